Source: an optimization exercise on an open RTL-to-GDS flow (aim: small area). Production flows keep margins and buffers that such runs may drop. RTL that was checked went through simulation tests only; none was proved equivalent to the original. Order is by start time. A run may have started before the one above it ended, and the first run may already hold edits. The series may have gaps, and a smaller design here may also do less where the tests do not look. No functional check of the RTL was part of run 4. The clock port is modelled as an ideal driver; clocking choices that lean on that would not hold on a real chip. Power and IR drop assume default switching activity.

<file path="flow/design.v">
module at21_ctrl
(
   clkin,
   reset,
   write,
   shift_bytes,
   datain,
   addr,
   read,
   read_sn,
   busy,
   data_valid,
   dataout,
   sdo,
   sdo_en,
   sdi
);
   parameter CLOCK_FREQ = 20_000000;
   parameter DEVADDR    = 3'b000;
   parameter CLOCK_DIV  = CLOCK_FREQ/1000000;
   input          clkin;        
   input          reset;        
   input          write;        
   input          shift_bytes;  
   input  [7:0]   datain;       
   input  [6:0]   addr;         
   input          read;         
   input          read_sn;      
   output         busy;         
   output         data_valid;   
   output [7:0]   dataout;      
   output         sdo;          
   output         sdo_en;       
   input          sdi;          
   reg  [9:0]  clkdiv_cnt;
   always@(posedge clkin) begin
      if(reset) begin
         clkdiv_cnt <= 0;
      end
      else begin
         clkdiv_cnt <= clkdiv_cnt + 1'b1;
         if(clkdiv_cnt==CLOCK_DIV-1)
            clkdiv_cnt <= 0;
      end
   end
   wire                    fsm_en=(clkdiv_cnt==CLOCK_DIV-1);
   reg  [2:0]              fsm_st;
   reg  [14*3-1:0]  fsm_cmd;
   reg  [3:0]              fsm_cnt;
   reg  [7:0]              fsm_time;
   wire [2:0]              fsm_st_next = fsm_cmd[14*3-1:14*3-3];
   reg                     busy;
   always@(posedge clkin) begin
      if(reset) begin
         fsm_st <= 3'b000;
         fsm_cmd <= {3'b001,3'b001,   3'b001,  3'b001,  3'b001,   3'b001,  3'b001,  3'b001,  3'b001,  3'b001,  3'b001,  3'b001, 3'b001, 3'b001};
         fsm_cnt <= 0;
         fsm_time <= 0;
         busy <= 1'b0;
      end
      else begin
         if(fsm_en) begin
            case(fsm_st)
               3'b000: begin
                  fsm_time <= fsm_time + 1'b1;
                  if(fsm_time==96+8+24-1) begin
                     fsm_time <= 0;
                     fsm_cmd <= {fsm_cmd[14*3-4:0],3'b001};
                     fsm_st <= fsm_st_next;
                  end
                  if(fsm_time==96+8+4)
                     busy <= sdi;
               end
               3'b001: begin
                  if(fsm_st_next!=3'b001) begin
                     fsm_time <= fsm_time + 1'b1;
                     if(fsm_time==150-1) begin
                        fsm_time <= 0;
                        fsm_cmd <= {fsm_cmd[14*3-4:0],3'b001};
                        fsm_st <= fsm_st_next;
                     end
                     busy <= 1'b1;
                  end
                  else begin
                     fsm_time <= 0;
                     fsm_cmd <= {fsm_cmd[14*3-4:0],3'b001};
                     fsm_st <= fsm_st_next;
                     busy <= 1'b0;
                  end
               end
               3'b011: begin  
                  fsm_time <= fsm_time + 1'b1;
                  if(fsm_time==16-1) begin
                     fsm_time <= 0;
                     fsm_cnt <= fsm_cnt + 1'b1;
                     if(fsm_cnt==8+1-1) begin
                        fsm_cnt <= 0;
                        fsm_cmd <= {fsm_cmd[14*3-4:0],3'b001};
                        fsm_st <= fsm_st_next;
                     end
                  end
               end
               3'b010: begin  
                  fsm_time <= fsm_time + 1'b1;
                  if(fsm_time==16-1) begin
                     fsm_time <= 0;
                     fsm_cnt <= fsm_cnt + 1'b1;
                     if(fsm_cnt==8+1-1) begin
                        fsm_cnt <= 0;
                        fsm_cmd <= {fsm_cmd[14*3-4:0],3'b001};
                        fsm_st <= fsm_st_next;
                     end
                  end
               end
               3'b100: begin  
                  fsm_time <= fsm_time + 1'b1;
                  if(fsm_time==16-1) begin
                     fsm_time <= 0;
                     fsm_cnt <= fsm_cnt + 1'b1;
                     if(fsm_cnt==8+1-1) begin
                        fsm_cnt <= 0;
                        fsm_cmd <= {fsm_cmd[14*3-4:0],3'b001};
                        fsm_st <= fsm_st_next;
                     end
                  end
               end
               3'b101: begin  
                  fsm_time <= fsm_time + 1'b1;
                  if(fsm_time==16-1) begin
                     fsm_time <= 0;
                     fsm_cnt <= fsm_cnt + 1'b1;
                     if(fsm_cnt==8+1-1) begin
                        fsm_cnt <= 0;
                        fsm_cmd <= {fsm_cmd[14*3-4:0],3'b001};
                        fsm_st <= fsm_st_next;
                     end
                  end
               end 
               3'b110: begin  
                  fsm_time <= fsm_time + 1'b1;
                  if(fsm_time==16-1) begin
                     fsm_time <= 0;
                     fsm_cnt <= fsm_cnt + 1'b1;
                     if(fsm_cnt==8+1-1) begin
                        fsm_cnt <= 0;
                        fsm_cmd <= {fsm_cmd[14*3-4:0],3'b001};
                        fsm_st <= fsm_st_next;
                     end
                  end
               end
               3'b111: begin
                  fsm_time <= fsm_time + 1'b1;
                  if(fsm_time==2-1) begin
                     fsm_time <= 0;
                     fsm_cmd <= {fsm_cmd[14*3-4:0],3'b001};
                     fsm_st <= fsm_st_next;
                  end
               end
            endcase
         end
         if(fsm_st==3'b001) begin
            if(write)
               fsm_cmd <= {3'b001,3'b011,3'b100,3'b110,3'b110, 3'b110,3'b110,3'b110,3'b110,3'b110,3'b110,3'b111,  3'b001, 3'b001};
            else if(read)
               fsm_cmd <= {3'b001,3'b011,3'b100,3'b001,  3'b010,3'b101, 3'b101, 3'b101, 3'b101, 3'b101, 3'b101, 3'b101,3'b101,3'b111 };
            else if(read_sn)
               fsm_cmd <= {3'b001,3'b011,3'b100,3'b001,  3'b010,3'b101, 3'b101, 3'b101, 3'b101, 3'b101, 3'b101, 3'b101,3'b101,3'b111 };
         end
      end
   end
   reg  [7:0]               tx_devaddr;
   reg  [7:0]               tx_memaddr;
   reg  [8*8-1:0]  tx_dataout;
   reg  [7:0]               shift_byte;
   reg                      data_valid;
   reg  [7:0]               dataout;
   always@(posedge clkin) begin
      if(reset) begin
         tx_devaddr <= 0;
         tx_memaddr <= 0;
         tx_dataout <= 0;
         shift_byte <= 0;
         data_valid <= 1'b0;
         dataout <= 0;
      end
      else begin
         if(shift_bytes)
            tx_dataout <= {tx_dataout[8*8-9:0],datain};
         case(fsm_st)
            3'b000: begin
               tx_dataout <= 0;
               shift_byte <= 0;
            end
            3'b001: begin
               if(write | read) begin
                  tx_devaddr <= {4'b1010,DEVADDR,1'b0};
                  tx_memaddr <= {1'b0,addr};
               end
               else if(read_sn) begin
                  tx_devaddr <= {4'b1011,DEVADDR,1'b0};
                  tx_memaddr <= 0;
               end
            end
            3'b011: begin
               if(fsm_cnt==0&fsm_time==0)
                  shift_byte <= tx_devaddr|1'b0;
               if(fsm_en&fsm_time==16-1)
                  shift_byte <= {shift_byte[6:0],1'b0};
            end
            3'b010: begin
               if(fsm_cnt==0&fsm_time==0)
                  shift_byte <= tx_devaddr|1'b1;
               if(fsm_en&fsm_time==16-1)
                  shift_byte <= {shift_byte[6:0],1'b0};
            end
            3'b100: begin
               if(fsm_cnt==0&fsm_time==0)
                  shift_byte <= tx_memaddr;
               if(fsm_en&fsm_time==16-1)
                  shift_byte <= {shift_byte[6:0],1'b0};
            end
            3'b101: begin
               if(fsm_en&fsm_time==3-1)
                  shift_byte <= {shift_byte[6:0],sdi};
               data_valid <= 1'b0;
               if(fsm_en&fsm_time==16-1&fsm_cnt==8-1) begin
                  data_valid <= 1'b1;
                  dataout <= shift_byte;
               end
            end 
            3'b110: begin
               if(fsm_en&fsm_cnt==0&fsm_time==0) begin
                  shift_byte <= tx_dataout[8*8-1:8*8-8];
                  tx_dataout <= {tx_dataout[8*8-9:0],8'h00};
               end
               if(fsm_en&fsm_time==16-1)
                  shift_byte <= {shift_byte[6:0],1'b0};
            end
            3'b111: begin
               shift_byte <= 0;
            end
         endcase
      end
   end
   reg   sdo;
   reg   sdo_en;
   wire  sdo_next = shift_byte[7];
   always@* begin
      if(reset) begin
         sdo <= 1'b0;
         sdo_en <= 1'b0;
      end
      else begin
         case(fsm_st)
            3'b000: begin
               sdo <= 1'b0;    
               if(fsm_time<96)   
                  sdo_en <= 1'b1;
               else if(fsm_time<96+8)  
                  sdo_en <= 1'b0;
               else if(fsm_time<96+8+2)  
                  sdo_en <= 1'b1;
               else
                  sdo_en <= 1'b0;
            end
            3'b001: begin
               sdo <= 1'b0;
               sdo_en <= 1'b0;
            end
            3'b010: begin
               sdo <= 1'b0;
               sdo_en <= fsm_cnt<8 ? (sdo_next ? fsm_time<2 : fsm_time<8) : (fsm_time<2);
            end
            3'b011: begin
               sdo <= 1'b0;
               sdo_en <= fsm_cnt<8 ? (sdo_next ? fsm_time<2 : fsm_time<8) : (fsm_time<2);
            end
            3'b100: begin
               sdo <= 1'b0;
               sdo_en <= fsm_cnt<8 ? (sdo_next ? fsm_time<2 : fsm_time<8) : (fsm_time<2);
            end
            3'b101: begin
               sdo <= 1'b0;
               sdo_en <= fsm_cnt<8 ? (fsm_time<2) : (fsm_st_next==3'b111 ? fsm_time<2 : fsm_time<8);
            end 
            3'b110: begin
               sdo <= 1'b0;
               sdo_en <= fsm_cnt<8 ? (sdo_next ? fsm_time<2 : fsm_time<8) : (fsm_time<2);
            end
            3'b111: begin
               sdo <= 1'b0;
               sdo_en <= 1'b0;
            end
         endcase
      end
   end
endmodule
</file>
<file path="flow/config.mk">
export PLATFORM = sky130hd
export DESIGN_NAME = at21_ctrl
export DESIGN_NICKNAME = at21_ctrl
export VERILOG_FILES = /design/flow/design.v
export SDC_FILE = /design/flow/constraint.sdc
export NUM_CORES = 4
export LEC_CHECK = 0
export CAP_MARGIN = 20
export CORE_MARGIN = 2
export CORE_UTILIZATION = 40
export SLEW_MARGIN = 20
</file>
<file path="flow/constraint.sdc">
create_clock -name core_clock -period 10.0 [get_ports {clkin}]
set_input_delay 2.0000 -clock core_clock [delete_from_list [all_inputs] [get_ports {clkin}]]
set_output_delay 2.0000 -clock core_clock [all_outputs]
set_load 0.01 [all_outputs]
</file>
<file path="flow/run.sh">
#!/bin/bash
# synth_recipe.tcl (not shown) runs the flow's synth.tcl, then flattens the netlist and writes it again
# the make line also repeats each setting of config.mk as NAME=value (left out here)
make -C /OpenROAD-flow-scripts/flow DESIGN_CONFIG=/design/flow/config.mk WORK_HOME=/design/flow/orfs CLKGATE_MAP_FILE= SYNTH_SCRIPT=/design/flow/synth_recipe.tcl finish
</file>
==> summary.md, run 1 <==
| Metric | Value |
|---|---|
| Area Growth Syn to Fin | 13.8% |
| Post-Synthesis Cells | 820 |
| Max cap viols | 0 |
| DIE HEIGHT | 136 um |
| Initial antenna violation count | 1 |
| Vias in the first global route | 5393 |
| Htree depth | 4 |
| # resized after CTS | 0 |
| Clock slew at reported path FFs | 0.06 ns |
| CTS tree | built |
| Fillers | between 1500 and 2000 |
| Synth Net Count | 848 |
| Final setup vio count | 0 |
| Achievable frequency | 200 MHz |
| Detailed router's first-iteration violation count | 537 |
| Initial core utilization | 0.406 |
| Worst-Skew Late Latency | 0.43 ns |
| Grt total ovfl | 0 |
| Final Hold Vio Count | 0 |
| Synth Cell Area | 7000 um^2 |
| Buffers on Ports | 32 |
| Crit path capture type | primary output |
| Slew Viols, Final | 0 |
| TritonCTS Sinks | about 160 |
| CP startpoint kind | primary input |
| Wire length per cell | 15.9 um |
| Post-CTS Setup Bufs | 0 |
| Library cells used by synthesis | 69 |
| RSZ-0062 raised after global routing | no |
| Setup CP Type | in2out |
| Outcome | no timing/DRC/antenna violations |
| First-pass GRT wire length | 27800 um |
| Measured slew at the worst slew-check pin | roughly 1.1 ns |
| DRT Pass-1 Iters | 5 |
| Slew headroom | 0.262 |
| Chip Width | 136 um |
| Cell leakage power | 2.82 nW |
| Gpl congestion | 0.833 |
| Vias per cell | between 5 and 6 |
| CP max FO | 11 |
| Class of the most critical hold timing path | reg2reg |
| Worst reg-to-reg setup slack | around 6.9 ns |
| Max VDD drop | 117 uV |
| Most frequent cells in the layout | dfxtp_1, nand2_1, nor2_1, nand3_1, a21oi_1 |
| Via count | 5922 |
| Post-layout minimum cycle time | 5.01 ns |
| Global Route Usage Sum | 0.188 |
| #FFs+latches synth | 158 |
| Tcrit/Tclk final | 0.501 |
| Top_reg_cell synth | dfxtp_1 |
| Cell row count | 48 |
| CP required | roughly 8.0 ns |
| CTS Buffer Depth | 2 |
| Die area | 18600 um^2 |
| Final net count | 848 |
| Power per standard cell area | 161 nW/um^2 |
| Cts bufs inserted | 17 |
| Largest net degree at the start of global routing | 68 |
| Setup TNS | 0 ns |
| Fraction of layout cells with a size suffix above 1 | 0.0744 |
| Root Driver | clkbuf_16 |
| Synth Warn # | 1 |
| Average size of a mapped cell | 8.54 um^2 |
| Core Area | 17200 um^2 |
| Worst hold stages | 1 |
| Post-route ant nets | 0 |
| Worst clock skew | 0.00966 ns |
| Io pins | 34 |
| Hold_buf cts | 0 |
| Most common cell after layout, fill and taps aside | dfxtp_1 |
| Util after Layout | 0.463 |
| HPWL after DPL | 10800 um |
| Worst reg-to-reg path cell count | 5 |
| Synth async-reset ratio | 0 |
| Sequential area share after synthesis | 0.452 |
| Post-synth EDFFs | 0 |
| Crit path arrival time | 3.01 ns |
| Number of remaining DRC errors | 0 |
| Final wirelength | 16900 um |
-- where the power goes --
group	internal, W	switching, W
Combinational	0.0000125	0.0000197
Sequential	0.000631	0.00000191
Clock	0.000334	0.000284
Total	0.000978	0.000306
-- routing by layer --
metal / vias to the layer above / wire length [um] / GRT usage
met5: - / 0 / 0
met4: 0 / 252 / 0.0654
met3: 17 / 861 / 0.0440
met2: 154 / 7270 / 0.274
met1: 2763 / 8490 / 0.270
li1: 2988 / - / -
-- worst max-delay path, stage by stage --
cell,delay [ns]
buf_2,0.19
a21oi_1,0.23
clkdlybuf4s50_1,0.58
-- cell usage after synthesis (4+ instances only) --
cell type / n / area, um^2
mux2_2: 4 / 45.0
a32oi_1: 5 / 43.8
nor2_1: 65 / 244
nor4_1: 4 / 25.0
nand2b_1: 7 / 43.8
o32ai_1: 13 / 114
xor2_1: 5 / 43.8
ha_1: 6 / 75.1
inv_1: 21 / 78.8
clkbuf_1: 36 / 135
a31o_2: 4 / 35.0
a21oi_1: 49 / 245
a31oi_1: 10 / 62.6
nand2_1: 107 / 402
nand3b_1: 4 / 30.0
a22oi_1: 19 / 143
and3_1: 19 / 119
nor3_1: 29 / 145
mux2i_1: 27 / 270
a21boi_0: 10 / 75.1
nand4_1: 8 / 50.1
o21ai_0: 30 / 150
a22o_1: 7 / 61.3
buf_2: 12 / 60.1
a211oi_1: 6 / 45.0
o22ai_1: 35 / 219
dfxtp_1: 158 / 3160
nand3_1: 53 / 265
buf_1: 5 / 18.8
-- sequential cells by signal, summed over array words and instances (netlist names) --
name,count
busy,1
clkdiv_cnt,10
data_valid,1
dataout,8
fsm_cmd,42
fsm_cnt,4
fsm_st,3
fsm_time,8
shift_byte,8
tx_dataout,64
tx_devaddr,2
tx_memaddr,7
-- cells by family (layout without fill, tap and decap cells) --
| group | count (synthesis) | after routing | share of synthesized area |
|---|---|---|---|
| xor+xnor | 8 | 8 | 0.0100 |
| simple gates | 326 | 326 | 0.227 |
| fa+ha+maj | 6 | 6 | 0.0107 |
| compound gates | 211 | 211 | 0.206 |
| other cells | 1 | 2 | 0.000535 |
| flops | 158 | 158 | 0.452 |
| mux | 31 | 31 | 0.0450 |
| buf+inv | 79 | 92 | 0.0488 |
-- worst paths after layout --
path / startpoint / to
setup / recovery: reset / sdo_en
hold / removal: fsm_cmd[0] / fsm_cmd[0]
setup reg to reg: fsm_st[0] / fsm_cmd[8]
hold reg to reg: fsm_cmd[0] / fsm_cmd[0]
-- final cells by class --
type	instances	area, um^2	share of cell area
flip-flops and latches	158	3160	0.397
diodes	1	2.50	0.000314
repair buffers	39	368	0.0461
clock inverters	13	124	0.0155
multi-input cells	583	3510	0.441
clock buffers	19	443	0.0555
well taps	225	282	0.0353
inverters	21	78.8	0.00989
-- stage by stage --
step	worst slack, ns	hold slack [ns]	instances	cell area (um^2)	power (W)
floorplan	5.35	0.415	820	7000	0.000664
detailed placement	4.99	0.430	1026	7400	0.000680
CTS	4.99	0.451	1058	7970	0.00130
global placement	5.00	0.427	1026	7400	0.000679
finish	4.99	0.447	1059	7970	0.00128
global route	4.72	0.467	1058	7970	0.00133
==> run 2: changes to the inputs <==
==> flow/design.v (replaced) <==
module at21_ctrl
(
   clkin,
   reset,
   write,
   shift_bytes,
   datain,
   addr,
   read,
   read_sn,
   busy,
   data_valid,
   dataout,
   sdo,
   sdo_en,
   sdi
);
   input          clkin;
   input          reset;
   input          write;
   input          shift_bytes;
   input  [7:0]   datain;
   input  [6:0]   addr;
   input          read;
   input          read_sn;
   output         busy;
   output         data_valid;
   output [7:0]   dataout;
   output         sdo;
   output         sdo_en;
   input          sdi;
   localparam C_RESET = 3'd0;
   localparam C_START = 3'd1;
   localparam C_STOP  = 3'd2;
   localparam C_DEV   = 3'd4;    
   localparam C_MEM   = 3'd5;    
   localparam C_DIN   = 3'd6;    
   localparam C_DOUT  = 3'd7;    
   localparam A_IDLE  = 2'd0;    
   localparam A_LOAD  = 2'd1;    
   localparam A_S0    = 2'd2;    
   localparam A_S1    = 2'd3;    
   reg  [4:0] div;
   wire       en = div[4] & div[1] & div[0];    
   always @(posedge clkin) begin
      if (reset | en)
         div <= 5'd0;
      else
         div <= div + 5'd1;
   end
   reg  [2:0] cls;
   reg  [2:0] aux;
   reg  [7:0] t;       
   reg        sn;      
   reg  [7:0] sb;      
   reg  [63:0] pbuf;   
   reg        busy;
   reg        data_valid;
   wire [3:0] tu = t[3:0];
   wire       c_reset = (cls == C_RESET);
   wire       c_start = (cls == C_START);
   wire       c_stop  = (cls == C_STOP);
   wire       c_bit   = cls[2];
   wire       c_dev   = (cls == C_DEV);
   wire       c_mem   = (cls == C_MEM);
   wire       c_din   = (cls == C_DIN);
   wire       c_dout  = (cls == C_DOUT);
   wire       s_wait  = ~aux[1];             
   wire       req     = c_start & (write | read | read_sn);
   reg term;
   always @* begin
      case (cls)
         C_RESET: term = &t[6:0];                         
         C_START: term = s_wait | (t[7] & t[4] & t[2] & t[0]);  
         C_STOP:  term = t[0];                            
         default: term = t[7] & (&tu);                    
      endcase
   end
   reg [2:0] cls_n;
   reg [2:0] aux_n;
   always @* begin
      cls_n = cls;
      aux_n = aux;
      case (cls)
         C_RESET: begin cls_n = C_START; aux_n = {1'b0, A_IDLE}; end
         C_START: begin
            case (aux[1:0])
               A_IDLE: ;
               A_LOAD: aux_n[1:0] = A_S0;
               A_S0:   begin cls_n = C_DEV; aux_n[1:0] = 2'b00; end
               A_S1:   begin cls_n = C_DEV; aux_n[1:0] = 2'b01; end
            endcase
         end
         C_STOP: begin cls_n = C_START; aux_n = {1'b0, A_IDLE}; end
         C_DEV: begin
            if (aux[1])
               begin cls_n = C_START; aux_n[1:0] = A_S0; end
            else if (aux[0])
               begin cls_n = C_DIN; aux_n = 3'd0; end
            else
               cls_n = C_MEM;
         end
         C_MEM: begin
            if (aux[2])
               begin cls_n = C_DOUT; aux_n = 3'd0; end
            else
               begin cls_n = C_START; aux_n[1:0] = A_S1; end
         end
         default: begin  
            if (&aux)
               cls_n = C_STOP;
            aux_n = aux + 3'd1;
         end
      endcase
   end
   always @(posedge clkin) begin
      if (reset) begin
         cls <= C_RESET;
         t <= 8'd0;
         busy <= 1'b0;
      end
      else begin
         if (en) begin
            if (term) begin
               t <= 8'd0;
               cls <= cls_n;
               aux <= aux_n;
            end
            else
               t <= t + 8'd1;
            if (c_reset && t[6:0] == 7'd108)
               busy <= sdi;
            if (c_start)
               busy <= aux[1];
         end
         if (req) begin
            aux[2] <= write;
            if (!(en && term && aux[1]))
               aux[1:0] <= A_LOAD;
            else
               aux[1:0] <= {1'b1, aux[0]};
         end
      end
   end
   always @(posedge clkin) begin
      if (req)
         sn <= ~(write | read);
   end
   wire dload = c_dout & en & (t == 8'd0);
   always @(posedge clkin) begin
      if (req)
         sb <= {1'b0, addr & {7{write | read}}};
      else if (dload)
         sb <= pbuf[63:56];
      else if (en && ((c_din && tu == 4'd2) || ((c_mem || c_dout) && tu == 4'd15)))
         sb <= {sb[6:0], sdi};
   end
   always @(posedge clkin) begin
      data_valid <= ~reset & en & c_din & (&t[6:0]);
   end
   always @(posedge clkin) begin
      if (shift_bytes | dload | c_reset)
         pbuf <= {pbuf[55:0], (dload | c_reset) ? 8'h00 : datain};
   end
   assign dataout = sb;
   assign sdo = 1'b0;
   reg pat;
   always @* begin
      case (t[6:4])
         3'd0: pat = 1'b1;
         3'd2: pat = 1'b1;
         3'd3: pat = sn;
         3'd7: pat = aux[0];
         default: pat = 1'b0;
      endcase
   end
   wire b = t[7] ? (~c_din | (&aux)) : (c_din | (c_dev ? pat : sb[7]));
   wire drv_bit = ~tu[3] & ((~tu[2] & ~tu[1]) | ~b);
   wire drv_rst = ~(t[6] & t[5]) | (t[6:1] == 6'b110100);
   assign sdo_en = ~reset & (c_bit ? drv_bit : (c_reset & drv_rst));
endmodule
==> run 2 against run 1 <==
Compared with the run above:
- sequential share of layout area is 18 points higher
- sequential cell count is 64 lower
- count of clock-buffer cells in the layout is 10 lower
- critical path depth stayed put
- global-route usage is 5.2 points lower
- setup slack worse by 0.58 ns
- cell count is 55% lower
- die area is 42% lower
- maximum frequency is 10% lower
- non-clock buffer count is 6 lower
- core utilization is 0.77 points higher
- register-to-register slack worse by 0.59 ns
==> summary.md, run 2 <==
| Metric | Value |
|---|---|
| Worst clock skew | 0.00626 ns |
| Worst hold stages | 0 |
| Sequential area share after synthesis | 0.661 |
| Slew headroom | 0.433 |
| Clock slew at reported path FFs | around 0.10 ns |
| Slew Viols, Final | 0 |
| RSZ-0062 raised after global routing | no |
| Max incr delay on CP | roughly 0.76 ns |
| Setup CP Type | in2out |
| Final Cell Area | 4580 um^2 |
| Reg-to-reg endpoint | pbuf[40] |
| Initial antenna violation count | 0 |
| HPWL after DPL | roughly 4600 um |
| WP buf/inv | 2 |
| Top post-synthesis cells by count | edfxtp_1, nand2_1, dfxtp_1 |
| Measured slew at the worst slew-check pin | about 0.84 ns |
| # resized after CTS | 0 |
| Post-Synthesis Cells | 308 |
| Setup TNS | 0 ns |
| CP startpoint kind | primary input |
| Via count | approximately 2400 |
| #FFs+latches synth | 94 |
| Worst Min Path Start | pbuf[33] |
| Synth Warn # | 1 |
| Top flop regs | pbuf (64), sb (8), t (8) |
| Area Growth Syn to Fin | 14.8% |
| Worst reg-to-reg setup slack | 6.28 ns |
| Post-layout minimum cycle time | 5.60 ns |
| Synth Cell Area | approximately 4000 um^2 |
| Root Driver | clkbuf_8 |
| Max VDD drop | 88.0 uV |
| Average size of a mapped cell | 12.9 um^2 |
| Fraction of layout cells with a size suffix above 1 | 0.0794 |
| Most frequent cells in the layout | edfxtp_1, clkdlybuf4s50_1, nand2_1, dfxtp_1, a21oi_1 |
| Leading cell type by number of instances after synthesis | edfxtp_1 |
| Tcrit/Tclk final | 0.560 |
| Crit path capture type | primary output |
| Library cells used by synthesis | 52 |
| Max reg flops | 64 |
| Placed insts | 457 |
| Reg2reg start | cls[0] |
| Achievable frequency | 179 MHz |
| Outcome | no timing/DRC/antenna violations |
| Number of remaining DRC errors | 0 |
| Ant. Diodes | 0 |
| Fillers | 905 |
| CTS Buffer Depth | 2 |
| Final net count | 367 |
| Hold Path End | pbuf[41] |
| CTS tree | built |
| Io pins | 34 |
| Vias in the first global route | 2170 |
| Global Route Usage Sum | 0.136 |
| CP Cell Sequence | clkdlybuf4s50_1 > a21oi_1 > clkdlybuf4s50_1 |
| Area leader, netlist | edfxtp_1 |
| CP delay by family, top | buffers and inverters |
| Post-CTS Setup Bufs | 0 |
| Most used cell along the critical path | clkdlybuf4s50_1 |
| Synth async-reset ratio | 0 |
| Cell row count | 36 |
| Htree depth | 3 |
| Worst-Skew Late Latency | between 0.3 and 0.4 ns |
| Grt peak-use layer | met1 |
| Area contributors post-synth | edfxtp_1, dfxtp_1, ha_1 |
| Cell leakage power | roughly 1.8 nW |
| Chip Width | around 100 um |
| Grt total ovfl | 0 |
| Most common cell after layout, fill and taps aside | edfxtp_1 |
| Vias per cell | 5.11 |
| Synth Net Count | 340 |
| Met3 Use GR | 0.0352 |
| Post-synth EDFFs | 75 |
| Power per standard cell area | about 150 nW/um^2 |
| Crit path arrival time | 3.60 ns |
| Wire length per cell | 14.9 um |
| Gpl congestion | ~0.86 |
| Final Hold Vio Count | 0 |
| Post-DP Area | 4380 um^2 |
| Routing usage on met2 | 0.181 |
| Detailed router's first-iteration violation count | approximately 170 |
| Met1 GRT Util | 0.204 |
| Fin cells | 473 |
| CP required | about 8.0 ns |
| CP max-delay cell | clkdlybuf4s50_1 |
| Die area | 10800 um^2 |
| Class of the most critical hold timing path | reg2reg |
| Pre-CTS setup slack | approximately 4.4 ns |
| CP max FO | 18 |
| DRT Pass-1 Iters | 4 |
| Hold_buf cts | 0 |
| Initial core utilization | 0.410 |
| Largest Register | pbuf |
| Top_reg_cell synth | edfxtp_1 |
| Final setup vio count | 0 |
| Largest net degree at the start of global routing | 54 |
| First-pass GRT wire length | 11500 um |
| Final wirelength | 7050 um |
| Worst reg-to-reg path cell count | 6 |
| Max cap viols | 0 |
| Crit path setup slack, layout | 4.40 ns |
| Post-route ant nets | 0 |
| TritonCTS Sinks | 94 |
| Post-synth top area share | 0.565 |
| Core Area | 9730 um^2 |
| Cts bufs inserted | 9 |
| DIE HEIGHT | 104 um |
| Buffers on Ports | 32 |
==> run 2: changes by cell type in the layout (fill, tap and decap cells not counted), sizes merged, moves of 18 or more <==
cell    previous run  this run
edfxtp             0        75
nand3             53        11
nor3              29        11
dfxtp            158        19
o22ai             35         0
mux2i             27         9
nor2              65        12
a21oi             50        18
nand2            108        24
==> run 2: cell families (layout without fill, tap and decap cells) <==
logic type      Yosys count  in the layout  synth area share
buf+inv                  26             58            0.0348
xor+xnor                  7              7            0.0154
compound gates           59             59            0.0983
simple gates            100            100             0.130
other cells               1              1          0.000941
fa+ha+maj                10             10            0.0314
flops                    94             94             0.661
mux                      11             11            0.0283
==> run 2: final cells by class <==
cell class / count / area [um^2] / area share
Clock buffer: 9 / 124 / 0.0271
Clock inverter: 7 / 75.1 / 0.0164
Inverter: 9 / 33.8 / 0.00738
Multi-Input combinational cell: 188 / 1220 / 0.266
Sequential cell: 94 / 2630 / 0.575
Tap cell: 133 / 166 / 0.0364
Timing Repair Buffer: 33 / 328 / 0.0716
==> run 2: per-layer routing <==
metal / wire length (um) / vias to the layer above
li1: - / 1200
met1: 3440 / 1131
met2: 3070 / 74
met3: 402 / 11
met4: 135 / 0
met5: 0 / -
==> run 2: power breakdown <==
group	leakage (nW)	internal [W]	switching [W]	total [W]
logic	0.639	0.0000103	0.00000558	0.0000159
clock network	0.0985	0.0000989	0.000148	0.000247
registers	1.04	0.000417	0.00000276	0.000420
==> run 2: worst max-delay path by stage <==
| stage | slack, ns | endpoint | from | cells after the start |
|---|---|---|---|---|
| CTS | 4.37 | sdo_en | reset | 3 |
| global placement | 4.43 | sdo_en | reset | 3 |
| detailed placement | 4.38 | sdo_en | reset | 3 |
| floorplan | 5.34 | sdo_en | reset | 3 |
| global route | 4.32 | sdo_en | reset | 3 |
| finish | 4.40 | sdo_en | reset | 3 |
==> run 2: per-stage QoR <==
step	hold WS, ns	utilization	total power [W]
after detailed placement	0.405	0.450	0.000445
final	0.420	0.470	0.000683
after CTS	0.423	0.470	0.000692
after floorplan	0.400	-	0.000435
after global placement	0.401	0.450	0.000445
after global routing	0.428	0.470	0.000710
==> run 2: worst reg2reg max path, cell delays in order, from the launching register on <==
cell and delay [ns]:
dfxtp_1 0.70, inv_1 0.30, nor4_1 0.31, nand4_1 0.62, a21boi_1 0.48, nand2b_2 0.35
buf_4 0.59
==> run 3: changes to the inputs <==
==> flow/flow/run.sh (new file) <==
#!/bin/bash
# Layout flow: the standard flow, with the smallest buffer for the port
# buffers and a clock tree without dummy loads.
set -euo pipefail
export BUFFER_PORTS_ARGS="-buffer_cell sky130_fd_sc_hd__buf_1"
export CTS_ARGS="-sink_clustering_enable -repair_clock_nets -dont_use_dummy_load"
bash standard.sh synth > synth.log 2>&1
bash standard.sh > layout.log 2>&1
==> flow/standard.sh (new file) <==
#!/bin/bash
# synth_recipe.tcl (not shown) runs the flow's synth.tcl, then flattens the netlist and writes it again
# the make line also repeats each setting of config.mk as NAME=value (left out here)
make -C /OpenROAD-flow-scripts/flow DESIGN_CONFIG=/design/flow/config.mk WORK_HOME=/design/flow/orfs CLKGATE_MAP_FILE= SYNTH_SCRIPT=/design/flow/synth_recipe.tcl "${@:-finish}"
removed: flow/run.sh
==> run 3 against run 2 <==
Compared with the run above:
- still clean on timing, DRC and antenna
- combinational power down about 30%
- cell count fell by 1.3%
- sequential cell count unchanged
- critical path depth up 1
- sequential share of layout area grew 3.6 points
- routed wire length is 1.9% higher
- critical endpoint unchanged
- highest routed layer unchanged
==> summary.md, run 3 <==
| Metric | Value |
|---|---|
| Outcome | no timing/DRC/antenna violations |
| CTS Buffer Depth | 2 |
| Power per standard cell area | between 100 and 150 nW/um^2 |
| CP required | 8.00 ns |
| Final net count | 368 |
| First-pass GRT wire length | between 10000 and 15000 um |
| Worst setup endpoint | sdo_en |
| Hold_buf cts | 0 |
| Post-CTS Setup Bufs | 0 |
| CP max FO | 18 |
| Die area | 10800 um^2 |
| Clock slew at reported path FFs | 0.09 ns |
| Switch share | 0.194 |
| Top_reg_cell synth | edfxtp_1 |
| Reg2reg start | cls[0] |
| Htree depth | 3 |
| Fraction of layout cells with a size suffix above 1 | 0.0629 |
| Final setup vio count | 0 |
| Met3 Use GR | 0.0352 |
| Adder-Cell Fraction of Synth Area | 0.0314 |
| Routing usage on met2 | 0.210 |
| Post-route ant nets | 0 |
| Max reg flops | 64 |
| Chip Width | 104 um |
| Synth async-reset ratio | 0 |
| Sequential power share | 0.673 |
| Worst reg-to-reg setup slack | approximately 6.2 ns |
| Met1 GRT Util | 0.191 |
| Post-Synthesis Cells | 308 |
| Largest family of logic cells by synthesized area | simple AND/OR/NAND/NOR gates |
| Initial antenna violation count | 0 |
| Power Internal | 0.000504 W |
| Synth Warn # | 1 |
| Worst-Skew Late Latency | 0.34 ns |
| Slew headroom | 0.486 |
| HPWL after DPL | ~4700 um |
| Achievable frequency | 219 MHz |
| Via count | 2393 |
| Top flop regs | pbuf (64), sb (8), t (8) |
| Crit path capture type | primary output |
| Post-synthesis mux area share | 0.0283 |
| Cts bufs inserted | 9 |
| Sw Pwr | between 0.0001 and 0.00015 W |
| Detailed router's first-iteration violation count | 124 |
| Tcrit/Tclk final | 0.456 |
| Area Growth Syn to Fin | 8.10% |
| Max VDD drop | 65.2 uV |
| Average size of a mapped cell | between 10 and 15 um^2 |
| Critical path origin | reset |
| Vias in the first global route | 2349 |
| Grt peak-use layer | met2 |
| CTS tree | built |
| Max cap viols | 0 |
| DRT Pass-1 Iters | 4 |
| Core Area | between 9000 and 10000 um^2 |
| Cell leakage power | between 1.5 and 2 nW |
| RSZ-0062 raised after global routing | no |
| Post-synth top area share | 0.565 |
| Gpl congestion | 0.858 |
| Combinational Power Share | 0.018 |
| Area leader, netlist | edfxtp_1 |
| Reg-to-reg endpoint | pbuf[23] |
| Synth Cell Area | 3990 um^2 |
| Wire length per cell | about 15 um |
| Most frequent cells in the layout | edfxtp_1, buf_1, nand2_1, dfxtp_1, a21oi_1 |
| Setup TNS | 0 ns |
| Setup CP Type | in2out |
| Class of the most critical hold timing path | reg2reg |
| Slew Viols, Final | 0 |
| Vias per cell | 5.12 |
| Leading cell type by number of instances after synthesis | edfxtp_1 |
| Initial core utilization | 0.410 |
| Cell row count | 36 |
| Most common cell after layout, fill and taps aside | edfxtp_1 |
| Largest net degree at the start of global routing | 53 |
| Measured slew at the worst slew-check pin | 0.770 ns |
| CP startpoint kind | primary input |
| Io pins | 34 |
| Root Driver | clkbuf_8 |
| Post-Synth Simple-Gate Area | 0.130 |
| Post-layout minimum cycle time | around 4.6 ns |
| Top post-synthesis cells by count | edfxtp_1, nand2_1, dfxtp_1 |
| Library cells used by synthesis | 52 |
| DIE HEIGHT | a little over 100 um |
| Post-synth EDFFs | 75 |
| Global Route Usage Sum | 0.139 |
| Final Hold Vio Count | 0 |
| Buffers on Ports | 32 |
| XOR/XNOR Fraction of Synth Area | 0.0154 |
| Ant. Diodes | 0 |
| Grt total ovfl | 0 |
| Final wirelength | 7180 um |
| Post-synthesis compound-gate area fraction | 0.0983 |
| # resized after CTS | 0 |
| Worst clock skew | 0.0309 ns |
| TritonCTS Sinks | 94 |
| Clock share of power | 0.310 |
| #FFs+latches synth | 94 |
| Sequential area share after synthesis | 0.661 |
| Synth Net Count | 340 |
| Number of remaining DRC errors | 0 |
| Worst reg-to-reg path cell count | 6 |
| Crit path arrival time | 2.56 ns |
| Worst hold slack | 0.402 ns |
| Largest Register | pbuf |
| Area contributors post-synth | edfxtp_1, dfxtp_1, ha_1 |
[run 3: cell counts after synthesis]
No cell type changed its count.
[run 3: layer usage]
layer  up-vias  part of all wire
li1       1185                 -
met1      1147              0.48
met2        53              0.46
met3         8             0.042
met4         0             0.017
met5         -                 0
[run 3: critical path, stage by stage]
cell     delay (ns)
buf_1          0.07
buf_4          0.20
a21oi_1        0.13
buf_1          0.16
[run 3: cell type report]
cell class,count,area (um^2)
Timing Repair Buffer,34,135
Multi-Input combinational cell,188,1220
Inverter,9,33.8
Clock buffer,9,124
Fill cell,936,5420
Tap cell,133,166
Sequential cell,94,2630
[run 3: power groups by stage]
| stage | sequential [W] | clock, W | combinational, W |
|---|---|---|---|
| floorplan | 0.000428 | 0 | 0.00000734 |
| global placement | 0.000429 | 0 | 0.0000107 |
| detailed placement | 0.000429 | 0 | 0.0000114 |
| CTS | 0.000420 | 0.000204 | 0.0000114 |
| global route | 0.000421 | 0.000219 | 0.0000128 |
| finish | 0.000420 | 0.000193 | 0.0000112 |
[run 3: worst min path at each step]
stage / from / to / slack [ns] / cells past startpoint
floorplan: pbuf[2] / pbuf[10] / 0.40 / 0
global placement: pbuf[4] / pbuf[12] / 0.40 / 0
detailed placement: pbuf[26] / pbuf[34] / 0.40 / 0
CTS: pbuf[30] / pbuf[38] / 0.41 / 0
global route: pbuf[30] / pbuf[38] / 0.41 / 0
finish: pbuf[30] / pbuf[38] / 0.40 / 0
[run 3: logic make-up (layout without fill, tap and decap cells)]
kind of cell | count (synthesis) | after routing
muxes | 11 | 11
adders and majority gates | 10 | 10
and+or+nand+nor | 100 | 100
AOI/OAI and AO/OA | 59 | 59
other | 1 | 1
buffers and inverters | 26 | 52
DFF | 94 | 94
xor gates and xnor gates | 7 | 7
[run 3: stage by stage]
stage	utilization	setup slack, ns	total power, W	std cells	area [um^2]
after floorplan	-	5.34	0.000435	308	3990
after global placement	0.430	5.43	0.000440	458	4180
after detailed placement	0.430	5.43	0.000440	458	4180
after CTS	0.443	5.42	0.000636	467	4310
after global routing	0.443	5.39	0.000652	467	4310
final	0.443	5.44	0.000625	467	4310
==> run 4: changes to the inputs <==
--- a/flow/design.v
+++ b/flow/design.v
@@ -41,12 +41,12 @@
    localparam A_S0    = 2'd2;    
    localparam A_S1    = 2'd3;    
    reg  [4:0] div;
-   wire       en = div[4] & div[1] & div[0];    
+   wire       en = div[4] & ~div[1] & ~div[0];
    always @(posedge clkin) begin
       if (reset | en)
          div <= 5'd0;
       else
-         div <= div + 5'd1;
+         div <= {div[3:0], ~(div[4] ^ div[1])};
    end
    reg  [2:0] cls;
    reg  [2:0] aux;
@@ -149,7 +149,7 @@
    wire dload = c_dout & en & (t == 8'd0);
    always @(posedge clkin) begin
       if (req)
-         sb <= {1'b0, addr & {7{write | read}}};
+         sb <= {1'b0, addr};
       else if (dload)
          sb <= pbuf[63:56];
       else if (en && ((c_din && tu == 4'd2) || ((c_mem || c_dout) && tu == 4'd15)))
@@ -174,7 +174,7 @@
          default: pat = 1'b0;
       endcase
    end
-   wire b = t[7] ? (~c_din | (&aux)) : (c_din | (c_dev ? pat : sb[7]));
+   wire b = t[7] ? (~c_din | (&aux)) : (c_din | (c_dev ? pat : (sb[7] & ~sn)));
    wire drv_bit = ~tu[3] & ((~tu[2] & ~tu[1]) | ~b);
    wire drv_rst = ~(t[6] & t[5]) | (t[6:1] == 6'b110100);
    assign sdo_en = ~reset & (c_bit ? drv_bit : (c_reset & drv_rst));
==> flow/flow/run.sh (replaced) <==
#!/bin/bash
# Layout flow: the standard flow with three changes.
# - synthesis: the standard script, but ABC maps the logic for area
#   (flow/area.abc) and Yosys's adder cells are not used;
# - the port buffers are the smallest buffer, buf_1;
# - the clock tree is built without dummy loads.
set -euo pipefail
W=$(pwd)
export MY_ABC_SCRIPT=$W/flow/area.abc
export BUFFER_PORTS_ARGS="-buffer_cell sky130_fd_sc_hd__buf_1"
export CTS_ARGS="-sink_clustering_enable -repair_clock_nets -dont_use_dummy_load"
sed "s#$W/synth_recipe.tcl#$W/flow/synth.tcl#" standard.sh > my_standard.sh
grep -q "$W/flow/synth.tcl" my_standard.sh
bash my_standard.sh synth > synth.log 2>&1
bash my_standard.sh > layout.log 2>&1
==> flow/flow/area.abc (new file) <==
strash
dch -f
amap
topo
==> flow/flow/synth.tcl (new file) <==
proc synth {args} { yosys synth -nofsm -noshare {*}$args }
# map the combinational logic with the flow's own ABC script (MY_ABC_SCRIPT)
proc my_abc_script {name1 name2 op} {
  upvar #0 abc_args a
  set i [lsearch -exact $a -script]
  if { $i >= 0 && [info exists ::env(MY_ABC_SCRIPT)] } {
    lset a [expr {$i + 1}] $::env(MY_ABC_SCRIPT)
  }
}
trace add variable ::abc_args write my_abc_script
# no adder cells: Yosys maps arithmetic to plain gates for ABC
set ::env(ADDER_MAP_FILE) ""
source $::env(SCRIPTS_DIR)/synth.tcl
# left out here: clear keep_hierarchy, flatten, clean up, hide names made inside functions, write 1_2_yosys.v
==> run 4 against run 3 <==
Compared with the run above:
- still clean on timing, DRC and antenna
- cell count down 11%
- via count down 7.5%
- register-to-register slack better by 0.66 ns
- clock skew down 0.0022 ns
- synthesized cell count down 13%
- critical path depth down 1
- die area down 10%
- count of clock-buffer cells in the layout unchanged
- area after synthesis down 11%
- global-route usage up 0.29 points
- critical endpoint unchanged
- largest cell class unchanged
- highest routed layer unchanged
==> summary.md, run 4 <==
| Metric | Value |
|---|---|
| Placed insts | 408 |
| Synth async-reset ratio | 0 |
| Root Driver | clkbuf_8 |
| Area leader, netlist | edfxtp_1 |
| Grt total ovfl | 0 |
| DRT Pass-1 Iters | 4 |
| Die area | 9670 um^2 |
| Tcrit/Tclk final | 0.461 |
| Buffers on Ports | 32 |
| Class of the most critical hold timing path | reg2reg |
| Initial antenna violation count | 0 |
| Final net count | 333 |
| Measured slew at the worst slew-check pin | around 1.0 ns |
| Clock slew at reported path FFs | 0.09 ns |
| Largest Register | pbuf |
| Post-layout minimum cycle time | approximately 4.6 ns |
| CP delay by family, top | buffers and inverters |
| Most frequent cells in the layout | edfxtp_1, nor2_1, buf_1, clkinv_1, dfxtp_1 |
| Slew Viols, Final | 0 |
| DIE HEIGHT | 98.3 um |
| Max reg flops | 64 |
| Vias in the first global route | around 2100 |
| Global Route Usage Sum | 0.142 |
| Slew headroom | 0.329 |
| Most used cell along the critical path | buf_1 |
| Final setup vio count | 0 |
| Synth Net Count | 289 |
| Post-route ant nets | 0 |
| Via count | 2214 |
| Crit path capture type | primary output |
| Fin cells | 417 |
| Number of remaining DRC errors | 0 |
| # resized after CTS | 0 |
| Max cap viols | 0 |
| CTS Buffer Depth | 2 |
| Reg2reg start | div[1] |
| Sequential area share after synthesis | 0.740 |
| Library cells used by synthesis | 32 |
| Worst-Skew Late Latency | 0.35 ns |
| Setup TNS | 0 ns |
| Final wirelength | 6510 um |
| Post-synth EDFFs | 75 |
| Average size of a mapped cell | 13.3 um^2 |
| Leading cell type by number of instances after synthesis | edfxtp_1 |
| Top_reg_cell synth | edfxtp_1 |
| CP Cell Sequence | buf_1 > nor2_1 > buf_1 |
| Most common cell after layout, fill and taps aside | edfxtp_1 |
| Vias per cell | 5.31 |
| Initial core utilization | 0.410 |
| Top flop regs | pbuf (64), sb (8), t (8) |
| Top post-synthesis cells by count | edfxtp_1, nor2_1, clkinv_1 |
| Gpl congestion | 0.823 |
| Cts bufs inserted | 9 |
| Area Growth Syn to Fin | 10.9% |
| Final Cell Area | 3950 um^2 |
| Io pins | 34 |
| Post-DP Area | 3820 um^2 |
| Area contributors post-synth | edfxtp_1, dfxtp_1, nor2_1 |
| RSZ-0062 raised after global routing | no |
| Outcome | no timing/DRC/antenna violations |
| Core Area | 8680 um^2 |
| Worst clock skew | 0.0287 ns |
| CP max-delay cell | buf_1 |
| Synth Warn # | 1 |
| CTS tree | built |
| First-pass GRT wire length | roughly 11000 um |
| Post-synth top area share | 0.633 |
| Final Hold Vio Count | 0 |
| Synth Cell Area | around 3600 um^2 |
| Post-Synthesis Cells | 267 |
| HPWL after DPL | around 4500 um |
| Cell row count | 34 |
| Achievable frequency | 217 MHz |
| Post-CTS Setup Bufs | 0 |
| Critical path origin | reset |
| CP required | roughly 8 ns |
| WP buf/inv | 2 |
| TritonCTS Sinks | 94 |
| Wire length per cell | 15.6 um |
| CP max FO | 10 |
| Setup CP Type | in2out |
| Max incr delay on CP | 0.36 ns |
| Worst Min Path Start | pbuf[46] |
| #FFs+latches synth | 94 |
| Ant. Diodes | 0 |
| Detailed router's first-iteration violation count | around 110 |
| Chip Width | 98.3 um |
| CP startpoint kind | primary input |
| Htree depth | 3 |
| Hold_buf cts | 0 |
| Crit path arrival time | 2.61 ns |
| Fraction of layout cells with a size suffix above 1 | 0.0388 |
| Largest net degree at the start of global routing | 65 |
run 4: path summary, 6_finish.rpt:
| kind | slack, ns | cells past startpoint | to |
|---|---|---|---|
| worst min-delay path | 0.40 | 0 | pbuf[54] |
| worst max register to register | 6.88 | 9 | sb[6] |
| worst min register to register | 0.40 | 0 | pbuf[54] |
| worst max-delay path | 5.39 | 3 | sdo_en |
run 4: stage by stage:
stage | hold WS, ns | utilization | setup slack [ns]
detailed placement | 0.405 | 0.440 | 5.42
global route | 0.398 | 0.455 | 5.33
CTS | 0.395 | 0.455 | 5.41
floorplan | 0.400 | - | 5.83
global placement | 0.401 | 0.440 | 5.45
finish | 0.398 | 0.455 | 5.39
run 4: routing by layer:
| metal | share of wire | global-route usage | vias up |
|---|---|---|---|
| met5 | 0 | 0 | - |
| met4 | 0.011 | 0.0580 | 0 |
| met3 | 0.047 | 0.0351 | 5 |
| met2 | 0.46 | 0.210 | 51 |
| met1 | 0.48 | 0.200 | 1060 |
| li1 | - | - | 1098 |
run 4: kinds of logic after synthesis:
logic type / Yosys count / share of synthesized area
AO/OA/AOI/OAI: 51 / 0.107
buffers and inverters: 29 / 0.0316
flip-flops: 94 / 0.740
other: 1 / 0.00105
AND/OR/NAND/NOR: 92 / 0.121
run 4: final cells by class:
class / count / area (um^2)
repair buffers: 34 / 135
fillers: 807 / 4730
clock buffers: 9 / 124
multi-input cells: 144 / 815
inverters: 28 / 105
well taps: 108 / 135
flip-flops and latches: 94 / 2630
Power of run 4 is not shown: the default activity estimate is doubtful for this run.
==> run 5: changes to the inputs <==
--- a/flow/design.v
+++ b/flow/design.v
@@ -55,7 +55,6 @@
    reg  [7:0] sb;      
    reg  [63:0] pbuf;   
    reg        busy;
-   reg        data_valid;
    wire [3:0] tu = t[3:0];
    wire       c_reset = (cls == C_RESET);
    wire       c_start = (cls == C_START);
@@ -82,7 +81,7 @@
       cls_n = cls;
       aux_n = aux;
       case (cls)
-         C_RESET: begin cls_n = C_START; aux_n = {1'b0, A_IDLE}; end
+         C_RESET: cls_n = C_START;   
          C_START: begin
             case (aux[1:0])
                A_IDLE: ;
@@ -91,7 +90,7 @@
                A_S1:   begin cls_n = C_DEV; aux_n[1:0] = 2'b01; end
             endcase
          end
-         C_STOP: begin cls_n = C_START; aux_n = {1'b0, A_IDLE}; end
+         C_STOP: cls_n = C_START;    
          C_DEV: begin
             if (aux[1])
                begin cls_n = C_START; aux_n[1:0] = A_S0; end
@@ -114,20 +113,23 @@
       endcase
    end
    always @(posedge clkin) begin
+      if (reset | (en & term))
+         t <= 8'd0;
+      else
+         t <= t + {7'd0, en};
+   end
+   always @(posedge clkin) begin
       if (reset) begin
          cls <= C_RESET;
-         t <= 8'd0;
+         aux <= 3'd0;
          busy <= 1'b0;
       end
       else begin
          if (en) begin
             if (term) begin
-               t <= 8'd0;
                cls <= cls_n;
                aux <= aux_n;
             end
-            else
-               t <= t + 8'd1;
             if (c_reset && t[6:0] == 7'd108)
                busy <= sdi;
             if (c_start)
@@ -155,9 +157,7 @@
       else if (en && ((c_din && tu == 4'd2) || ((c_mem || c_dout) && tu == 4'd15)))
          sb <= {sb[6:0], sdi};
    end
-   always @(posedge clkin) begin
-      data_valid <= ~reset & en & c_din & (&t[6:0]);
-   end
+   assign data_valid = c_din & t[7] & ~(|tu) & ~(|div[2:0]);
    always @(posedge clkin) begin
       if (shift_bytes | dload | c_reset)
          pbuf <= {pbuf[55:0], (dload | c_reset) ? 8'h00 : datain};
==> flow/flow/run.sh (replaced) <==
#!/bin/bash
# Layout flow: the standard flow with three changes.
# - synthesis: the standard script, but ABC maps the logic for area with
#   several scripts (flow/area*.abc) and the smallest result is kept, and
#   Yosys's adder cells are not used (flow/synth.tcl);
# - the port buffers are the smallest buffer, buf_1;
# - the clock tree is built without dummy loads.
# Each make step's full log is in orfs/logs/; make's output is in synth.log
# and layout.log.
set -euo pipefail
W=$(pwd)
export MY_ABC_SCRIPTS="$(ls $W/flow/area*.abc | tr '\n' ' ')"
export BUFFER_PORTS_ARGS="-buffer_cell sky130_fd_sc_hd__buf_1"
export CTS_ARGS="-sink_clustering_enable -repair_clock_nets -dont_use_dummy_load"
sed "s#$W/synth_recipe.tcl#$W/flow/synth.tcl#" standard.sh > my_standard.sh
grep -q "$W/flow/synth.tcl" my_standard.sh
bash my_standard.sh synth > synth.log 2>&1
bash my_standard.sh > layout.log 2>&1
==> flow/flow/area1.abc (new file) <==
strash
&get -n
&deepsyn -J 200 -S 1
&put
dch -f
amap
topo
==> flow/flow/area2.abc (new file) <==
strash
&get -n
&deepsyn -J 200 -S 2
&put
dch -f
amap
topo
==> flow/flow/area3.abc (new file) <==
strash
&get -n
&deepsyn -J 200 -S 3
&put
dch -f
amap
topo
==> flow/flow/area4.abc (new file) <==
strash
&get -n
&deepsyn -J 200 -S 4
&put
dch -f
amap
topo
==> flow/flow/area5.abc (new file) <==
strash
&get -n
&deepsyn -J 200 -S 5
&put
dch -f
amap
topo
==> flow/flow/area6.abc (new file) <==
strash
&get -n
&deepsyn -J 200 -S 6
&put
dch -f
amap
topo
==> flow/flow/synth.tcl (replaced) <==
# synth_recipe.tcl with one change: ABC maps the combinational logic with
# each of the flow's area scripts (MY_ABC_SCRIPTS) in turn and the smallest
# result is kept. Registers are mapped before ABC, so they are unchanged.
proc synth {args} { yosys synth -nofsm -noshare {*}$args }
proc my_area {} {
  set s [tee -q -s result.string stat {*}$::lib_args]
  if { [regexp {Chip area for module[^:]*:\s*([0-9.]+)} $s -> a] } { return $a }
  return 1e18
}
proc my_abc {args} {
  set i [lsearch -exact $args -script]
  design -save my_pre_abc
  set best 1e18
  foreach scr $::env(MY_ABC_SCRIPTS) {
    design -load my_pre_abc
    yosys abc {*}[lreplace $args [expr {$i + 1}] [expr {$i + 1}] $scr]
    set a [my_area]
    puts "MY_ABC $scr area $a"
    if { $a < $best } {
      set best $a
      design -save my_best_abc
    }
  }
  design -load my_best_abc
  puts "MY_ABC best area $best"
}
# the preamble sets abc_args after importing Yosys's commands: replace abc then
proc my_hook {name1 name2 op} {
  if { [info commands abc] ne "" && [info commands my_orig_abc] eq "" } {
    rename abc my_orig_abc
    proc abc {args} { my_abc {*}$args }
  }
}
trace add variable ::abc_args write my_hook
# no adder cells: Yosys maps arithmetic to plain gates for ABC
set ::env(ADDER_MAP_FILE) ""
source $::env(SCRIPTS_DIR)/synth.tcl
# left out here: clear keep_hierarchy, flatten, clean up, hide names made inside functions, write 1_2_yosys.v
removed: flow/flow/area.abc
==> run 5 against run 4 <==
Compared with the run above:
- synthesized cell count decreased by 4.9%
- setup slack improved by 0.044 ns
- hold slack better by 0.013 ns
- area after synthesis fell by 4.3%
- register-to-register slack improved by 0.05 ns
- cell area shrank 3.8%
- cell count shrank 3.6%
- via count decreased by 8.3%
- clock skew is 0.0096 ns lower
- critical path depth unchanged
- sequential share of layout area up 1.3 points
- critical path type unchanged
- non-clock buffer count increased by 1
==> summary.md, run 5 <==
| Metric | Value |
|---|---|
| #FFs+latches synth | 93 |
| Achievable frequency | 219 MHz |
| Synth async-reset ratio | 0 |
| Hold Path End | pbuf[24] |
| Worst clock skew | 0.0191 ns |
| Combinational Power Share | 0.015 |
| Largest Register | pbuf |
| Power Internal | 0.000496 W |
| Class of the most critical hold timing path | reg2reg |
| Most frequent cells in the layout | edfxtp_1, nor2_1, clkinv_1, buf_1, dfxtp_1 |
| Wire length per cell | 13.7 um |
| Average size of a mapped cell | 13.4 um^2 |
| Post-synth EDFFs | 72 |
| Hold_buf cts | 0 |
| Via count | slightly above 2000 |
| HPWL after DPL | 3680 um |
| Synth Net Count | approximately 280 |
| Post-route ant nets | 0 |
| Sequential area share after synthesis | 0.758 |
| Cell row count | 33 |
| Slew headroom | 0.501 |
| Vias in the first global route | 1804 |
| Sequential power share | 0.675 |
| Crit path capture type | primary output |
| Initial antenna violation count | 0 |
| Final setup vio count | 0 |
| Slew Viols, Final | 0 |
| Final Hold Vio Count | 0 |
| Largest net degree at the start of global routing | 65 |
| # resized after CTS | 0 |
| Power per standard cell area | between 150 and 200 nW/um^2 |
| Synth Warn # | 1 |
| CTS Buffer Depth | 2 |
| CTS tree | built |
| Post-synth top area share | 0.635 |
| Switch share | 0.187 |
| Core Area | 8220 um^2 |
| CP startpoint kind | primary input |
| Post-CTS Setup Bufs | 0 |
| Max reg flops | 64 |
| Root Driver | clkbuf_8 |
| Worst reg-to-reg setup slack | 6.93 ns |
| Die area | 9270 um^2 |
| TritonCTS Sinks | 93 |
| Worst hold stages | 0 |
| Area contributors post-synth | edfxtp_1, dfxtp_1, nor2_1 |
| Placed insts | 393 |
| Htree depth | 3 |
| Grt total ovfl | 0 |
| Final net count | between 300 and 400 |
| Initial core utilization | 0.415 |
| Area leader, netlist | edfxtp_1 |
| Buffers on Ports | 32 |
| Fin cells | 402 |
| Measured slew at the worst slew-check pin | 0.748 ns |
| Library cells used by synthesis | 30 |
| Final wirelength | approximately 5500 um |
| Post-layout minimum cycle time | 4.57 ns |
| Worst Min Path Start | pbuf[16] |
| Worst reg-to-reg path cell count | 7 |
| Clock slew at reported path FFs | approximately 0.090 ns |
| Design Power | 0.000610 W |
| Area Growth Syn to Fin | 11.5% |
| Post-Synthesis Cells | 254 |
| Tcrit/Tclk final | 0.457 |
| Ant. Diodes | 0 |
| Critical path origin | reset |
| Worst-Skew Late Latency | 0.34 ns |
| Setup CP Type | in2out |
| Global Route Usage Sum | 0.127 |
| CP required | 8.00 ns |
| Chip Width | 96.3 um |
| Max VDD drop | 78.0 uV |
| Vias per cell | about 5 |
| Leading cell type by number of instances after synthesis | edfxtp_1 |
| Io pins | 34 |
| Synth Cell Area | approximately 3400 um^2 |
| DIE HEIGHT | 96.3 um |
| Setup TNS | 0 ns |
| Top_reg_cell synth | edfxtp_1 |
| Max cap viols | 0 |
| Top post-synthesis cells by count | edfxtp_1, nor2_1, clkinv_1 |
| DRT Pass-1 Iters | 5 |
| Gpl congestion | 0.900 |
| Crit path arrival time | approximately 2.6 ns |
| Number of remaining DRC errors | 0 |
| Most common cell after layout, fill and taps aside | edfxtp_1 |
| Top flop regs | pbuf (64), sb (8), t (8) |
| Reg2reg start | cls[0] |
| Detailed router's first-iteration violation count | 176 |
| Fraction of layout cells with a size suffix above 1 | 0.0438 |
| Reg-to-reg endpoint | pbuf[0] |
| Cell leakage power | 1.38 nW |
| Clock share of power | 0.309 |
| Sw Pwr | 0.000114 W |
| First-pass GRT wire length | 8560 um |
| CP max FO | 10 |
| Crit path setup slack, layout | 5.43 ns |
| Outcome | no timing/DRC/antenna violations |
| RSZ-0062 raised after global routing | no |
| Cts bufs inserted | 9 |
| Pre-CTS setup slack | 5.42 ns |
run 5: metrics by stage:
step	hold slack, ns	utilization	area [um^2]
after floorplan	0.400	-	3410
after global placement	0.400	0.447	3670
after detailed placement	0.405	0.447	3670
after CTS	0.409	0.462	3800
after global routing	0.407	0.462	3800
final	0.412	0.462	3800
run 5: area by class of cell:
type,count,area [um^2]
clock buffer,9,124
fill,736,4420
inverter,32,120
multi-input combinational,128,697
sequential,93,2580
tap,105,131
timing repair buffer,35,143
run 5: power groups by stage:
stage	clock, W	sequential (W)	combinational (W)
global route	0.000210	0.000412	0.0000107
floorplan	0	0.000421	0.00000448
global placement	0	0.000421	0.00000930
detailed placement	0	0.000421	0.00000937
finish	0.000189	0.000412	0.00000936
CTS	0.000196	0.000412	0.00000946
run 5: kinds of logic (layout without fill, tap and decap cells):
logic type             Yosys count  in the layout  synth area share
AOI/OAI and AO/OA               43             43            0.0911
other                            1              1           0.00110
DFF                             93             93             0.758
and+or+nand+nor                 84             84             0.112
buffers and inverters           33             76            0.0375
run 5: how the worst max path moves through the flow:
stage / end / slack (ns)
after global placement: sdo_en / 5.44
after floorplan: pbuf[0] / 5.26
final: sdo_en / 5.43
after global routing: sdo_en / 5.33
after detailed placement: sdo_en / 5.42
after CTS: sdo_en / 5.43
run 5: routing by layer:
metal  routed length (um)  track usage  vias to the layer above
li1                     -            -                     1020
met1                 2760        0.177                      953
met3                  277       0.0329                        6
met4                   74       0.0669                        0
met2                 2400        0.181                       51
met5                    0            0                        -
run 5: worst max-delay path, stage by stage:
cell and delay, ns:
buf_1 0.33, nor2_1 0.09, buf_1 0.14
==> run 6: changes to the inputs <==
==> flow/flow/run.sh (replaced) <==
#!/bin/bash
# Layout flow: the standard flow with three changes.
# - synthesis: the standard script, but ABC maps the logic for area with
#   several scripts (flow/area*.abc) and the smallest result is kept, and
#   Yosys's adder cells are not used (flow/synth.tcl);
# - the port buffers are the smallest buffer, buf_1;
# - the clock tree is built from clkbuf_4 without dummy loads, and
#   flow/cts_post.tcl upsizes the clock buffers whose load slew is high.
# Each make step's full log is in orfs/logs/; make's output is in synth.log
# and layout.log.
set -euo pipefail
W=$(pwd)
export MY_ABC_SCRIPTS="$(ls $W/flow/area*.abc | tr '\n' ' ')"
export BUFFER_PORTS_ARGS="-buffer_cell sky130_fd_sc_hd__buf_1"
export CTS_ARGS="-sink_clustering_enable -repair_clock_nets -dont_use_dummy_load -buf_list sky130_fd_sc_hd__clkbuf_4"
export POST_CTS_TCL=$W/flow/cts_post.tcl
sed "s#$W/synth_recipe.tcl#$W/flow/synth.tcl#" standard.sh > my_standard.sh
grep -q "$W/flow/synth.tcl" my_standard.sh
bash my_standard.sh synth > synth.log 2>&1
bash my_standard.sh > layout.log 2>&1
==> flow/flow/area10.abc (new file) <==
strash
&get -n
&deepsyn -J 200 -S 10
&put
dch -f
amap
topo
==> flow/flow/area7.abc (new file) <==
strash
&get -n
&deepsyn -J 200 -S 7
&put
dch -f
amap
topo
==> flow/flow/area8.abc (new file) <==
strash
&get -n
&deepsyn -J 200 -S 8
&put
dch -f
amap
topo
==> flow/flow/area9.abc (new file) <==
strash
&get -n
&deepsyn -J 200 -S 9
&put
dch -f
amap
topo
==> flow/flow/cts_post.tcl (new file) <==
set my_target 0.110
for {set it 0} {$it < 4} {incr it} {
  estimate_parasitics -placement
  set changed 0
  foreach inst [get_cells *] {
    set m [get_property $inst ref_name]
    if { $m ne "sky130_fd_sc_hd__clkbuf_4" } { continue }
    set out [get_pins -of_objects $inst -filter "direction == output"]
    set mx 0
    foreach p [get_pins -of_objects [get_nets -of_objects $out] -filter "direction == input"] {
      set s [get_property $p slew_max]
      if { $s > $mx } { set mx $s }
    }
    if { $mx > $my_target } {
      puts "cts_post: [get_property $inst full_name] load slew $mx: clkbuf_8"
      replace_cell $inst sky130_fd_sc_hd__clkbuf_8
      incr changed
    }
  }
  if { $changed == 0 } { break }
}
detailed_placement
check_placement -verbose
estimate_parasitics -placement
--- a/flow/flow/synth.tcl
+++ b/flow/flow/synth.tcl
@@ -13,7 +13,10 @@
   set best 1e18
   foreach scr $::env(MY_ABC_SCRIPTS) {
     design -load my_pre_abc
-    yosys abc {*}[lreplace $args [expr {$i + 1}] [expr {$i + 1}] $scr]
+    if { [catch { yosys abc {*}[lreplace $args [expr {$i + 1}] [expr {$i + 1}] $scr] } err] } {
+      puts "MY_ABC $scr failed: $err"
+      continue
+    }
     set a [my_area]
     puts "MY_ABC $scr area $a"
     if { $a < $best } {
==> run 6 against run 5 <==
Compared with the run above:
- count of clock-buffer cells in the layout is the same
- core utilization shrank 0.23 points
- cell count is the same
==> summary.md, run 6 <==
| Metric | Value |
|---|---|
| Outcome | no timing/DRC/antenna violations |
| Worst clock skew | a little under 0.02 ns |
| #FFs+latches synth | 93 |
| Max cap viols | 0 |
| Cell row count | 33 |
| Ant. Diodes | 0 |
| Synth Net Count | 276 |
| HPWL after DPL | between 3000 and 4000 um |
| Top_reg_cell synth | edfxtp_1 |
| Post-DP Area | 3670 um^2 |
| Worst-Skew Late Latency | 0.35 ns |
| Largest Register | pbuf |
| Die area | just over 9000 um^2 |
| Post-Synthesis Cells | 254 |
| Area Growth Syn to Fin | 10.9% |
| Achievable frequency | 219 MHz |
| Largest net degree at the start of global routing | 65 |
| Area contributors post-synth | edfxtp_1, dfxtp_1, nor2_1 |
| Synth Warn # | 1 |
| Max incr delay on CP | about 0.33 ns |
| Synth async-reset ratio | 0 |
| Final setup vio count | 0 |
| DIE HEIGHT | 96.3 um |
| Fin cells | 402 |
| Cell leakage power | 1.37 nW |
| Final wirelength | 5530 um |
| Worst hold slack | 0.413 ns |
| Fraction of layout cells with a size suffix above 1 | 0.0438 |
| Initial core utilization | 0.415 |
| Leading cell type by number of instances after synthesis | edfxtp_1 |
| Class of the most critical hold timing path | reg2reg |
| WP buf/inv | 2 |
| First-pass GRT wire length | 8570 um |
| Final net count | 321 |
| Area leader, netlist | edfxtp_1 |
| Sequential area share after synthesis | 0.758 |
| Setup TNS | 0 ns |
| CP Cell Sequence | buf_1 > nor2_1 > buf_1 |
| Chip Width | 96.3 um |
| Post-synth top area share | 0.635 |
| Initial antenna violation count | 0 |
| Slew Viols, Final | 0 |
| Gpl congestion | 0.900 |
| RSZ-0062 raised after global routing | no |
| Vias per cell | 5.07 |
| Tcrit/Tclk final | 0.457 |
| DRT Pass-1 Iters | 4 |
| Buffers on Ports | 32 |
| TritonCTS Sinks | between 90 and 100 |
| Average size of a mapped cell | 13.4 um^2 |
| Wire length per cell | 13.8 um |
| Clock slew at reported path FFs | 0.09 ns |
| Sequential power share | 0.690 |
| Vias in the first global route | 1838 |
| Synth Cell Area | 3410 um^2 |
| Most used cell along the critical path | buf_1 |
| Most frequent cells in the layout | edfxtp_1, nor2_1, clkinv_1, buf_1, dfxtp_1 |
| Clock share of power | 0.294 |
| Library cells used by synthesis | 30 |
| Top flop regs | pbuf (64), sb (8), t (8) |
| Post-layout minimum cycle time | between 4 and 5 ns |
| Placed insts | 393 |
| CP required | 8.00 ns |
| Slew headroom | 0.501 |
| Post-synth EDFFs | 72 |
| Crit path arrival time | between 2 and 3 ns |
| Crit path capture type | primary output |
| Sw Pwr | about 0.00011 W |
| Setup CP Type | in2out |
| Combinational Power Share | 0.016 |
| Number of remaining DRC errors | 0 |
| Global Route Usage Sum | 0.128 |
| CP startpoint kind | primary input |
| Most common cell after layout, fill and taps aside | edfxtp_1 |
| Grt total ovfl | 0 |
| CP delay by family, top | buffers and inverters |
| Max reg flops | 64 |
| Io pins | 34 |
| Final Cell Area | about 3800 um^2 |
| Top post-synthesis cells by count | edfxtp_1, nor2_1, clkinv_1 |
| Via count | 2037 |
| Core Area | 8220 um^2 |
| CP max FO | 10 |
| Util after Layout | 0.460 |
| CP max-delay cell | buf_1 |
| Power Internal | 0.000484 W |
| Max VDD drop | approximately 78 uV |
| Measured slew at the worst slew-check pin | between 0.7 and 0.8 ns |
| Final Hold Vio Count | 0 |
| Post-route ant nets | 0 |
| Detailed router's first-iteration violation count | 137 |
| CTS tree | built |
| Power per standard cell area | between 150 and 200 nW/um^2 |
| Switch share | 0.190 |
run 6: cell counts after synthesis:
Identical to the previous run, type by type.
run 6: kinds of logic (layout without fill, tap and decap cells):
kind of cell / after synthesis / count (layout) / share of synthesized area
flops: 93 / 93 / 0.758
other cells: 1 / 1 / 0.00110
compound gates: 43 / 43 / 0.0911
simple gates: 84 / 84 / 0.112
buf+inv: 33 / 76 / 0.0375
run 6: through the flow:
| stage | setup WS (ns) | power, W |
|---|---|---|
| floorplan | 5.26 | 0.000426 |
| global placement | 5.44 | 0.000430 |
| detailed placement | 5.42 | 0.000430 |
| global route | 5.33 | 0.000620 |
| finish | 5.43 | 0.000597 |
run 6: power groups by stage:
stage,clock network [W],logic (W),registers (W)
after floorplan,0,0.00000448,0.000421
after global placement,0,0.00000930,0.000421
after detailed placement,0,0.00000937,0.000421
after global routing,0.000197,0.0000107,0.000412
final,0.000176,0.00000941,0.000412
run 6: final timing paths:
kind / start / endpoint / slack (ns) / cells after the start
max: reset / sdo_en / 5.43 / 3
min: pbuf[24] / pbuf[32] / 0.41 / 0
max reg2reg: cls[0] / pbuf[22] / 6.94 / 7
min reg2reg: pbuf[24] / pbuf[32] / 0.41 / 0
run 6: area by class of cell:
| type | count | area, um^2 |
|---|---|---|
| fill | 732 | 4440 |
| sequential | 93 | 2580 |
| multi-input combinational | 128 | 697 |
| timing repair buffer | 35 | 143 |
| tap | 105 | 131 |
| inverter | 32 | 120 |
| clock buffer | 9 | 105 |
run 6: per-layer routing:
| metal | GRT usage | share of wire |
|---|---|---|
| met1 | 0.177 | 0.50 |
| met2 | 0.179 | 0.42 |
| met3 | 0.0345 | 0.059 |
| met4 | 0.0775 | 0.017 |
| met5 | 0 | 0 |
==> run 7: changes to the inputs <==
==> flow/flow/cts_post.tcl (replaced) <==
set my_target 0.120
for {set it 0} {$it < 12} {incr it} {
  estimate_parasitics -placement
  set worst ""
  set wslew $my_target
  foreach inst [get_cells *] {
    set m [get_property $inst ref_name]
    if { $m ne "sky130_fd_sc_hd__clkbuf_4" } { continue }
    set out [get_pins -of_objects $inst -filter "direction == output"]
    foreach p [get_pins -of_objects [get_nets -of_objects $out] -filter "direction == input"] {
      set s [get_property $p slew_max]
      if { $s > $wslew } {
        set wslew $s
        set worst $inst
      }
    }
  }
  if { $worst eq "" } { break }
  puts "cts_post: [get_property $worst full_name] load slew $wslew: clkbuf_8"
  replace_cell $worst sky130_fd_sc_hd__clkbuf_8
}
detailed_placement
check_placement -verbose
estimate_parasitics -placement
==> run 7 against run 6 <==
Compared with the run above:
- still clean on timing, DRC and antenna
- critical path depth stayed put
- routed wire length is 0.58% lower
- area after synthesis stayed put
- critical path type unchanged
==> summary.md, run 7 <==
| Metric | Value |
|---|---|
| Outcome | no timing/DRC/antenna violations |
| #FFs+latches synth | between 90 and 100 |
| CP max-delay cell | buf_1 |
| Final setup vio count | 0 |
| Achievable frequency | approximately 220 MHz |
| Grt total ovfl | 0 |
| Fillers | roughly 730 |
| Vias in the first global route | roughly 1800 |
| Number of remaining DRC errors | 0 |
| Max cap viols | 0 |
| Cell leakage power | 1.37 nW |
| Reg-to-reg endpoint | pbuf[22] |
| Post-synth top area share | 0.635 |
| Clock slew at reported path FFs | 0.12 ns |
| Initial antenna violation count | 0 |
| XOR/XNOR Fraction of Synth Area | 0 |
| Fin cells | 402 |
| HPWL after DPL | roughly 3700 um |
| DRT Pass-1 Iters | 4 |
| Final Hold Vio Count | 0 |
| Synth Net Count | 276 |
| RSZ-0062 raised after global routing | no |
| DIE HEIGHT | 96.3 um |
| Top_reg_cell synth | edfxtp_1 |
| Area contributors post-synth | edfxtp_1, dfxtp_1, nor2_1 |
| Top flop regs | pbuf (64), sb (8), t (8) |
| Largest net degree at the start of global routing | 65 |
| Crit path arrival time | 2.57 ns |
| Synth async-reset ratio | 0 |
| Largest Register | pbuf |
| Initial core utilization | 0.415 |
| Global Route Usage Sum | 0.127 |
| Post-synth EDFFs | 72 |
| Setup CP Type | in2out |
| Critical path origin | reset |
| Top post-synthesis cells by count | edfxtp_1, nor2_1, clkinv_1 |
| Most frequent cells in the layout | edfxtp_1, nor2_1, clkinv_1, buf_1, dfxtp_1 |
| Worst reg-to-reg setup slack | 6.89 ns |
| TritonCTS Sinks | 93 |
| Detailed router's first-iteration violation count | 136 |
| Adder-Cell Fraction of Synth Area | 0 |
| Worst reg-to-reg path cell count | 7 |
| Max reg flops | 64 |
| Area Growth Syn to Fin | 10.7% |
| Buffers on Ports | 32 |
| Die area | 9270 um^2 |
| CP Cell Sequence | buf_1 > nor2_1 > buf_1 |
| Worst-Skew Late Latency | between 0.3 and 0.4 ns |
| Vias per cell | 5.04 |
| Max incr delay on CP | 0.33 ns |
| Core Area | 8220 um^2 |
| CTS tree | built |
| Post-Synthesis Cells | 254 |
| Via count | 2026 |
| First-pass GRT wire length | between 8000 and 9000 um |
| Average size of a mapped cell | 13.4 um^2 |
| Post-synthesis mux area share | 0 |
| Final net count | 321 |
| Measured slew at the worst slew-check pin | ~0.75 ns |
| Area leader, netlist | edfxtp_1 |
| Io pins | 34 |
| Chip Width | 96.3 um |
| Power per standard cell area | 157 nW/um^2 |
| Crit path capture type | primary output |
| Setup TNS | 0 ns |
| Slew headroom | 0.500 |
| Tcrit/Tclk final | 0.457 |
| Cell row count | 33 |
| Reg2reg start | cls[0] |
| Max VDD drop | 78.2 uV |
| Fraction of layout cells with a size suffix above 1 | 0.0438 |
| Synth Cell Area | approximately 3400 um^2 |
| CP max FO | 10 |
| CP startpoint kind | primary input |
| Slew Viols, Final | 0 |
| Post-synthesis compound-gate area fraction | 0.0911 |
| Leading cell type by number of instances after synthesis | edfxtp_1 |
| Wire length per cell | around 14 um |
| Post-route ant nets | 0 |
| Most used cell along the critical path | buf_1 |
| Post-layout minimum cycle time | 4.57 ns |
| Post-Synth Simple-Gate Area | 0.112 |
| CP required | 8.00 ns |
| Class of the most critical hold timing path | reg2reg |
| Library cells used by synthesis | 30 |
| Placed insts | ~390 |
| Largest family of logic cells by synthesized area | simple AND/OR/NAND/NOR gates |
| Gpl congestion | 0.900 |
| Most common cell after layout, fill and taps aside | edfxtp_1 |
| Worst clock skew | between 0.03 and 0.04 ns |
| Ant. Diodes | 0 |
| Synth Warn # | 1 |
| Final wirelength | 5500 um |
| Sequential area share after synthesis | 0.758 |
| Worst setup endpoint | sdo_en |
run 7: cell counts after synthesis:
Identical to the previous run, type by type.
run 7: worst min-delay path by stage:
stage	endpoint	slack, ns	startpoint	cells past startpoint
global route	div[1]	0.43	div[0]	2
finish	div[1]	0.41	div[0]	2
global placement	pbuf[53]	0.40	pbuf[45]	0
floorplan	pbuf[10]	0.40	pbuf[2]	0
detailed placement	pbuf[15]	0.40	pbuf[7]	0
run 7: per-layer routing:
| metal | vias to the layer above | GRT usage | part of all wire |
|---|---|---|---|
| met4 | 0 | 0.0739 | 0.017 |
| met3 | 7 | 0.0329 | 0.042 |
| met5 | - | 0 | 0 |
| met2 | 43 | 0.179 | 0.42 |
| met1 | 956 | 0.176 | 0.52 |
| li1 | 1020 | - | - |
run 7: cell families after synthesis:
| kind of cell | count (synthesis) |
|---|---|
| flops | 93 |
| simple gates | 84 |
| compound gates | 43 |
| buf+inv | 33 |
| other cells | 1 |
run 7: worst max-delay path, delay by kind of cell:
family,cells,cell delay (ns)
AND/OR/NAND/NOR,1,0.09
buffers and inverters,2,0.47
run 7: cell type report:
class                           count  area (um^2)  area share
Clock buffer                        9         98.8      0.0262
Inverter                           32          120      0.0318
Multi-Input combinational cell    128          697       0.185
Sequential cell                    93         2580       0.685
Tap cell                          105          131      0.0348
Timing Repair Buffer               35          143      0.0378
run 7: per-stage QoR:
step            util  total power, W  hold WS (ns)  area [um^2]  setup WS [ns]
3_3_place_gp   0.447        0.000430         0.400         3670           5.44
2_1_floorplan      -        0.000426         0.400         3410           5.26
3_5_place_dp   0.447        0.000430         0.405         3670           5.42
6_report       0.459        0.000592         0.406         3770           5.43
5_1_grt        0.459        0.000614         0.429         3770           5.33
run 7: report_power, final:
group	internal, W	leakage, nW	switching, W	total, W
clock network	0.0000640	0.0544	0.000106	0.000170
registers	0.000411	1.03	0.000000667	0.000412
logic	0.00000414	0.281	0.00000523	0.00000937
total	0.000480	1.37	0.000112	0.000592
==> run 8: changes to the inputs <==
--- a/flow/flow/cts_post.tcl
+++ b/flow/flow/cts_post.tcl
@@ -1,4 +1,4 @@
-set my_target 0.120
+set my_target 0.112
 for {set it 0} {$it < 12} {incr it} {
   estimate_parasitics -placement
   set worst ""
==> run 8 against run 7 <==
Compared with the run above:
- still clean
- synthesized cell count unchanged
- clock skew down 0.016 ns
- maximum frequency about the same
- clock power up 4%
- setup slack better by 0.0030 ns
- global-route usage up 0.10 points
- via count up 0.54%
- critical path type unchanged
- highest routed layer unchanged
==> summary.md, run 8 <==
| Metric | Value |
|---|---|
| Outcome | no timing/DRC/antenna violations |
| Crit path arrival time | 2.57 ns |
| CP max-delay cell | buf_1 |
| Worst hold slack | 0.413 ns |
| Synth Warn # | 1 |
| CP required | 8.00 ns |
| Io pins | 34 |
| Initial core utilization | 0.415 |
| Post-Synthesis Cells | roughly 250 |
| Final wirelength | 5530 um |
| Measured slew at the worst slew-check pin | 0.748 ns |
| Via count | roughly 2000 |
| Top_reg_cell synth | edfxtp_1 |
| Leading cell type by number of instances after synthesis | edfxtp_1 |
| CP startpoint kind | primary input |
| DIE HEIGHT | 96.3 um |
| Detailed router's first-iteration violation count | 137 |
| Average size of a mapped cell | 13.4 um^2 |
| Worst clock skew | 0.0195 ns |
| Most used cell along the critical path | buf_1 |
| Area contributors post-synth | edfxtp_1, dfxtp_1, nor2_1 |
| Chip Width | 96.3 um |
| RSZ-0062 raised after global routing | no |
| Pre-CTS setup slack | 5.42 ns |
| Tcrit/Tclk final | 0.457 |
| Area leader, netlist | edfxtp_1 |
| Post-route ant nets | 0 |
| Power per standard cell area | 158 nW/um^2 |
| TritonCTS Sinks | just over 90 |
| CP Cell Sequence | buf_1 > nor2_1 > buf_1 |
| Ant. Diodes | 0 |
| Area Growth Syn to Fin | 10.9% |
| Fraction of layout cells with a size suffix above 1 | 0.0438 |
| Post-layout minimum cycle time | 4.57 ns |
| HPWL after DPL | ~3700 um |
| Slew Viols, Final | 0 |
| Buffers on Ports | 32 |
| Achievable frequency | between 200 and 250 MHz |
| First-pass GRT wire length | 8570 um |
| Slew headroom | 0.501 |
| Vias per cell | about 5 |
| Library cells used by synthesis | 30 |
| Most common cell after layout, fill and taps aside | edfxtp_1 |
| Initial antenna violation count | 0 |
| Largest net degree at the start of global routing | 65 |
| Class of the most critical hold timing path | reg2reg |
| Max reg flops | 64 |
| Core Area | 8220 um^2 |
| Number of remaining DRC errors | 0 |
| Synth Net Count | 276 |
| CP max FO | 10 |
| DRT Pass-1 Iters | 4 |
| Clock slew at reported path FFs | 0.09 ns |
| Top post-synthesis cells by count | edfxtp_1, nor2_1, clkinv_1 |
| Post-synth EDFFs | roughly 70 |
| Gpl congestion | 0.900 |
| Final net count | 321 |
| Synth Cell Area | 3410 um^2 |
| Cell leakage power | 1.37 nW |
| Setup CP Type | in2out |
| Max cap viols | 0 |
| Post-synth top area share | 0.635 |
| Vias in the first global route | roughly 1800 |
| #FFs+latches synth | 93 |
| Crit path setup slack, layout | between 5 and 6 ns |
| Global Route Usage Sum | 0.128 |
| Final setup vio count | 0 |
| Max incr delay on CP | 0.33 ns |
| Setup TNS | 0 ns |
| Crit path capture type | primary output |
| Largest Register | pbuf |
| Die area | 9270 um^2 |
| Top flop regs | pbuf (64), sb (8), t (8) |
| Synth async-reset ratio | 0 |
| Max VDD drop | about 78 uV |
| Sequential area share after synthesis | 0.758 |
| Cell row count | 33 |
| Wire length per cell | 13.8 um |
| Grt total ovfl | 0 |
| CTS tree | built |
| Most frequent cells in the layout | edfxtp_1, nor2_1, clkinv_1, buf_1, dfxtp_1 |
| Final Hold Vio Count | 0 |
| Worst-Skew Late Latency | 0.35 ns |
[run 8: cell counts after synthesis]
Identical to the previous run, type by type.
[run 8: cell type report]
type                       count  area [um^2]
fill                         732         4440
sequential                    93         2580
multi-input combinational    128          697
timing repair buffer          35          143
tap                          105          131
inverter                      32          120
clock buffer                   9          105
[run 8: critical path, delay by kind of cell]
kind | cells | cell delay (ns)
buffers and inverters | 2 | 0.47
AND/OR/NAND/NOR | 1 | 0.09
[run 8: through the flow]
step | cells | util | power (W) | instance area [um^2]
floorplan | 254 | - | 0.000426 | 3410
global placement | 393 | 0.447 | 0.000430 | 3670
detailed placement | 393 | 0.447 | 0.000430 | 3670
global route | 402 | 0.460 | 0.000620 | 3780
finish | 402 | 0.460 | 0.000597 | 3780
[run 8: kinds of logic (layout without fill, tap and decap cells)]
family	Yosys count	in the layout	synth area share
buf+inv	33	76	0.0375
simple gates	84	84	0.112
compound gates	43	43	0.0911
other cells	1	1	0.00110
flops	93	93	0.758
[run 8: worst paths after layout]
kind / end / cells past startpoint / slack, ns / startpoint
worst min-delay path: pbuf[32] / 0 / 0.41 / pbuf[24]
worst max-delay path: sdo_en / 3 / 5.43 / reset
worst min register to register: pbuf[32] / 0 / 0.41 / pbuf[24]
worst max register to register: pbuf[22] / 7 / 6.94 / cls[0]
[run 8: per-layer routing]
layer | global-route usage | vias to the layer above | part of all wire
met1 | 0.177 | 950 | 0.50
met3 | 0.0345 | 7 | 0.059
met2 | 0.179 | 56 | 0.42
met4 | 0.0775 | 0 | 0.017
li1 | - | 1024 | -
met5 | 0 | - | 0
[run 8: where the power goes]
part | leakage [nW] | internal [W] | switching [W]
sequential | 1.03 | 0.000411 | 0.000000675
combinational | 0.281 | 0.00000413 | 0.00000528
clock | 0.0569 | 0.0000682 | 0.000107
==> run 9: changes to the inputs <==
--- a/flow/config.mk
+++ b/flow/config.mk
@@ -5,7 +5,7 @@
 export SDC_FILE = /design/flow/constraint.sdc
 export NUM_CORES = 4
 export LEC_CHECK = 0
-export CAP_MARGIN = 20
+export CAP_MARGIN = 0
 export CORE_MARGIN = 2
 export CORE_UTILIZATION = 40
-export SLEW_MARGIN = 20
+export SLEW_MARGIN = 0
==> run 9 against run 8 <==
Compared with the run above:
- sequential share of layout area unchanged
- area after synthesis unchanged
- critical path depth unchanged
- total power unchanged
- sequential power hardly changed
- combinational power barely moved
- hold slack unchanged
- maximum frequency did not move
- critical endpoint unchanged
==> summary.md, run 9 <==
| Metric | Value |
|---|---|
| Area contributors post-synth | edfxtp_1, dfxtp_1, nor2_1 |
| Crit path arrival time | 2.57 ns |
| Post-layout minimum cycle time | around 4.6 ns |
| Worst clock skew | 0.0195 ns |
| Fin cells | 402 |
| Power Internal | 0.000484 W |
| Initial antenna violation count | 0 |
| Crit path capture type | primary output |
| Buffers on Ports | 32 |
| Via count | 2037 |
| Fraction of layout cells with a size suffix above 1 | 0.0438 |
| Largest net degree at the start of global routing | 65 |
| RSZ-0062 raised after global routing | no |
| Combinational Power Share | 0.016 |
| Gpl congestion | between 0.9 and 1 |
| Top post-synthesis cells by count | edfxtp_1, nor2_1, clkinv_1 |
| HPWL after DPL | about 3700 um |
| TritonCTS Sinks | 93 |
| Sw Pwr | 0.000113 W |
| Final Hold Vio Count | 0 |
| Synth Cell Area | 3410 um^2 |
| Clock slew at reported path FFs | around 0.090 ns |
| Sequential area share after synthesis | 0.758 |
| Post-synth EDFFs | around 70 |
| Library cells used by synthesis | 30 |
| Worst Min Path Start | pbuf[24] |
| Final setup vio count | 0 |
| Detailed router's first-iteration violation count | around 140 |
| Average size of a mapped cell | 13.4 um^2 |
| CP max FO | 10 |
| Synth Warn # | 1 |
| Clock share of power | 0.294 |
| Initial core utilization | 0.415 |
| Largest Register | pbuf |
| Worst hold slack | 0.413 ns |
| Placed insts | 393 |
| DIE HEIGHT | 96.3 um |
| Final Cell Area | 3780 um^2 |
| Die area | 9270 um^2 |
| Cell row count | 33 |
| Top_reg_cell synth | edfxtp_1 |
| Tcrit/Tclk final | 0.457 |
| Vias in the first global route | 1838 |
| Most frequent cells in the layout | edfxtp_1, nor2_1, clkinv_1, buf_1, dfxtp_1 |
| Final wirelength | between 5000 and 6000 um |
| Post-DP Area | about 3700 um^2 |
| Worst-Skew Late Latency | around 0.35 ns |
| Max reg flops | 64 |
| Slew headroom | 0.501 |
| Post-route ant nets | 0 |
| Measured slew at the worst slew-check pin | 0.748 ns |
| Grt total ovfl | 0 |
| First-pass GRT wire length | around 8600 um |
| Post-synth top area share | 0.635 |
| CP startpoint kind | primary input |
| Util after Layout | 0.460 |
| Power per standard cell area | 158 nW/um^2 |
| Area Growth Syn to Fin | 10.9% |
| Class of the most critical hold timing path | reg2reg |
| Most common cell after layout, fill and taps aside | edfxtp_1 |
| Area leader, netlist | edfxtp_1 |
| Sequential power share | 0.690 |
| Vias per cell | ~5.1 |
| #FFs+latches synth | 93 |
| Outcome | no timing/DRC/antenna violations |
| Final net count | 321 |
| Post-Synthesis Cells | roughly 250 |
| Setup CP Type | in2out |
| Reg2reg start | cls[0] |
| Critical path origin | reset |
| Wire length per cell | 13.8 um |
| CP required | around 8 ns |
| Chip Width | roughly 96 um |
| Synth Net Count | 276 |
| Switch share | 0.190 |
| Number of remaining DRC errors | 0 |
| Ant. Diodes | 0 |
| Global Route Usage Sum | 0.128 |
| Top flop regs | pbuf (64), sb (8), t (8) |
| Cell leakage power | 1.37 nW |
| Synth async-reset ratio | 0 |
| Core Area | 8220 um^2 |
| Io pins | 34 |
| Setup TNS | 0 ns |
| Leading cell type by number of instances after synthesis | edfxtp_1 |
| Slew Viols, Final | 0 |
| DRT Pass-1 Iters | 4 |
| Max cap viols | 0 |
| Achievable frequency | 219 MHz |
| Max VDD drop | 78.2 uV |
| CTS tree | built |
-- run 9: layer usage --
layer	vias up	share of wire	wire length, um	GRT usage
li1	1024	-	-	-
met1	950	0.50	2770	0.177
met2	56	0.42	2340	0.179
met3	7	0.059	329	0.0345
met4	0	0.017	93	0.0775
met5	-	0	0	0
-- run 9: power by group through the flow --
stage / clock network (W) / registers (W) / logic, W
3_3_place_gp: 0 / 0.000421 / 0.00000930
3_5_place_dp: 0 / 0.000421 / 0.00000937
6_report: 0.000176 / 0.000412 / 0.00000941
2_1_floorplan: 0 / 0.000421 / 0.00000448
5_1_grt: 0.000197 / 0.000412 / 0.0000107
-- run 9: logic make-up after synthesis --
logic type	after synthesis	share of synthesized area
AO/OA/AOI/OAI	43	0.0911
buffers and inverters	33	0.0375
flip-flops	93	0.758
other	1	0.00110
AND/OR/NAND/NOR	84	0.112
-- run 9: area by class of cell --
type                            instances  area, um^2
Fill cell                             732        4440
Tap cell                              105         131
Sequential cell                        93        2580
Inverter                               32         120
Timing Repair Buffer                   35         143
Clock buffer                            9         105
Multi-Input combinational cell        128         697
-- run 9: final timing paths --
check / end / slack (ns) / cells past startpoint
worst min register to register: pbuf[32] / 0.41 / 0
worst min-delay path: pbuf[32] / 0.41 / 0
worst max-delay path: sdo_en / 5.43 / 3
worst max register to register: pbuf[22] / 6.94 / 7
-- run 9: critical path: stages --
cell and delay (ns):
buf_1 0.33, nor2_1 0.09, buf_1 0.14
-- run 9: stage by stage --
step                      setup WS [ns]  total power, W
after global routing               5.33        0.000620
after floorplan                    5.26        0.000426
after detailed placement           5.42        0.000430
after global placement             5.44        0.000430
final                              5.43        0.000597
==> run 10: changes to the inputs <==
==> flow/flow/area11.abc (new file) <==
strash
&get -n
&deepsyn -J 200 -S 11
&put
dch -f
amap
topo
==> flow/flow/area12.abc (new file) <==
strash
&get -n
&deepsyn -J 200 -S 12
&put
dch -f
amap
topo
==> flow/flow/area13.abc (new file) <==
strash
&get -n
&deepsyn -J 200 -S 13
&put
dch -f
amap
topo
==> flow/flow/area14.abc (new file) <==
strash
&get -n
&deepsyn -J 200 -S 14
&put
dch -f
amap
topo
==> flow/flow/area15.abc (new file) <==
strash
&get -n
&deepsyn -J 200 -S 15
&put
dch -f
amap
topo
==> flow/flow/area16.abc (new file) <==
strash
&get -n
&deepsyn -J 200 -S 16
&put
dch -f
amap
topo
==> flow/flow/area17.abc (new file) <==
strash
&get -n
&deepsyn -J 200 -S 17
&put
dch -f
amap
topo
==> flow/flow/area18.abc (new file) <==
strash
&get -n
&deepsyn -J 200 -S 18
&put
dch -f
amap
topo
==> flow/flow/area19.abc (new file) <==
strash
&get -n
&deepsyn -J 200 -S 19
&put
dch -f
amap
topo
==> flow/flow/area20.abc (new file) <==
strash
&get -n
&deepsyn -J 200 -S 20
&put
dch -f
amap
topo
--- a/flow/config.mk
+++ b/flow/config.mk
@@ -5,7 +5,7 @@
 export SDC_FILE = /design/flow/constraint.sdc
 export NUM_CORES = 4
 export LEC_CHECK = 0
-export CAP_MARGIN = 0
+export CAP_MARGIN = 20
 export CORE_MARGIN = 2
 export CORE_UTILIZATION = 40
-export SLEW_MARGIN = 0
+export SLEW_MARGIN = 20
==> run 10 against run 9 <==
Compared with the run above:
- global-route usage increased by 0.52 points
- register-to-register slack worse by 0.18 ns
- hold slack got worse by 0.0089 ns
- sequential share of layout area increased by 0.36 points
- sequential power is essentially flat
- first-iteration DRC count down 24%
- clock skew grew 0.0063 ns
- count of clock-buffer cells in the layout unchanged
- routed wire length rose by 2.3%
- maximum frequency fell by 1.9%
- core utilization is 0.24 points lower
- total power decreased by 1.6%
- largest power group unchanged
==> summary.md, run 10 <==
| Metric | Value |
|---|---|
| CP required | 8.00 ns |
| Top post-synthesis cells by count | edfxtp_1, nor2_1, clkinv_1 |
| Setup CP Type | in2out |
| Design Power | 0.000588 W |
| Detailed router's first-iteration violation count | approximately 100 |
| Synth Warn # | 1 |
| Sequential area share after synthesis | 0.761 |
| Global Route Usage Sum | 0.133 |
| First-pass GRT wire length | 9110 um |
| Top flop regs | pbuf (64), sb (8), t (8) |
| Cell leakage power | 1.37 nW |
| Slew Viols, Final | 0 |
| Most used cell along the critical path | buf_1 |
| Power per standard cell area | 156 nW/um^2 |
| Average size of a mapped cell | 13.4 um^2 |
| Synth async-reset ratio | 0 |
| CP startpoint kind | primary input |
| Initial core utilization | 0.413 |
| Worst-Skew Late Latency | 0.34 ns |
| Measured slew at the worst slew-check pin | 0.772 ns |
| TritonCTS Sinks | 93 |
| Max incr delay on CP | around 0.40 ns |
| Final net count | 321 |
| Tcrit/Tclk final | 0.466 |
| Most common cell after layout, fill and taps aside | edfxtp_1 |
| Ant. Diodes | 0 |
| Final setup vio count | 0 |
| CP max-delay cell | buf_1 |
| Setup TNS | 0 ns |
| Max cap viols | 0 |
| WP buf/inv | 2 |
| Post-synth EDFFs | 72 |
| Achievable frequency | roughly 210 MHz |
| HPWL after DPL | a little under 4000 um |
| Library cells used by synthesis | 31 |
| Grt total ovfl | 0 |
| RSZ-0062 raised after global routing | no |
| Buffers on Ports | 32 |
| Most frequent cells in the layout | edfxtp_1, nor2_1, buf_1, clkinv_1, dfxtp_1 |
| Storage element area | ~2600 um^2 |
| Post-layout minimum cycle time | 4.66 ns |
| Final wirelength | 5660 um |
| Max reg flops | 64 |
| DIE HEIGHT | between 90 and 100 um |
| Worst clock skew | 0.0259 ns |
| Vias per cell | between 5 and 6 |
| #FFs+latches synth | 93 |
| Slew headroom | 0.485 |
| Largest net degree at the start of global routing | 65 |
| Via count | 2061 |
| Leading cell type by number of instances after synthesis | edfxtp_1 |
| Cell row count | 33 |
| Crit path arrival time | 2.66 ns |
| Outcome | no timing/DRC/antenna violations |
| Core Area | 8220 um^2 |
| Post-synth top area share | 0.637 |
| Final Hold Vio Count | 0 |
| CTS tree | built |
| CP Cell Sequence | buf_1 > nor2_1 > buf_1 |
| Class of the most critical hold timing path | reg2reg |
| Synth Cell Area | roughly 3400 um^2 |
| CP delay by family, top | buffers and inverters |
| Post-route ant nets | 0 |
| Area leader, netlist | edfxtp_1 |
| Post-Synthesis Cells | 254 |
| Multi-input gate area | 713 um^2 |
| Wire length per cell | roughly 14 um |
| CP max FO | 13 |
| Clock slew at reported path FFs | 0.10 ns |
| Vias in the first global route | 1896 |
| Area Growth Syn to Fin | 10.8% |
| Area contributors post-synth | edfxtp_1, dfxtp_1, nor2_1 |
| Synth Net Count | 276 |
| Top_reg_cell synth | edfxtp_1 |
| Chip Width | ~96 um |
| Crit path capture type | primary output |
| Util after Layout | 0.457 |
| Initial antenna violation count | 0 |
| Fillers | 768 |
| Gpl congestion | 0.858 |
| Die area | 9240 um^2 |
| DRT Pass-1 Iters | 4 |
| Max VDD drop | 72.8 uV |
| Io pins | 34 |
| Largest Register | pbuf |
| Fraction of layout cells with a size suffix above 1 | 0.0438 |
| Number of remaining DRC errors | 0 |
## run 10: cell types whose count changed in the layout (fill, tap and decap cells not counted), moves of 2 or more
cell / before / now
nor2_1: 40 / 52
nand2_1: 13 / 4
clkinv_1: 32 / 24
a222oi_1: 7 / 0
o22ai_1: 2 / 7
nor3_1: 4 / 7
o21ai_0: 6 / 9
a2111oi_0: 0 / 2
a22oi_1: 2 / 0
a311oi_1: 2 / 0
a31oi_1: 4 / 2
nor4_1: 5 / 3
o211ai_1: 2 / 0
## run 10: metal layers
layer | vias up | track usage | routed length [um]
li1 | 1030 | - | -
met1 | 978 | 0.191 | 2730
met2 | 47 | 0.185 | 2510
met3 | 6 | 0.0305 | 330
met4 | 0 | 0.0738 | 87
met5 | - | 0 | 0
## run 10: cell type report
class / instances / share of cell area
flip-flops and latches: 93 / 0.687
multi-input cells: 136 / 0.190
repair buffers: 35 / 0.0379
well taps: 105 / 0.0350
clock buffers: 9 / 0.0263
inverters: 24 / 0.0240
## run 10: cells by family (layout without fill, tap and decap cells)
group,after synthesis,count (layout),share of synthesized area
and+or+nand+nor,91,91,0.123
AOI/OAI and AO/OA,44,44,0.0863
DFF,93,93,0.761
other,1,1,0.00111
buffers and inverters,25,68,0.0288
## run 10: report_power, final
group	leakage (nW)	internal, W	switching, W	total [W]
registers	1.03	0.000411	0.00000119	0.000413
clock network	0.0544	0.0000640	0.000102	0.000166
logic	0.281	0.00000378	0.00000464	0.00000842
## run 10: worst paths after layout
| kind | from | end | slack [ns] | cells after the start |
|---|---|---|---|---|
| setup / recovery | reset | sdo_en | 5.34 | 3 |
| hold / removal | pbuf[39] | pbuf[47] | 0.40 | 0 |
| setup reg to reg | cls[1] | pbuf[39] | 6.76 | 9 |
| hold reg to reg | pbuf[39] | pbuf[47] | 0.40 | 0 |
## run 10: stage by stage
stage / setup slack [ns] / cell area [um^2] / hold WS (ns) / instances
floorplan: 5.26 / 3390 / 0.400 / 254
global placement: 5.39 / 3660 / 0.400 / 393
detailed placement: 5.34 / 3660 / 0.405 / 393
global route: 5.27 / 3760 / 0.415 / 402
finish: 5.34 / 3760 / 0.404 / 402
==> run 11: changes to the inputs <==
--- a/flow/flow/run.sh
+++ b/flow/flow/run.sh
@@ -1,7 +1,8 @@
 #!/bin/bash
 # Layout flow: the standard flow with three changes.
 # - synthesis: the standard script, but ABC maps the logic for area with
-#   several scripts (flow/area*.abc) and the smallest result is kept, and
+#   several scripts (flow/area*.abc: one ABC area flow with different
+#   random seeds) and the smallest result is kept, and
 #   Yosys's adder cells are not used (flow/synth.tcl);
 # - the port buffers are the smallest buffer, buf_1;
 # - the clock tree is built from clkbuf_4 without dummy loads, and
==> run 11 against run 10 <==
Compared with the run above:
- still clean on timing, DRC and antenna
- maximum frequency unchanged
- die area stayed put
- total power unchanged
- clock skew stayed put
==> summary.md, run 11 <==
| Metric | Value |
|---|---|
| Outcome | no timing/DRC/antenna violations |
| Ant. Diodes | 0 |
| Die area | about 9000 um^2 |
| Cell row count | 33 |
| Final Hold Vio Count | 0 |
| Leading cell type by number of instances after synthesis | edfxtp_1 |
| Global Route Usage Sum | 0.133 |
| Area Growth Syn to Fin | 10.8% |
| Fraction of layout cells with a size suffix above 1 | 0.0438 |
| Core Area | 8220 um^2 |
| Slew headroom | 0.485 |
| Tcrit/Tclk final | 0.466 |
| Via count | 2061 |
| Worst clock skew | around 0.026 ns |
| Post-Synthesis Cells | 254 |
| Design Power | 0.000588 W |
| Synth Net Count | 276 |
| #FFs+latches synth | slightly above 90 |
| Vias in the first global route | 1896 |
| Worst reg-to-reg setup slack | 6.76 ns |
| Worst reg-to-reg path cell count | 9 |
| Cell leakage power | 1.37 nW |
| Post-synth EDFFs | 72 |
| Class of the most critical hold timing path | reg2reg |
| Area leader, netlist | edfxtp_1 |
| Worst hold stages | 0 |
| Wire length per cell | 14.1 um |
| Achievable frequency | 215 MHz |
| Buffers on Ports | 32 |
| Post-route ant nets | 0 |
| CP max-delay cell | buf_1 |
| Post-layout minimum cycle time | approximately 4.7 ns |
| Pre-CTS setup slack | 5.34 ns |
| Worst Min Path Start | pbuf[39] |
| Setup TNS | 0 ns |
| Gpl congestion | 0.858 |
| Crit path arrival time | about 2.7 ns |
| Chip Width | 96.1 um |
| HPWL after DPL | between 3000 and 4000 um |
| Area contributors post-synth | edfxtp_1, dfxtp_1, nor2_1 |
| Average size of a mapped cell | 13.4 um^2 |
| Most frequent cells in the layout | edfxtp_1, nor2_1, buf_1, clkinv_1, dfxtp_1 |
| Crit path setup slack, layout | between 5 and 6 ns |
| Largest Register | pbuf |
| Initial core utilization | 0.413 |
| Crit path capture type | primary output |
| Largest net degree at the start of global routing | 65 |
| Grt total ovfl | 0 |
| Clock slew at reported path FFs | 0.10 ns |
| Final net count | 321 |
| Synth async-reset ratio | 0 |
| Post-synth top area share | 0.637 |
| Final setup vio count | 0 |
| Reg2reg start | cls[1] |
| Max reg flops | 64 |
| Synth Cell Area | 3390 um^2 |
| Most common cell after layout, fill and taps aside | edfxtp_1 |
| Top post-synthesis cells by count | edfxtp_1, nor2_1, clkinv_1 |
| Max VDD drop | 72.8 uV |
| Io pins | 34 |
| Max incr delay on CP | ~0.40 ns |
| CP required | approximately 8.0 ns |
| Vias per cell | 5.13 |
| Top flop regs | pbuf (64), sb (8), t (8) |
| CP max FO | 13 |
| CP startpoint kind | primary input |
| Detailed router's first-iteration violation count | 104 |
| Util after Layout | 0.457 |
| TritonCTS Sinks | 93 |
| Measured slew at the worst slew-check pin | 0.772 ns |
| DRT Pass-1 Iters | 4 |
| RSZ-0062 raised after global routing | no |
| DIE HEIGHT | 96.1 um |
| CTS tree | built |
| Max cap viols | 0 |
| Reg-to-reg endpoint | pbuf[39] |
| Slew Viols, Final | 0 |
| Most used cell along the critical path | buf_1 |
| Setup CP Type | in2out |
| First-pass GRT wire length | approximately 9100 um |
| Hold Path End | pbuf[47] |
| Synth Warn # | 1 |
| Initial antenna violation count | 0 |
| Number of remaining DRC errors | 0 |
| Power per standard cell area | 156 nW/um^2 |
| Library cells used by synthesis | 31 |
| Worst-Skew Late Latency | 0.34 ns |
| Top_reg_cell synth | edfxtp_1 |
| CP Cell Sequence | buf_1 > nor2_1 > buf_1 |
| Final wirelength | approximately 5700 um |
| Sequential area share after synthesis | 0.761 |
## run 11: cell counts after synthesis
No cell type changed its count.
## run 11: layer usage
layer / share of wire / track usage / vias to the layer above
met1: 0.48 / 0.191 / 978
li1: - / - / 1030
met2: 0.44 / 0.185 / 47
met5: 0 / 0 / -
met4: 0.015 / 0.0738 / 0
met3: 0.058 / 0.0305 / 6
## run 11: logic make-up after synthesis
kind of cell,after synthesis,share of synthesized area
and+or+nand+nor,91,0.123
buffers and inverters,25,0.0288
AOI/OAI and AO/OA,44,0.0863
other,1,0.00111
DFF,93,0.761
## run 11: per-stage QoR
stage	area [um^2]	hold WS (ns)	cells
2_1_floorplan	3390	0.400	254
3_3_place_gp	3660	0.400	393
3_5_place_dp	3660	0.405	393
5_1_grt	3760	0.415	402
6_report	3760	0.404	402
## run 11: how the worst max path moves through the flow
stage                      startpoint      end  slack (ns)  cells past startpoint
after floorplan           shift_bytes  pbuf[0]        5.26                      1
after global placement          reset   sdo_en        5.39                      3
after detailed placement        reset   sdo_en        5.34                      3
after global routing            reset   sdo_en        5.27                      3
final                           reset   sdo_en        5.34                      3
## run 11: where the power goes
part / internal (W) / total, W / switching, W / leakage [nW]
sequential: 0.000411 / 0.000413 / 0.00000119 / 1.03
combinational: 0.00000378 / 0.00000842 / 0.00000464 / 0.281
clock: 0.0000640 / 0.000166 / 0.000102 / 0.0544
## run 11: cell type report
type / count / area [um^2]
Multi-Input combinational cell: 136 / 713
Clock buffer: 9 / 98.8
Inverter: 24 / 90.1
Fill cell: 768 / 4460
Sequential cell: 93 / 2580
Tap cell: 105 / 131
Timing Repair Buffer: 35 / 143
## run 11: critical path, delay by kind of cell
kind | cells | cell delay, ns
buf+inv | 2 | 0.55
simple gates | 1 | 0.11
==> run 12: changes to the inputs <==
--- a/flow/flow/run.sh
+++ b/flow/flow/run.sh
@@ -1,8 +1,8 @@
 #!/bin/bash
 # Layout flow: the standard flow with three changes.
 # - synthesis: the standard script, but ABC maps the logic for area with
-#   several scripts (flow/area*.abc: one ABC area flow with different
-#   random seeds) and the smallest result is kept, and
+#   several scripts (one ABC area flow with 30 different random
+#   seeds, written to abc/) and the smallest result is kept, and
 #   Yosys's adder cells are not used (flow/synth.tcl);
 # - the port buffers are the smallest buffer, buf_1;
 # - the clock tree is built from clkbuf_4 without dummy loads, and
@@ -11,7 +11,14 @@
 # and layout.log.
 set -euo pipefail
 W=$(pwd)
-export MY_ABC_SCRIPTS="$(ls $W/flow/area*.abc | tr '\n' ' ')"
+# ABC area flow, one script per random seed of &deepsyn
+mkdir -p $W/abc
+MY_ABC_SCRIPTS=""
+for S in $(seq 1 30); do
+  printf 'strash\n&get -n\n&deepsyn -J 200 -S %d\n&put\ndch -f\namap\ntopo\n' $S > $W/abc/area$S.abc
+  MY_ABC_SCRIPTS="$MY_ABC_SCRIPTS $W/abc/area$S.abc"
+done
+export MY_ABC_SCRIPTS
 export BUFFER_PORTS_ARGS="-buffer_cell sky130_fd_sc_hd__buf_1"
 export CTS_ARGS="-sink_clustering_enable -repair_clock_nets -dont_use_dummy_load -buf_list sky130_fd_sc_hd__clkbuf_4"
 export POST_CTS_TCL=$W/flow/cts_post.tcl
removed: flow/flow/area1.abc
removed: flow/flow/area10.abc
removed: flow/flow/area11.abc
removed: flow/flow/area12.abc
removed: flow/flow/area13.abc
removed: flow/flow/area14.abc
removed: flow/flow/area15.abc
removed: flow/flow/area16.abc
removed: flow/flow/area17.abc
removed: flow/flow/area18.abc
removed: flow/flow/area19.abc
removed: flow/flow/area2.abc
removed: flow/flow/area20.abc
removed: flow/flow/area3.abc
removed: flow/flow/area4.abc
removed: flow/flow/area5.abc
removed: flow/flow/area6.abc
removed: flow/flow/area7.abc
removed: flow/flow/area8.abc
removed: flow/flow/area9.abc
==> run 12 against run 11 <==
Compared with the run above:
- combinational power about the same
- via count unchanged
- area after synthesis unchanged
- sequential share of layout area unchanged
- still clean
- synthesized cell count unchanged
- global-route usage unchanged
- non-clock buffer count unchanged
- maximum frequency unchanged
- clock skew unchanged
- largest power group unchanged
==> summary.md, run 12 <==
| Metric | Value |
|---|---|
| Outcome | no timing/DRC/antenna violations |
| Leading cell type by number of instances after synthesis | edfxtp_1 |
| Library cells used by synthesis | 31 |
| Top post-synthesis cells by count | edfxtp_1, nor2_1, clkinv_1 |
| Worst clock skew | 0.0259 ns |
| Clock slew at reported path FFs | 0.10 ns |
| Max reg flops | 64 |
| Most common cell after layout, fill and taps aside | edfxtp_1 |
| CP max-delay cell | buf_1 |
| Wire length per cell | 14.1 um |
| Fraction of layout cells with a size suffix above 1 | 0.0438 |
| Setup TNS | 0 ns |
| Final net count | 321 |
| Tcrit/Tclk final | 0.466 |
| Worst hold stages | 0 |
| HPWL after DPL | 3890 um |
| Clock share of power | 0.283 |
| Post-Synthesis Cells | 254 |
| Sequential area share after synthesis | 0.761 |
| First-pass GRT wire length | around 9100 um |
| Detailed router's first-iteration violation count | 104 |
| Worst Min Path Start | pbuf[39] |
| Core Area | just over 8000 um^2 |
| Most used cell along the critical path | buf_1 |
| CP Cell Sequence | buf_1 > nor2_1 > buf_1 |
| Reg-to-reg endpoint | pbuf[39] |
| Setup CP Type | in2out |
| Average size of a mapped cell | between 10 and 15 um^2 |
| Final setup vio count | 0 |
| Design Power | 0.000588 W |
| Synth Warn # | 1 |
| Switch share | 0.184 |
| Max VDD drop | between 70 and 80 uV |
| Largest Register | pbuf |
| Fillers | around 770 |
| CP required | 8.00 ns |
| Reg2reg start | cls[1] |
| Max incr delay on CP | around 0.40 ns |
| Combinational Power Share | 0.014 |
| Crit path capture type | primary output |
| Post-synth top area share | 0.637 |
| Max cap viols | 0 |
| Largest net degree at the start of global routing | 65 |
| Storage element area | 2580 um^2 |
| Achievable frequency | 215 MHz |
| Vias in the first global route | 1896 |
| Measured slew at the worst slew-check pin | roughly 0.77 ns |
| Post-layout minimum cycle time | 4.66 ns |
| DRT Pass-1 Iters | 4 |
| Ant. Diodes | 0 |
| Gpl congestion | 0.858 |
| Final wirelength | between 5000 and 6000 um |
| Power per standard cell area | 156 nW/um^2 |
| Via count | 2061 |
| Slew headroom | 0.485 |
| RSZ-0062 raised after global routing | no |
| Cell row count | 33 |
| Top_reg_cell synth | edfxtp_1 |
| Chip Width | roughly 96 um |
| CP startpoint kind | primary input |
| Number of remaining DRC errors | 0 |
| Initial core utilization | 0.413 |
| Synth Cell Area | about 3400 um^2 |
| CTS tree | built |
| Hold Path End | pbuf[47] |
| Slew Viols, Final | 0 |
| Io pins | 34 |
| CP max FO | 13 |
| Global Route Usage Sum | 0.133 |
| Area leader, netlist | edfxtp_1 |
| Grt total ovfl | 0 |
| Initial antenna violation count | 0 |
| Final Hold Vio Count | 0 |
| Die area | between 9000 and 10000 um^2 |
| Worst reg-to-reg path cell count | 9 |
| Power Internal | 0.000479 W |
| DIE HEIGHT | a little under 100 um |
| Multi-input gate area | 713 um^2 |
| Post-synth EDFFs | 72 |
| Worst-Skew Late Latency | 0.34 ns |
| Area Growth Syn to Fin | 10.8% |
| Class of the most critical hold timing path | reg2reg |
| Cell leakage power | about 1.4 nW |
| Sequential power share | 0.702 |
| Vias per cell | about 5.1 |
| Most frequent cells in the layout | edfxtp_1, nor2_1, buf_1, clkinv_1, dfxtp_1 |
| Synth async-reset ratio | 0 |
| Synth Net Count | 276 |
| Buffers on Ports | 32 |
| Worst reg-to-reg setup slack | 6.76 ns |
| Top flop regs | pbuf (64), sb (8), t (8) |
| #FFs+latches synth | 93 |
| Sw Pwr | 0.000108 W |
| Post-route ant nets | 0 |
| Area contributors post-synth | edfxtp_1, dfxtp_1, nor2_1 |
| Crit path arrival time | about 2.7 ns |
| TritonCTS Sinks | 93 |
-- run 12: cell counts in the layout (fill, tap and decap cells not counted) --
No cell type changed its count.
-- run 12: final cells by class --
cell class	count	area share
Inverter	24	0.0240
Tap cell	105	0.0350
Multi-Input combinational cell	136	0.190
Clock buffer	9	0.0263
Timing Repair Buffer	35	0.0379
Sequential cell	93	0.687
-- run 12: critical path: cells and delay by family --
kind                   cells  cell delay, ns
buffers and inverters      2            0.55
and+or+nand+nor            1            0.11
-- run 12: per-stage QoR --
stage / util / area (um^2) / setup slack, ns / hold slack, ns / cells
2_1_floorplan: - / 3390 / 5.26 / 0.400 / 254
3_3_place_gp: 0.445 / 3660 / 5.39 / 0.400 / 393
3_5_place_dp: 0.445 / 3660 / 5.34 / 0.405 / 393
5_1_grt: 0.457 / 3760 / 5.27 / 0.415 / 402
6_report: 0.457 / 3760 / 5.34 / 0.404 / 402
-- run 12: power groups by stage --
stage,logic [W],registers [W],clock network [W]
after floorplan,0.00000353,0.000421,0
after global placement,0.00000837,0.000421,0
after detailed placement,0.00000849,0.000421,0
after global routing,0.00000945,0.000413,0.000191
final,0.00000842,0.000413,0.000166
-- run 12: metal layers --
layer	GRT usage	routed length, um	vias up
li1	-	-	1030
met1	0.191	2730	978
met2	0.185	2510	47
met3	0.0305	330	6
met4	0.0738	87	0
met5	0	0	-
-- run 12: worst max path at each step --
stage	startpoint	to	slack [ns]	depth (start not counted)
floorplan	shift_bytes	pbuf[0]	5.26	1
finish	reset	sdo_en	5.34	3
detailed placement	reset	sdo_en	5.34	3
global route	reset	sdo_en	5.27	3
global placement	reset	sdo_en	5.39	3
-- run 12: cells by family after synthesis --
family / after synthesis / share of synthesized area
compound gates: 44 / 0.0863
other cells: 1 / 0.00111
simple gates: 91 / 0.123
buf+inv: 25 / 0.0288
flops: 93 / 0.761

[port drivers added, routing unchanged]
The results above use ideal ports. As a check the final layouts listed here were re-extracted and re-timed, cells and wires unchanged. Step 1, drivers: a clkbuf_16 drives clkin and a buf_2 each remaining input, both assumed. Step 2 adds t to the input delays and takes it off the output delays; t is the mean of the earliest and latest rising clock arrival at the registers after step 1. Input paths then give back, and output paths get back, about the clock's delay inside the block. Three values: no drivers, after step 1, after step 2; two values: the first two.
run | shift t [ns] | setup WS [ns] | hold WS [ns] | worst data-port slew with drivers (ns)
run 1 | 0.468 | 4.989 / 4.967 / 4.968 | 0.447 / 0.447 / 0.447 | 0.07
run 2 | 0.393 | 4.404 / 4.384 / 4.384 | 0.420 / 0.420 / 0.420 | 0.03
run 3 | 0.357 | 5.437 / 5.417 / 5.417 | 0.402 / 0.402 / 0.402 | 0.03
run 4 | 0.367 | 5.387 / 5.365 / 5.365 | 0.398 / 0.398 / 0.398 | 0.03
run 5 | 0.365 | 5.432 / 5.408 / 5.408 | 0.412 / 0.412 / 0.412 | 0.03
run 6 | 0.368 | 5.432 / 5.409 / 5.409 | 0.413 / 0.413 / 0.413 | 0.03
run 7 | 0.373 | 5.429 / 5.406 / 5.406 | 0.406 / 0.406 / 0.406 | 0.03
run 8 | 0.368 | 5.432 / 5.409 / 5.409 | 0.413 / 0.413 / 0.413 | 0.03
run 9 | 0.368 | 5.432 / 5.409 / 5.409 | 0.413 / 0.413 / 0.413 | 0.03
run 10 | 0.360 | 5.343 / 5.320 / 5.320 | 0.404 / 0.404 / 0.404 | 0.04
run 11 | 0.360 | 5.343 / 5.320 / 5.320 | 0.404 / 0.404 / 0.404 | 0.04
run 12 | 0.360 | 5.343 / 5.320 / 5.320 | 0.404 / 0.404 / 0.404 | 0.04
After both steps setup and hold are still met in every run listed. For run 5, which loses most, drivers alone change the setup slack by -0.024 ns; drivers and shift together by -0.024 ns.
